Background: an optimization exercise with open tools, aiming at small area. Do not read the settings as production practice. Function was checked by simulation only, so behaviour that the tests miss may differ from the original. Runs are listed by start time; runs that overlapped did not see each other's results, and the first one shown may already differ from the original design. The series may have gaps, and a smaller design here may also do less where the tests do not look. The clock port is modelled as an ideal driver; clocking choices that lean on that would not hold on a real chip. Power figures rest on the tool's default switching activity, not on a simulated workload.

`config.mk`:
```
export PLATFORM = sky130hd
export DESIGN_NAME = rtc_mmio
export DESIGN_NICKNAME = rtc_mmio
export VERILOG_FILES = /design/flow/design.v
export SDC_FILE = /design/flow/constraint.sdc
export NUM_CORES = 4
export LEC_CHECK = 0
export CAP_MARGIN = 20
export CORE_MARGIN = 2
export CORE_UTILIZATION = 40
export SLEW_MARGIN = 20
```
`constraint.sdc`:
```
create_clock -name core_clock -period 12.0 [get_ports {clk}]
set_input_delay 2.4000 -clock core_clock [delete_from_list [all_inputs] [get_ports {clk}]]
set_output_delay 2.4000 -clock core_clock [all_outputs]
set_load 0.01 [all_outputs]
```
`design.v`:
```
`timescale 1ns/1ps
module rtc_mmio #(
    parameter [31:0] BASE_ADDR      = 32'h8100_9000,
    parameter [31:0] CLK_FREQ       = 32'd100_000_000,       
    parameter [31:0] DEFAULT_YEAR   = 32'h2026_01_01,
    parameter [31:0] DEFAULT_TIME   = 32'h00__00__00,
    parameter [31:0] EXT_CLK_FREQ   = 32'd32768              
)(
    input  wire        clk,
    input  wire        ext_clk,                              
    input  wire        use_ext_clk,                          
    input  wire        resetn,
    input  wire        mem_valid,
    input  wire        mem_instr,
    output reg         mem_ready,
    input  wire [31:0] mem_addr,
    /*verilator lint_off UNUSEDSIGNAL*/
    input  wire [31:0] mem_wdata,
    /*verilator lint_on UNUSEDSIGNAL*/
    input  wire [3:0]  mem_wstrb,
    output reg  [31:0] mem_rdata,
    output reg         irq,
    input  wire        eoi
);
    localparam [31:0] RW_REG_CTRL       = BASE_ADDR + 32'h00;
    localparam [31:0] RW_REG_DATE       = BASE_ADDR + 32'h04;   
    localparam [31:0] RW_REG_TIME       = BASE_ADDR + 32'h08;   
    localparam [31:0] RW_REG_ALARM_DATE = BASE_ADDR + 32'h0C;   
    localparam [31:0] RW_REG_ALARM_TIME = BASE_ADDR + 32'h10;   
    localparam [31:0] RO_REG_CUR_DATE   = BASE_ADDR + 32'h14;   
    localparam [31:0] RO_REG_CUR_TIME   = BASE_ADDR + 32'h18;   
    localparam [31:0] RW_REG_INT_MASK   = BASE_ADDR + 32'h1C;   
    localparam [31:0] RW_REG_EXT_FREQ   = BASE_ADDR + 32'h20;   
    localparam [31:0] RO_REG_IS_LEAPY   = BASE_ADDR + 32'h24;   
    localparam [31:0] RO_REG_MONTH_DAYS = BASE_ADDR + 32'h28;   
    reg [31:0] ctrl_reg;
    reg [31:0] date_reg;
    reg [31:0] time_reg;
    reg [31:0] alarm_date_reg;
    reg [31:0] alarm_time_reg;
    reg [31:0] int_mask_reg;
    reg [31:0] ext_freq_reg;
    reg [31:0] cur_date;
    reg [31:0] cur_time;
    reg [31:0] clk_divider;
    reg        tick_1hz;
    wire ctrl_enable     = ctrl_reg[0];
    wire ctrl_alarm_en   = ctrl_reg[1];
    wire ctrl_date_valid = ctrl_reg[3];
    wire int_mask_second = int_mask_reg[0];  
    wire int_mask_minute = int_mask_reg[1];  
    wire int_mask_hour   = int_mask_reg[2];  
    wire int_mask_alarm  = int_mask_reg[3];  
    reg second_irq, minute_irq, hour_irq, alarm_irq;
    reg second_tick, minute_tick, hour_tick, alarm_match;
    reg [2:0] ext_sync;
    wire ext_rise = ext_sync[1] & ~ext_sync[2];
    wire rtc_en = use_ext_clk ? ext_rise : 1'b1;
    wire [31:0] wmask = { {8{mem_wstrb[3]}}, {8{mem_wstrb[2]}}, {8{mem_wstrb[1]}}, {8{mem_wstrb[0]}} };
    wire [31:0] wdata = mem_wdata & wmask;
    wire [31:0] actual_ext_freq = (ext_freq_reg > 0) ? ext_freq_reg : EXT_CLK_FREQ;
    wire [31:0] target_freq = use_ext_clk ? actual_ext_freq : CLK_FREQ;
    wire [31:0] divider_value = (target_freq > 0) ? target_freq - 1 : 0;
    wire [15:0] year_bin = cur_date[31:28] * 16'd1000 + cur_date[27:24] * 16'd100 + cur_date[23:20] * 16'd10 + {12'b0, cur_date[19:16]};
    wire is_leap_year = ((year_bin % 4 == 0) && (year_bin % 100 != 0)) || (year_bin % 400 == 0);
    wire [7:0] current_month_days;                
    function [7:0] get_month_days;
        input [7:0] bcd_month;
        input is_leap;
        reg [7:0] decimal_month;
        reg [7:0] result;
        begin
            decimal_month = (bcd_month[7:4] * 8'd10) + {4'b0, bcd_month[3:0]};
            case (decimal_month)
                8'd1, 8'd3, 8'd5, 8'd7, 8'd8, 8'd10, 8'd12:
                    result = 8'h31;
                8'd4, 8'd6, 8'd9, 8'd11:
                    result = 8'h30;
                8'd2: begin
                    if (is_leap)
                        result = 8'h29;
                    else
                        result = 8'h28;
                end
                default: result = 8'h31;
            endcase
            get_month_days = result;
        end
    endfunction
    assign current_month_days = get_month_days(cur_date[15:8], is_leap_year);
    always @(posedge clk) begin: EXT_SYNC_FF
        if (!resetn) begin
            ext_sync <= 3'b0;
        end else begin
            ext_sync <= {ext_sync[1:0], ext_clk};
        end
    end
    always @(posedge clk) begin: GEN_1Hz_TICK
        if (!resetn) begin
            clk_divider <= 0;
            tick_1hz <= 0;
        end else begin
            if (ctrl_enable && target_freq > 0) begin
                if (!rtc_en) begin
                    tick_1hz <= 0;
                end else if (clk_divider >= divider_value) begin
                    clk_divider <= 0;
                    tick_1hz <= 1;
                end else begin
                    clk_divider <= clk_divider + 1;
                    tick_1hz <= 0;
                end
            end else begin
                clk_divider <= 0;
                tick_1hz <= 0;
            end
        end
    end
    wire load_time = mem_valid && (!mem_instr) && mem_wstrb != 0 && mem_addr == RW_REG_CTRL && wdata[3];
    always @(posedge clk) begin: RTC_TIMER
        reg [7:0] day_temp, month_temp;
        reg [15:0] year_temp;
        reg [7:0] month_days_temp;
        if (!resetn) begin
            cur_date <= DEFAULT_YEAR;
            cur_time <= DEFAULT_TIME;
            second_tick <= 0;
            minute_tick <= 0;
            hour_tick <= 0;
            alarm_match <= 0;
        end else begin
            second_tick <= 0;
            minute_tick <= 0;
            hour_tick <= 0;
            alarm_match <= 0;
            if (load_time) begin
                cur_date <= date_reg;
                cur_time <= time_reg;
            end else if (ctrl_enable && tick_1hz) begin
                second_tick <= 1;
                if (cur_time[7:0] < 8'h59) begin: SECOND
                    if (cur_time[3:0] < 4'h9) begin
                        cur_time[3:0] <= cur_time[3:0] + 1;
                    end else begin
                        cur_time[3:0] <= 0;
                        cur_time[7:4] <= cur_time[7:4] + 1;
                    end
                end else begin
                    cur_time[7:0] <= 0;
                    minute_tick <= 1;
                    if (cur_time[15:8] < 8'h59) begin: MINUTE
                        if (cur_time[11:8] < 4'h9) begin
                            cur_time[11:8] <= cur_time[11:8] + 1;
                        end else begin
                            cur_time[11:8] <= 0;
                            cur_time[15:12] <= cur_time[15:12] + 1;
                        end
                    end else begin
                        cur_time[15:8] <= 0;
                        hour_tick <= 1;
                        if (cur_time[23:16] < 8'h23) begin: HOUR
                            if (cur_time[19:16] < 4'h9) begin
                                cur_time[19:16] <= cur_time[19:16] + 1;
                            end else begin
                                cur_time[19:16] <= 0;
                                cur_time[23:20] <= cur_time[23:20] + 1;
                            end
                        end else begin: YYYYMMDD
                            cur_time[23:16] <= 0;
                            day_temp = cur_date[7:0];
                            month_temp = cur_date[15:8];
                            year_temp = cur_date[31:16];
                            month_days_temp = get_month_days(month_temp, is_leap_year);
                            if (day_temp < month_days_temp) begin: DD
                                if (day_temp[3:0] < 4'h9) begin
                                    day_temp[3:0] = day_temp[3:0] + 1;
                                end else begin
                                    day_temp[3:0] = 0;
                                    day_temp[7:4] = day_temp[7:4] + 1;
                                end
                            end else begin: MM
                                day_temp = 8'h01;
                                if (month_temp < 8'h12) begin
                                    if (month_temp[3:0] < 4'h9) begin
                                        month_temp[3:0] = month_temp[3:0] + 1;
                                    end else begin
                                        month_temp[3:0] = 0;
                                        month_temp[7:4] = month_temp[7:4] + 1;
                                    end
                                end else begin: YYYY
                                    month_temp = 8'h01;
                                    if (year_temp[3:0] < 4'h9) begin
                                        year_temp[3:0] = year_temp[3:0] + 1;
                                    end else begin
                                        year_temp[3:0] = 0;
                                        if (year_temp[7:4] < 4'h9) begin
                                            year_temp[7:4] = year_temp[7:4] + 1;
                                        end else begin
                                            year_temp[7:4] = 0;
                                            if (year_temp[11:8] < 4'h9) begin
                                                year_temp[11:8] = year_temp[11:8] + 1;
                                            end else begin
                                                year_temp[11:8] = 0;
                                                if (year_temp[15:12] < 4'h9) begin
                                                    year_temp[15:12] = year_temp[15:12] + 1;
                                                end else begin
                                                    year_temp[15:12] = 0;
                                                end
                                            end
                                        end
                                    end
                                end
                            end
                            cur_date <= {year_temp, month_temp, day_temp};
                        end
                    end
                end
                if (ctrl_alarm_en && (cur_date == alarm_date_reg) && (cur_time == alarm_time_reg)) begin
                    alarm_match <= 1;
                end
            end
        end
    end
    always @(posedge clk) begin
        if (!resetn || eoi) begin
            irq <= 0;
            second_irq <= 0;
            minute_irq <= 0;
            hour_irq <= 0;
            alarm_irq <= 0;
        end else begin
            if (second_tick && !int_mask_second) second_irq <= 1;
            if (minute_tick && !int_mask_minute) minute_irq <= 1;
            if (hour_tick && !int_mask_hour) hour_irq <= 1;
            if (alarm_match && !int_mask_alarm) alarm_irq <= 1;
            irq <= second_irq || minute_irq || hour_irq || alarm_irq;
        end
    end
    always @(posedge clk) begin
        if (!resetn) begin
            mem_ready <= 0;
        end else mem_ready <= mem_valid && !mem_instr;
    end
    always @(posedge clk) begin: MMIO_READ
        if (!resetn) begin
            mem_rdata <= 0;
        end else begin
            if (mem_valid && (!mem_instr) && mem_wstrb == 0) begin
                case (mem_addr)
                    RW_REG_CTRL:        mem_rdata <= ctrl_reg;
                    RW_REG_DATE:        mem_rdata <= date_reg;
                    RW_REG_TIME:        mem_rdata <= time_reg;
                    RW_REG_ALARM_DATE:  mem_rdata <= alarm_date_reg;
                    RW_REG_ALARM_TIME:  mem_rdata <= alarm_time_reg;
                    RO_REG_CUR_DATE:    mem_rdata <= cur_date;
                    RO_REG_CUR_TIME:    mem_rdata <= cur_time;
                    RW_REG_INT_MASK:    mem_rdata <= int_mask_reg;
                    RW_REG_EXT_FREQ:    mem_rdata <= ext_freq_reg;
                    RO_REG_IS_LEAPY:    mem_rdata <= {31'b0, is_leap_year};
                    RO_REG_MONTH_DAYS:  mem_rdata <= {24'b0, current_month_days};
                    default:            mem_rdata <= 32'h0;
                endcase
            end else begin
                mem_rdata <= 0;
            end
        end
    end
    integer j;
    always @(posedge clk) begin: MMIO_WRITE
        if (!resetn) begin
            ctrl_reg <= 0;
            date_reg <= DEFAULT_YEAR;
            time_reg <= DEFAULT_TIME;
            alarm_date_reg <= DEFAULT_YEAR;
            alarm_time_reg <= DEFAULT_TIME;
            int_mask_reg <= 32'hF;
            ext_freq_reg <= EXT_CLK_FREQ;
        end else begin
            if (mem_valid && (!mem_instr) && mem_wstrb != 0) begin
                case(mem_addr)
                    RW_REG_CTRL:        ctrl_reg <= wdata;
                    RW_REG_DATE:        date_reg <= wdata;
                    RW_REG_TIME:        time_reg <= wdata;
                    RW_REG_ALARM_DATE:  alarm_date_reg <= wdata;
                    RW_REG_ALARM_TIME:  alarm_time_reg <= wdata;
                    RW_REG_INT_MASK:    int_mask_reg <= wdata;
                    RW_REG_EXT_FREQ:    ext_freq_reg <= (wdata > 0) ? wdata : EXT_CLK_FREQ;
                endcase
            end
        end
    end
endmodule
```
`run.sh`:
```
#!/bin/bash
# synth_recipe.tcl (not shown) runs the flow's synth.tcl, then flattens the netlist and writes it again
# the make line also repeats each setting of config.mk as NAME=value (left out here)
make -C /OpenROAD-flow-scripts/flow DESIGN_CONFIG=/design/flow/config.mk WORK_HOME=/design/flow/orfs CLKGATE_MAP_FILE= SYNTH_SCRIPT=/design/flow/synth_recipe.tcl finish
```
==> results of run 1 <==
[worst paths after layout]
kind | start | cells after the start | slack, ps | endpoint
max | cur_date[31] | 39 | 830 | cur_date[18]
min | ext_sync[1] | 2 | 450 | ext_sync[2]
max reg2reg | cur_date[31] | 39 | 830 | cur_date[18]
min reg2reg | ext_sync[1] | 2 | 450 | ext_sync[2]
[metal layers]
metal,track usage,vias up,wire (µm)
met1,0.369,10046,33500
met4,0.101,0,2850
li1,-,9902,-
met2,0.422,1033,34300
met5,0,-,0
met3,0.0546,180,7400
[tightest hold or removal path, stage by stage, from the launching register on]
cell and delay (ps):
dfxtp_1 300, inv_1 60, nor2_1 40
[area by class of cell]
type | count | area [µm²] | area share
Timing Repair Buffer | 135 | 1280 | 0.0519
Sequential cell | 366 | 7330 | 0.297
Inverter | 100 | 383 | 0.0155
Clock inverter | 13 | 209 | 0.00848
Tap cell | 696 | 871 | 0.0353
Multi-Input combinational cell | 2132 | 13400 | 0.544
Clock buffer | 58 | 1170 | 0.0474
[through the flow]
stage | power, mW | hold WS (ps) | area (µm²)
after CTS | 2.62 | 448 | 24600
final | 2.61 | 448 | 24600
after floorplan | 1.28 | 412 | 21700
after global placement | 1.33 | 436 | 23200
after detailed placement | 1.33 | 431 | 23200
after global routing | 2.68 | 472 | 24600
[logic make-up after synthesis]
group	Yosys count	synth area share
XOR/XNOR	148	0.0598
AND/OR/NAND/NOR	1057	0.216
buffers and inverters	265	0.0468
AO/OA/AOI/OAI	764	0.240
adder cells (fa/ha/maj)	143	0.0891
flip-flops	366	0.338
multiplexers	20	0.00964
[power by group through the flow]
stage	combinational, mW	clock (mW)	sequential [mW]
2_1_floorplan	0.0384	0	1.24
3_3_place_gp	0.0849	0	1.24
3_5_place_dp	0.0857	0	1.24
4_1_cts	0.0860	1.32	1.22
5_1_grt	0.0923	1.37	1.21
6_report	0.0875	1.31	1.22
[cell usage in the layout, fill, tap and decap left out, types with 29 or more instances in the layout]
master,count
nor2_1,565
dfxtp_1,365
a21oi_1,290
nand2_1,183
ha_1,124
a22oi_1,114
clkdlybuf4s50_1,107
inv_1,99
xnor2_1,91
o21ai_0,58
xor2_1,56
nand3_1,53
nand4_1,44
nor3_1,43
clkbuf_16,40
a222oi_1,33
nor4_1,31
o211ai_1,31
a41oi_1,29
==> impl_metrics.csv, run 1 <==
group,metric,value,unit
die,die_w,237,µm
cts,cts.path.max_buffers,3,
routing,wirelength,78000,µm
worst_setup_path,worst-path-max-fanout,21,
logic_synthesis,synthMostInstantiatedCell,"nor2_1",
routing,ant_nets,0,
cts,clock-sinks,366,
place,io_buffers,108,
sta,rsz0062_at_grt,"false",
die,dieArea,56100,µm²
routing,routedWlPerCell,22.3,µm
cts,cts-root-buf,"clkbuf_16",
routing,vias,21161,
worst_setup_path,slowest_stage,"fa_1",
cts,clk_pin_slew,60,ps
final_layout,nNetsFinal,2992,
place,placed_cells,3429,
pwr,power_switching_share,0.223,
sta,fin_crit_sh,0.930,
logic_synthesis,synth_cells,2763,
cts,cts_setup_buffers,0,
worst_setup_path,cp_common_cell,"ha_1",
final_layout,diodes,0,
grt,overflow,0,
logic_synthesis,ys_ff_latch,366,
place,dp_slack,621,ps
status,status,"finished clean",
worst_setup_path,criticalPathCategory,"register to register",
logic_synthesis,syn_area,21700,µm²
logic_synthesis,synthFlopType,"dfxtp_1",
final_layout,final_cells,3500,
pwr,ir_drop,106,µV
pwr,power.leakage,9.25,nW
sta,tightest_slew,1150,ps
logic_synthesis,ys_top_cells_by_area,"dfxtp_1 34%, nor2_1 9.9%, ha_1 7.2%",
die,die_h,237,µm
routing,drtIter0Drc,2309,
pwr,p_sw,0.583,mW
worst_setup_path,end_kind,"register",
worst_setup_path,arrival,11560,ps
pwr,clockPowerShare,0.501,
place,dpl.hpwl,54100,µm
logic_synthesis,yosys-top-cells-count,"569 x nor2_1, 366 x dfxtp_1, 290 x a21oi_1, 190 x nand2_1, 152 x clkbuf_1",
sta,min_period,11170,ps
worst_setup_path,required,12400,ps
sta,slew-limit-headroom,0.232,
logic_synthesis,ys_types,98,
pwr,pwr-share-seq,0.465,
worst_hold_path,worstHoldPathType,"register to register",
die,pin_count,109,
cts,hold_buffers,0,
logic_synthesis,ys_warn_count,1,
die,core,53700,µm²
routing,viasPerCell,6.05,
die,rows,85,
cts,cts_tree,"built",
logic_synthesis,synthArstFlopShare,0,
place,gp_congestion,0.916,
logic_synthesis,yosysTopAreaCell,"dfxtp_1",
worst_setup_path,cpPeakStageDelay,560,ps
final_layout,fillCellCount,5233,
pwr,intPower,2.03,mW
sta,setup_ws,835,ps
sta,slew_viol_final,0,
worst_setup_path,critPathTopFamily,"compound AO/OA/AOI/OAI gates",
logic_synthesis,syn_nets,2981,
logic_synthesis,syn_area_per_cell,7.85,µm²
logic_synthesis,yosysTopAreaCellShare,0.338,
cts,cts-htree-levels,2,
logic_synthesis,yosysSeqAreaShare,0.338,
routing,firstDrtPassIters,7,
cts,cts_resized,0,
cts,worstSkewPairLatency,560,ps
cts,cts_buffers,39,
sta,finalSetupViolations,0,
routing,drc,0,
final_layout,syn_to_final_growth,13.7,%
worst_setup_path,start_kind,"register",
grt,grt.total_usage,0.271,
grt,grt_max_degree,158,
die,start_util,0.404,
grt,grt_antenna_before_repair,0,
worst_setup_path,path_buf_inv,2,
final_layout,drive_gt1_frac,0.0535,
sta,hold_violations,0,
sta,max_freq,89.6,MHz
logic_synthesis,synth_edf_count,0,
final_layout,final_core_util,0.459,
grt,grt_pass1_vias,19776,
sta,tns,0,ps
pwr,combPwrFrac,0.034,
run,maxCapViolCount,0,
sta,clock_skew,20.6,ps
grt,grt_pass1_wl,119000,µm
pwr,powerDensity,106,nW/µm²
==> inputs of run 2 (changes only) <==
==> design.v (replaced) <==
`timescale 1ns/1ps
module rtc_mmio #(
    parameter [31:0] BASE_ADDR      = 32'h8100_9000,
    parameter [31:0] CLK_FREQ       = 32'd100_000_000,       
    parameter [31:0] DEFAULT_YEAR   = 32'h2026_01_01,
    parameter [31:0] DEFAULT_TIME   = 32'h00__00__00,
    parameter [31:0] EXT_CLK_FREQ   = 32'd32768              
)(
    input  wire        clk,
    input  wire        ext_clk,                              
    input  wire        use_ext_clk,                          
    input  wire        resetn,
    input  wire        mem_valid,
    input  wire        mem_instr,
    output reg         mem_ready,
    input  wire [31:0] mem_addr,
    /*verilator lint_off UNUSEDSIGNAL*/
    input  wire [31:0] mem_wdata,
    /*verilator lint_on UNUSEDSIGNAL*/
    input  wire [3:0]  mem_wstrb,
    output reg  [31:0] mem_rdata,
    output reg         irq,
    input  wire        eoi
);
    localparam [3:0] I_CTRL       = 4'd0;
    localparam [3:0] I_DATE       = 4'd1;
    localparam [3:0] I_TIME       = 4'd2;
    localparam [3:0] I_ALARM_DATE = 4'd3;
    localparam [3:0] I_ALARM_TIME = 4'd4;
    localparam [3:0] I_CUR_DATE   = 4'd5;
    localparam [3:0] I_CUR_TIME   = 4'd6;
    localparam [3:0] I_INT_MASK   = 4'd7;
    localparam [3:0] I_EXT_FREQ   = 4'd8;
    localparam [3:0] I_IS_LEAPY   = 4'd9;
    localparam [3:0] I_MONTH_DAYS = 4'd10;
    reg [31:0] ctrl_reg;
    reg [31:0] date_reg;
    reg [31:0] time_reg;
    reg [31:0] alarm_date_reg;
    reg [31:0] alarm_time_reg;
    reg [31:0] int_mask_reg;
    reg [31:0] ext_freq_reg;
    reg [31:0] cur_date;         
    reg [31:0] cur_time;         
    reg [31:0] clk_divider;
    reg        tick_1hz;
    reg        ld;               
    reg        adv;              
    reg        alarm_match;
    reg        irq_flag;
    reg [3:0]  rd_sel;
    reg [2:0]  ext_sync;
    wire ctrl_enable   = ctrl_reg[0];
    wire ctrl_alarm_en = ctrl_reg[1];
    wire       req     = mem_valid & ~mem_instr;
    wire       wr      = req & (|mem_wstrb);
    wire       hit     = (mem_addr[31:6] == BASE_ADDR[31:6]) & (mem_addr[1:0] == 2'b00);
    wire [3:0] idx     = mem_addr[5:2];
    wire       wr_hit  = wr & hit;
    wire [31:0] wmask = { {8{mem_wstrb[3]}}, {8{mem_wstrb[2]}}, {8{mem_wstrb[1]}}, {8{mem_wstrb[0]}} };
    wire [31:0] wdata = mem_wdata & wmask;
    wire load_time = wr_hit & (idx == I_CTRL) & wdata[3];
    always @(posedge clk) begin
        mem_ready <= resetn & req;
        rd_sel    <= idx | {4{~hit}};
    end
    always @(posedge clk) if (!resetn || (wr_hit && idx == I_CTRL))       ctrl_reg       <= resetn ? wdata : 32'h0;
    always @(posedge clk) if (!resetn || (wr_hit && idx == I_DATE))       date_reg       <= resetn ? wdata : DEFAULT_YEAR;
    always @(posedge clk) if (!resetn || (wr_hit && idx == I_TIME))       time_reg       <= resetn ? wdata : DEFAULT_TIME;
    always @(posedge clk) if (!resetn || (wr_hit && idx == I_ALARM_DATE)) alarm_date_reg <= resetn ? wdata : DEFAULT_YEAR;
    always @(posedge clk) if (!resetn || (wr_hit && idx == I_ALARM_TIME)) alarm_time_reg <= resetn ? wdata : DEFAULT_TIME;
    always @(posedge clk) if (!resetn || (wr_hit && idx == I_INT_MASK))   int_mask_reg   <= resetn ? wdata : 32'hF;
    always @(posedge clk) if (!resetn || (wr_hit && idx == I_EXT_FREQ))
        ext_freq_reg <= (resetn && wdata != 0) ? wdata : EXT_CLK_FREQ;
    always @(posedge clk) begin
        if (!resetn) ext_sync <= 3'b0;
        else         ext_sync <= {ext_sync[1:0], ext_clk};
    end
    wire ext_rise = ext_sync[1] & ~ext_sync[2];
    wire rtc_en   = use_ext_clk ? ext_rise : 1'b1;
    wire [31:0] target  = use_ext_clk ? ext_freq_reg : CLK_FREQ;
    wire [32:0] div_inc = {1'b0, clk_divider} + 33'd1;
    wire        reach   = div_inc >= {1'b0, target};
    always @(posedge clk) begin
        if (!resetn || !ctrl_enable) begin
            clk_divider <= 0;
            tick_1hz <= 0;
        end else if (!rtc_en) begin
            tick_1hz <= 0;
        end else if (reach) begin
            clk_divider <= 0;
            tick_1hz <= 1;
        end else begin
            clk_divider <= div_inc[31:0];
            tick_1hz <= 0;
        end
    end
    function [3:0] dinc;
        input [3:0] u;
        begin
            dinc[0] = ~u[0];
            dinc[1] = ~u[3] & (u[1] ^ u[0]);
            dinc[2] = u[2] ^ (u[1] & u[0]);
            dinc[3] = u[3] ? ~u[0] : (u[2] & u[1] & u[0]);
        end
    endfunction
    function [2:0] tinc6;
        input [2:0] t;
        begin
            tinc6[0] = ~t[0];
            tinc6[1] = ~t[2] & (t[1] ^ t[0]);
            tinc6[2] = (t[1] & t[0]) | (t[2] & ~t[0]);
        end
    endfunction
    wire [3:0] s_u = cur_time[3:0];
    wire [2:0] s_t = cur_time[6:4];
    wire [3:0] m_u = cur_time[11:8];
    wire [2:0] m_t = cur_time[14:12];
    wire [3:0] h_u = cur_time[19:16];
    wire [1:0] h_t = cur_time[21:20];
    wire s_u9  = s_u[3] & s_u[0];
    wire sec59 = s_u9 & s_t[2] & s_t[0];
    wire m_u9  = m_u[3] & m_u[0];
    wire min59 = m_u9 & m_t[2] & m_t[0];
    wire h_u9  = h_u[3] & h_u[0];
    wire hr23  = h_t[1] & h_u[1] & h_u[0];
    wire c_s   = sec59;                  
    wire c_m   = sec59 & min59;          
    wire c_h   = c_m & hr23;             
    wire [23:0] time_nx;
    assign time_nx[3:0]   = dinc(s_u);
    assign time_nx[6:4]   = sec59 ? 3'd0 : s_u9 ? tinc6(s_t) : s_t;
    assign time_nx[7]     = cur_time[7];
    assign time_nx[11:8]  = ~c_s ? m_u : dinc(m_u);
    assign time_nx[14:12] = ~c_s ? m_t : c_m ? 3'd0 : m_u9 ? tinc6(m_t) : m_t;
    assign time_nx[15]    = cur_time[15];
    assign time_nx[19:16] = ~c_m ? h_u : hr23 ? 4'd0 : dinc(h_u);
    assign time_nx[21:20] = ~c_m ? h_t : hr23 ? 2'd0 : h_u9 ? {h_t[0], ~h_t[0]} : h_t;
    assign time_nx[23:22] = cur_time[23:22];
    wire [3:0] d_u = cur_date[3:0];
    wire [1:0] d_t = cur_date[5:4];
    wire [3:0] mo_u = cur_date[11:8];
    wire       mo_t = cur_date[12];
    wire [7:0] y_lo = cur_date[23:16];
    wire [7:0] y_hi = cur_date[31:24];
    wire lo_div4 = ~y_lo[0] & (y_lo[4] == y_lo[1]);
    wire hi_div4 = ~y_hi[0] & (y_hi[4] == y_hi[1]);
    wire is_leap_year = (|y_lo) ? lo_div4 : hi_div4;
    wire feb      = ~mo_t & mo_u[1] & ~mo_u[2] & ~mo_u[0];
    wire long_mo  = mo_u[0] ^ mo_u[3] ^ mo_t;
    wire [7:0] current_month_days = {2'b00, 1'b1, ~feb, feb, 2'b00, feb ? is_leap_year : long_mo};
    wire last_day = feb ? (d_t[1] & d_u[3] & (d_u[0] | ~is_leap_year))
                        : (d_t[1] & d_t[0] & (d_u[0] | ~long_mo));
    wire dec_mo   = mo_t & mo_u[1];
    wire d_u9     = d_u[3] & d_u[0];
    wire mo_u9    = mo_u[3] & mo_u[0];
    wire [31:0] date_nx;
    assign date_nx[3:0]   = last_day ? 4'd1 : dinc(d_u);
    assign date_nx[5:4]   = last_day ? 2'd0 : d_u9 ? d_t + 2'd1 : d_t;
    assign date_nx[7:6]   = cur_date[7:6];
    assign date_nx[11:8]  = ~last_day ? mo_u : dec_mo ? 4'd1 : dinc(mo_u);
    assign date_nx[12]    = ~last_day ? mo_t : dec_mo ? 1'b0 : (mo_t | mo_u9);
    assign date_nx[15:13] = cur_date[15:13];
    wire c_y  = last_day & dec_mo;
    wire c_y0 = c_y  & (y_lo[3:0]   == 4'h9);
    wire c_y1 = c_y0 & (y_lo[7:4]   == 4'h9);
    wire c_y2 = c_y1 & (y_hi[3:0]   == 4'h9);
    assign date_nx[19:16] = c_y  ? dinc(y_lo[3:0]) : y_lo[3:0];
    assign date_nx[23:20] = c_y0 ? dinc(y_lo[7:4]) : y_lo[7:4];
    assign date_nx[27:24] = c_y1 ? dinc(y_hi[3:0]) : y_hi[3:0];
    assign date_nx[31:28] = c_y2 ? dinc(y_hi[7:4]) : y_hi[7:4];
    wire [31:0] cur_time_d = ld ? time_reg : adv ? {cur_time[31:24], time_nx} : cur_time;
    wire [31:0] cur_date_d = ld ? date_reg : (adv & c_h) ? date_nx : cur_date;
    always @(posedge clk) begin
        if (!resetn) begin
            cur_date <= DEFAULT_YEAR;
            cur_time <= DEFAULT_TIME;
        end else begin
            cur_date <= cur_date_d;
            cur_time <= cur_time_d;
        end
    end
    wire tick_now = ctrl_enable & tick_1hz & ~load_time;
    always @(posedge clk) begin
        if (!resetn) begin
            ld <= 0;
            adv <= 0;
            alarm_match <= 0;
        end else begin
            ld <= load_time;
            adv <= tick_now;
            alarm_match <= tick_now & ctrl_alarm_en &
                           (cur_date_d == alarm_date_reg) & (cur_time_d == alarm_time_reg);
        end
    end
    wire irq_set = (adv & ~int_mask_reg[0]) |
                   (adv & c_s & ~int_mask_reg[1]) |
                   (adv & c_m & ~int_mask_reg[2]) |
                   (alarm_match & ~int_mask_reg[3]);
    always @(posedge clk) begin
        if (!resetn || eoi) begin
            irq <= 0;
            irq_flag <= 0;
        end else begin
            irq_flag <= irq_flag | irq_set;
            irq <= irq_flag;
        end
    end
    always @(*) begin
        case (rd_sel)
            I_CTRL:       mem_rdata = ctrl_reg;
            I_DATE:       mem_rdata = date_reg;
            I_TIME:       mem_rdata = time_reg;
            I_ALARM_DATE: mem_rdata = alarm_date_reg;
            I_ALARM_TIME: mem_rdata = alarm_time_reg;
            I_CUR_DATE:   mem_rdata = cur_date;
            I_CUR_TIME:   mem_rdata = cur_time;
            I_INT_MASK:   mem_rdata = int_mask_reg;
            I_EXT_FREQ:   mem_rdata = ext_freq_reg;
            I_IS_LEAPY:   mem_rdata = {31'b0, is_leap_year};
            I_MONTH_DAYS: mem_rdata = {24'b0, current_month_days};
            default:      mem_rdata = 32'h0;
        endcase
    end
endmodule
==> run 2 against run 1 <==
  * Global-route usage increased by 0.55 points
  * Area after synthesis is 19% lower
  * Worst setup slack improved by 5300 ps
  * Core utilization up 1.6 points
  * Critical path depth fell by 32
  * First-iteration DRC count is 24% lower
  * Wire length down 19%
  * Clock skew fell by 0.82 ps
  * Hold slack worse by 10 ps
  * Critical path type is now register to output port
  * Critical endpoint is now mem_rdata[9]
==> impl_metrics.csv, run 2 <==
group,metric,value,unit
place,dpl.hpwl,43100,µm
sta,tightest_slew,886,ps
grt,grt_max_degree,91,
place,gp_congestion,0.913,
cts,cts_setup_buffers,0,
worst_hold_path,worstHoldPathType,"register to register",
logic_synthesis,yosys-top-cells-count,"224 x edfxtp_1, 152 x nand2_1, 123 x nor2_1, 110 x dfxtp_1, 100 x and3_1",
final_layout,final_cell_mix,"224 x edfxtp_1, 151 x nand2_1, 120 x nor2_1",
cts,clk_pin_slew,60,ps
routing,firstDrtPassIters,9,
grt,grt.total_usage,0.276,
cts,hold_buffers,0,
final_layout,design_area,20500,µm²
logic_synthesis,ys_warn_count,1,
logic_synthesis,ys_ff_latch,334,
worst_setup_path,worst-path-max-fanout,31,
final_layout,final_core_util,0.475,
place,io_buffers,108,
cts,worstSkewPairLatency,550,ps
logic_synthesis,synth_xor_area_frac,0.0562,
cts,cts-htree-levels,2,
final_layout,syn_to_final_growth,16.7,%
die,die_w,214,µm
routing,drtIter0Drc,1765,
logic_synthesis,yosysTopAreaCellShare,0.382,
routing,wirelength,62800,µm
final_layout,layout_commonest_cell,"edfxtp_1",
pwr,power.leakage,7.41,nW
sta,finalSetupViolations,0,
routing,viasPerCell,6.18,
sta,slew_viol_final,0,
status,status,"finished clean",
cts,clock-sinks,334,
logic_synthesis,ys_top_cells_by_area,"edfxtp_1 38%, dfxtp_1 13%, and3_1 3.6%",
die,dieArea,45700,µm²
logic_synthesis,synthMuxAreaShare,0.0167,
logic_synthesis,synth_cells,1703,
logic_synthesis,yosysSeqAreaShare,0.507,
logic_synthesis,syn_area_per_cell,10.3,µm²
sta,fin_crit_sh,0.490,
pwr,powerDensity,131,nW/µm²
logic_synthesis,synth_adder_area_share,0.0348,
sta,slew-limit-headroom,0.407,
routing,vias,14709,
cts,cts-root-buf,"clkbuf_16",
worst_setup_path,required,9600,ps
worst_setup_path,criticalPathCategory,"register to output port",
pwr,ir_drop,76.4,µV
cts,cts.path.max_buffers,3,
die,core,43300,µm²
final_layout,nNetsFinal,1891,
routing,drc,0,
sta,tns,0,ps
grt,grt_pass1_wl,92900,µm
cts,cts_tree,"built",
logic_synthesis,synthArstFlopShare,0,
logic_synthesis,syn_area,17600,µm²
logic_synthesis,synthFlopType,"edfxtp_1",
grt,grt_antenna_before_repair,0,
grt,grt_pass1_vias,14312,
logic_synthesis,yosysTopAreaCell,"edfxtp_1",
sta,min_period,5880,ps
routing,routedWlPerCell,26.4,µm
place,placed_area,19300,µm²
sta,max_freq,170,MHz
logic_synthesis,synth_edf_count,224,
die,pin_count,109,
sta,rsz0062_at_grt,"false",
worst_setup_path,start_kind,"register",
sta,hold_violations,0,
cts,cts_buffers,38,
worst_setup_path,end_kind,"output port",
logic_synthesis,ys_types,82,
logic_synthesis,synth_compound_area_frac,0.154,
worst_setup_path,arrival,3480,ps
logic_synthesis,synthMostInstantiatedCell,"edfxtp_1",
routing,ant_nets,0,
logic_synthesis,synth_top_family_by_area,"simple AND/OR/NAND/NOR gates",
die,die_h,214,µm
grt,overflow,0,
run,maxCapViolCount,0,
sta,clock_skew,19.8,ps
die,rows,76,
final_layout,drive_gt1_frac,0.0729,
final_layout,diodes,0,
logic_synthesis,synth-simple-area-share,0.200,
logic_synthesis,syn_nets,1827,
sta,whs,438,ps
die,start_util,0.407,
cts,cts_resized,0,
-- run 2: where the power goes --
part | internal, mW | switching (mW)
Clock | 0.679 | 0.487
Sequential | 1.29 | 0.0530
Combinational | 0.0620 | 0.107
Total | 2.03 | 0.647
-- run 2: kinds of logic after synthesis --
kind of cell | Yosys count
DFF | 334
muxes | 29
AOI/OAI and AO/OA | 373
adders and majority gates | 49
and+or+nand+nor | 669
buffers and inverters | 137
xor gates and xnor gates | 112
-- run 2: path summary, 6_finish.rpt --
path | from | to | slack [ps] | cells after the start
worst max-delay path | rd_sel[3] | mem_rdata[9] | 6120 | 7
worst min register to register | ext_sync[0] | ext_sync[1] | 440 | 1
worst min-delay path | ext_sync[0] | ext_sync[1] | 440 | 1
worst max register to register | clk_divider[0] | clk_divider[4] | 7040 | 20
-- run 2: final cells by class --
cell class	instances	area [µm²]
Fill cell	3986	22700
Sequential cell	334	8930
Multi-Input combinational cell	1232	8250
Timing Repair Buffer	136	1290
Clock buffer	56	1130
Tap cell	585	732
Clock inverter	14	106
Inverter	25	93.8
-- run 2: worst max-delay path, stage by stage (launching register included) --
cell and delay, ps:
dfxtp_1 600, nand2b_1 350, nor3_2 60, buf_4 310, a22o_1 320, a221oi_1 520
nand3_1 230, clkdlybuf4s50_1 530
-- run 2: stage by stage --
| stage | instances | worst slack, ps | total power, mW |
|---|---|---|---|
| final | 2382 | 6120 | 2.68 |
| after global routing | 2382 | 6020 | 2.75 |
| after CTS | 2382 | 6170 | 2.69 |
| after detailed placement | 2312 | 5920 | 1.53 |
| after global placement | 2312 | 5990 | 1.53 |
| after floorplan | 1703 | 5500 | 1.43 |
-- run 2: routing by layer --
layer  share of wire  GRT usage
met1            0.41      0.376
met4           0.038      0.114
met5               0          0
met2            0.46      0.435
met3           0.090     0.0499
==> inputs of run 3 (changes only) <==
--- a/design.v
+++ b/design.v
@@ -66,10 +66,17 @@
     end
-    always @(posedge clk) if (!resetn || (wr_hit && idx == I_CTRL))       ctrl_reg       <= resetn ? wdata : 32'h0;
-    always @(posedge clk) if (!resetn || (wr_hit && idx == I_DATE))       date_reg       <= resetn ? wdata : DEFAULT_YEAR;
-    always @(posedge clk) if (!resetn || (wr_hit && idx == I_TIME))       time_reg       <= resetn ? wdata : DEFAULT_TIME;
-    always @(posedge clk) if (!resetn || (wr_hit && idx == I_ALARM_DATE)) alarm_date_reg <= resetn ? wdata : DEFAULT_YEAR;
-    always @(posedge clk) if (!resetn || (wr_hit && idx == I_ALARM_TIME)) alarm_time_reg <= resetn ? wdata : DEFAULT_TIME;
-    always @(posedge clk) if (!resetn || (wr_hit && idx == I_INT_MASK))   int_mask_reg   <= resetn ? wdata : 32'hF;
-    always @(posedge clk) if (!resetn || (wr_hit && idx == I_EXT_FREQ))
-        ext_freq_reg <= (resetn && wdata != 0) ? wdata : EXT_CLK_FREQ;
+    wire [31:0] wd_r0 = wdata & {32{resetn}};       
+    wire [31:0] wd_r1 = wdata | {32{~resetn}};      
+    function [31:0] wsel;
+        input [31:0] rv;
+        wsel = (wd_r0 & ~rv) | (wd_r1 & rv);
+    endfunction
+    wire        ef_dflt = ~resetn | ~|wdata;
+    wire [31:0] wd_ef   = wd_r0 | ({32{ef_dflt}} & EXT_CLK_FREQ);
+    always @(posedge clk) if (!resetn || (wr_hit && idx == I_CTRL))       ctrl_reg       <= wsel(32'h0);
+    always @(posedge clk) if (!resetn || (wr_hit && idx == I_DATE))       date_reg       <= wsel(DEFAULT_YEAR);
+    always @(posedge clk) if (!resetn || (wr_hit && idx == I_TIME))       time_reg       <= wsel(DEFAULT_TIME);
+    always @(posedge clk) if (!resetn || (wr_hit && idx == I_ALARM_DATE)) alarm_date_reg <= wsel(DEFAULT_YEAR);
+    always @(posedge clk) if (!resetn || (wr_hit && idx == I_ALARM_TIME)) alarm_time_reg <= wsel(DEFAULT_TIME);
+    always @(posedge clk) if (!resetn || (wr_hit && idx == I_INT_MASK))   int_mask_reg   <= wsel(32'hF);
+    always @(posedge clk) if (!resetn || (wr_hit && idx == I_EXT_FREQ))   ext_freq_reg   <= wd_ef;
     always @(posedge clk) begin
@@ -80,18 +87,21 @@
     wire rtc_en   = use_ext_clk ? ext_rise : 1'b1;
-    wire [31:0] target  = use_ext_clk ? ext_freq_reg : CLK_FREQ;
-    wire [32:0] div_inc = {1'b0, clk_divider} + 33'd1;
-    wire        reach   = div_inc >= {1'b0, target};
-    always @(posedge clk) begin
-        if (!resetn || !ctrl_enable) begin
-            clk_divider <= 0;
-            tick_1hz <= 0;
-        end else if (!rtc_en) begin
-            tick_1hz <= 0;
-        end else if (reach) begin
-            clk_divider <= 0;
-            tick_1hz <= 1;
-        end else begin
-            clk_divider <= div_inc[31:0];
-            tick_1hz <= 0;
-        end
+    wire [31:0] ntarget = ~(use_ext_clk ? ext_freq_reg : CLK_FREQ);
+    reg  [31:0] div_sum;
+    reg         reach;
+    reg         cy;
+    integer     k;
+    always @(*) begin
+        cy = rtc_en;
+        for (k = 0; k < 32; k = k + 1) begin
+            div_sum[k] = clk_divider[k] ^ cy;
+            cy = cy & clk_divider[k];
+        end
+        reach = 1'b1;
+        for (k = 0; k < 32; k = k + 1)
+            reach = (div_sum[k] & ntarget[k]) | (div_sum[k] & reach) | (ntarget[k] & reach);
+    end
+    wire div_clr = ~ctrl_enable | (rtc_en & reach);
+    always @(posedge clk) begin
+        clk_divider <= div_clr ? 32'd0 : div_sum;
+        tick_1hz    <= ctrl_enable & rtc_en & reach;
     end
@@ -171,12 +181,10 @@
     assign date_nx[31:28] = c_y2 ? dinc(y_hi[7:4]) : y_hi[7:4];
-    wire [31:0] cur_time_d = ld ? time_reg : adv ? {cur_time[31:24], time_nx} : cur_time;
-    wire [31:0] cur_date_d = ld ? date_reg : (adv & c_h) ? date_nx : cur_date;
-    always @(posedge clk) begin
-        if (!resetn) begin
-            cur_date <= DEFAULT_YEAR;
-            cur_time <= DEFAULT_TIME;
-        end else begin
-            cur_date <= cur_date_d;
-            cur_time <= cur_time_d;
-        end
+    wire        adv_d = adv & c_h;
+    wire [31:0] cur_time_d = ({32{ld}} & time_reg) | ({32{adv}} & {cur_time[31:24], time_nx}) |
+                             ({32{~ld & ~adv}} & cur_time);
+    wire [31:0] cur_date_d = ({32{ld}} & date_reg) | ({32{adv_d}} & date_nx) |
+                             ({32{~ld & ~adv_d}} & cur_date);
+    always @(posedge clk) begin
+        cur_date <= cur_date_d;
+        cur_time <= cur_time_d;
     end
@@ -184,12 +192,6 @@
     always @(posedge clk) begin
-        if (!resetn) begin
-            ld <= 0;
-            adv <= 0;
-            alarm_match <= 0;
-        end else begin
-            ld <= load_time;
-            adv <= tick_now;
-            alarm_match <= tick_now & ctrl_alarm_en &
-                           (cur_date_d == alarm_date_reg) & (cur_time_d == alarm_time_reg);
-        end
+        ld  <= ~resetn | load_time;
+        adv <= resetn & tick_now;
+        alarm_match <= tick_now & ctrl_alarm_en &
+                       (cur_date_d == alarm_date_reg) & (cur_time_d == alarm_time_reg);
     end
@@ -208,17 +210,21 @@
     end
+    wire [10:0] rs;
+    genvar gi;
+    generate
+        for (gi = 0; gi < 11; gi = gi + 1) begin: RS
+            assign rs[gi] = (rd_sel == gi);
+        end
+    endgenerate
     always @(*) begin
-        case (rd_sel)
-            I_CTRL:       mem_rdata = ctrl_reg;
-            I_DATE:       mem_rdata = date_reg;
-            I_TIME:       mem_rdata = time_reg;
-            I_ALARM_DATE: mem_rdata = alarm_date_reg;
-            I_ALARM_TIME: mem_rdata = alarm_time_reg;
-            I_CUR_DATE:   mem_rdata = cur_date;
-            I_CUR_TIME:   mem_rdata = cur_time;
-            I_INT_MASK:   mem_rdata = int_mask_reg;
-            I_EXT_FREQ:   mem_rdata = ext_freq_reg;
-            I_IS_LEAPY:   mem_rdata = {31'b0, is_leap_year};
-            I_MONTH_DAYS: mem_rdata = {24'b0, current_month_days};
-            default:      mem_rdata = 32'h0;
-        endcase
+        mem_rdata = ({32{rs[I_CTRL]}}       & ctrl_reg)       |
+                    ({32{rs[I_DATE]}}       & date_reg)       |
+                    ({32{rs[I_TIME]}}       & time_reg)       |
+                    ({32{rs[I_ALARM_DATE]}} & alarm_date_reg) |
+                    ({32{rs[I_ALARM_TIME]}} & alarm_time_reg) |
+                    ({32{rs[I_CUR_DATE]}}   & cur_date)       |
+                    ({32{rs[I_CUR_TIME]}}   & cur_time)       |
+                    ({32{rs[I_INT_MASK]}}   & int_mask_reg)   |
+                    ({32{rs[I_EXT_FREQ]}}   & ext_freq_reg)   |
+                    ({32{rs[I_IS_LEAPY]}}   & {31'b0, is_leap_year}) |
+                    ({32{rs[I_MONTH_DAYS]}} & {24'b0, current_month_days});
     end
--- a/config.mk
+++ b/config.mk
@@ -7,2 +7,3 @@
 export LEC_CHECK = 0
+export ABC_AREA = 1
 export CAP_MARGIN = 20
@@ -10,2 +11,3 @@
 export CORE_UTILIZATION = 40
+export CTS_BUF_LIST = sky130_fd_sc_hd__clkbuf_4 sky130_fd_sc_hd__clkbuf_8
 export SLEW_MARGIN = 20
==> run 3 against run 2 <==
  * Hold slack about the same
  * Synthesized cell count shrank 7.3%
  * Wire length fell by 10%
  * Critical path type is now input port to register
  * Largest cell class unchanged
  * Highest routed layer unchanged
==> impl_metrics.csv, run 3 <==
group,metric,value,unit
status,status,"finished clean",
logic_synthesis,yosys-top-cells-count,"247 x inv_1, 233 x nand2_1, 224 x edfxtp_1, 160 x nor2_1, 110 x dfxtp_1",
worst_setup_path,arrival,10480,ps
final_layout,drive_gt1_frac,0.107,
worst_hold_path,worstHoldPathType,"register to register",
worst_setup_path,cp_common_cell,"ha_1",
sta,finalSetupViolations,0,
sta,fin_crit_sh,0.833,
logic_synthesis,yosysTopAreaCellShare,0.425,
logic_synthesis,syn_nets,1700,
grt,grt_max_degree,34,
sta,slew_viol_final,0,
place,dpl.hpwl,38400,µm
die,core,38800,µm²
final_layout,syn_to_final_growth,18.5,%
grt,grt_antenna_before_repair,0,
cts,clock-sinks,334,
routing,routedWlPerCell,24.7,µm
worst_setup_path,required,12480,ps
worst_setup_path,slowest_stage,"clkdlybuf4s50_1",
routing,ant_nets,0,
routing,drtIter0Drc,1490,
final_layout,fillCellCount,3629,
worst_setup_path,rrSetupSlack,4170,ps
worst_setup_path,start_kind,"input port",
worst_setup_path,critPathTopFamily,"adder cells",
cts,cts-root-buf,"clkbuf_8",
die,start_util,0.407,
die,die_h,203,µm
place,placed_cells,2183,
cts,cts_setup_buffers,0,
routing,wirelength,56400,µm
final_layout,layout_commonest_cell,"inv_1",
cts,cts_resized,0,
final_layout,final_cell_mix,"247 x inv_1, 232 x nand2_1, 224 x edfxtp_1",
sta,slew-limit-headroom,0.253,
worst_setup_path,cpPeakStageDelay,510,ps
logic_synthesis,yosysTopAreaCell,"edfxtp_1",
cts,cts_tree,"built",
logic_synthesis,synthArstFlopShare,0,
final_layout,design_area,18700,µm²
routing,viasPerCell,5.74,
cts,cts-htree-levels,2,
pwr,power.leakage,7.50,nW
logic_synthesis,ys_types,66,
worst_setup_path,worst-path-max-fanout,17,
final_layout,final_cells,2287,
logic_synthesis,syn_area,15800,µm²
die,pin_count,109,
sta,whs,438,ps
place,gp_congestion,0.918,
final_layout,nNetsFinal,1845,
routing,drc,0,
pwr,powerDensity,143,nW/µm²
cts,worstSkewPairLatency,620,ps
cts,cts_buffers,56,
worst_setup_path,criticalPathCategory,"input port to register",
grt,overflow,0,
grt,grt_pass1_vias,12853,
cts,cts.path.max_buffers,3,
logic_synthesis,ys_ff_latch,334,
sta,clock_skew,30.7,ps
logic_synthesis,synthFlopType,"edfxtp_1",
place,placed_area,17600,µm²
sta,tns,0,ps
sta,tightest_slew,1120,ps
logic_synthesis,synth_cells,1578,
routing,vias,13121,
cts,clk_pin_slew,60,ps
die,die_w,203,µm
grt,grt_pass1_wl,82400,µm
sta,max_freq,100,MHz
die,rows,72,
pwr,ir_drop,89.9,µV
final_layout,final_core_util,0.483,
die,dieArea,41100,µm²
logic_synthesis,synthMostInstantiatedCell,"inv_1",
sta,rsz0062_at_grt,"false",
worst_setup_path,path_buf_inv,6,
cts,hold_buffers,0,
sta,hold_violations,0,
place,io_buffers,108,
grt,grt.total_usage,0.274,
logic_synthesis,ys_warn_count,1,
logic_synthesis,syn_area_per_cell,10.0,µm²
sta,min_period,10000,ps
worst_setup_path,end_kind,"register",
run,maxCapViolCount,0,
logic_synthesis,yosysSeqAreaShare,0.565,
logic_synthesis,synth_edf_count,224,
logic_synthesis,ys_top_cells_by_area,"edfxtp_1 43%, dfxtp_1 14%, inv_1 5.9%",
routing,firstDrtPassIters,6,
run 3: cell types whose count changed in the layout (fill, tap and decap cells not counted), moves of 41 or more:
| cell | before | now |
|---|---|---|
| clkbuf_8 | 5 | 60 |
| and3_1 | 100 | 0 |
| clkbuf_16 | 41 | 0 |
| xnor2_1 | 66 | 6 |
| inv_1 | 24 | 247 |
| nand3_1 | 86 | 45 |
| nand2_1 | 151 | 232 |
run 3: layer usage:
layer,vias to the layer above,global-route usage,part of all wire
met3,123,0.0507,0.098
met4,0,0.137,0.051
met2,720,0.423,0.44
met5,-,0,0
met1,6396,0.369,0.41
li1,5882,-,-
run 3: worst reg2reg max path, delay by kind of cell (launching register included):
kind	cells	cell delay, ps
adders and majority gates	31	5680
and+or+nand+nor	6	660
DFF	1	310
buffers and inverters	5	530
AOI/OAI and AO/OA	3	510
run 3: worst paths after layout:
| path | to | cells after the start | startpoint |
|---|---|---|---|
| hold / removal | irq | 2 | irq_flag |
| setup / recovery | clk_divider[31] | 46 | use_ext_clk |
| hold reg to reg | irq | 2 | irq_flag |
| setup reg to reg | clk_divider[31] | 45 | ext_sync[2] |
run 3: power by group:
group	total (mW)	internal, mW	switching, mW	leakage (nW)
sequential	1.37	1.32	0.0539	3.06
clock	1.04	0.574	0.468	0.606
combinational	0.270	0.0854	0.184	3.83
run 3: per-stage QoR:
| stage | setup slack (ps) | power, mW |
|---|---|---|
| after global placement | 1410 | 1.65 |
| after detailed placement | 1360 | 1.65 |
| final | 2000 | 2.68 |
| after CTS | 1980 | 2.68 |
| after floorplan | 2690 | 1.53 |
| after global routing | 1460 | 2.77 |
run 3: logic make-up (layout without fill, tap and decap cells):
logic type,Yosys count,after routing,share of synthesized area
other,0,1,0
flip-flops,334,334,0.565
XOR/XNOR,34,34,0.0188
buffers and inverters,311,501,0.0783
multiplexers,1,1,0.000712
adder cells (fa/ha/maj),47,47,0.0372
AND/OR/NAND/NOR,502,502,0.140
AO/OA/AOI/OAI,349,349,0.160
run 3: area by class of cell:
cell class / count / area [µm²] / area share
Inverter: 261 / 995 / 0.0531
Antenna cell: 1 / 2.50 / 0.000134
Clock buffer: 76 / 946 / 0.0505
Multi-Input combinational cell: 933 / 5730 / 0.306
Clock inverter: 27 / 195 / 0.0104
Sequential cell: 334 / 8930 / 0.476
Tap cell: 518 / 648 / 0.0346
Timing Repair Buffer: 137 / 1300 / 0.0693
==> inputs of run 4 (changes only) <==
==> flow/run.sh (new file) <==
#!/bin/bash
# Own layout flow: the standard ORFS flow (standard.sh, unchanged synthesis
# script synth_recipe.tcl) with three differences:
#  - ABC maps the combinational logic with an area-oriented script
#    (flow/abc_area.script) instead of ORFS's speed script;
#  - port buffers use sky130_fd_sc_hd__buf_1;
#  - CTS uses small clock buffers and inserts no dummy loads.
# Each tool's full output stays in orfs/logs/ (ORFS) and flow_make.log here.
set -euo pipefail
HERE=$(pwd)
rm -rf "$HERE/scripts_mod"
cp -r "$FLOW_HOME/scripts" "$HERE/scripts_mod"
cp "$HERE/flow/abc_area.script" "$HERE/scripts_mod/abc_speed.script"
cp "$HERE/flow/abc_area.script" "$HERE/scripts_mod/abc_area.script"
export BUFFER_PORTS_ARGS="-buffer_cell sky130_fd_sc_hd__buf_1"
export CTS_ARGS="-sink_clustering_enable -repair_clock_nets -dont_use_dummy_load -buf_list {sky130_fd_sc_hd__clkbuf_4 sky130_fd_sc_hd__clkbuf_8}"
bash standard.sh SCRIPTS_DIR="$HERE/scripts_mod" finish > "$HERE/flow_make.log" 2>&1
==> flow/abc_area.script (new file) <==
strash
dc2
&get -n
&st
&syn2
&dch -f
&nf -R 1000
&st
&dch -f
&nf -R 1000
&put
topo
stime -c
==> standard.sh (new file) <==
#!/bin/bash
# synth_recipe.tcl (not shown) runs the flow's synth.tcl, then flattens the netlist and writes it again
# the make line also repeats each setting of config.mk as NAME=value (left out here)
make -C /OpenROAD-flow-scripts/flow DESIGN_CONFIG=/design/flow/config.mk WORK_HOME=/design/flow/orfs CLKGATE_MAP_FILE= SYNTH_SCRIPT=/design/flow/synth_recipe.tcl "${@:-finish}"
--- a/config.mk
+++ b/config.mk
@@ -7,3 +7,2 @@
 export LEC_CHECK = 0
-export ABC_AREA = 1
 export CAP_MARGIN = 20
@@ -11,3 +10,2 @@
 export CORE_UTILIZATION = 40
-export CTS_BUF_LIST = sky130_fd_sc_hd__clkbuf_4 sky130_fd_sc_hd__clkbuf_8
 export SLEW_MARGIN = 20
removed: run.sh
==> run 4 against run 3 <==
  * Maximum frequency is 4.0% higher
  * Core utilization fell by 2.1 points
  * Area after synthesis down 9.9%
  * Hold slack improved by 30 ps
  * Flip-flop and latch count unchanged
==> impl_metrics.csv, run 4 <==
group,metric,value,unit
sta,min_period,9610,ps
logic_synthesis,synthMostInstantiatedCell,"edfxtp_1",
pwr,p_sw,0.600,mW
die,start_util,0.403,
sta,setup_ws,2390,ps
sta,clock_skew,49.3,ps
grt,grt_pass1_wl,69500,µm
cts,hold_buffers,0,
logic_synthesis,synth_cells,1111,
die,die_h,193,µm
place,gp_congestion,0.907,
pwr,powerDensity,146,nW/µm²
pwr,power_switching_share,0.252,
routing,routedWlPerCell,27.3,µm
final_layout,drive_gt1_frac,0.0776,
die,pin_count,109,
pwr,combPwrFrac,0.078,
status,status,"finished clean",
final_layout,final_core_util,0.462,
routing,wirelength,48000,µm
pwr,pwr-share-seq,0.585,
pwr,clockPowerShare,0.338,
sta,rsz0062_at_grt,"false",
sta,max_freq,104,MHz
routing,ant_nets,0,
logic_synthesis,ys_types,49,
logic_synthesis,syn_area,14200,µm²
cts,worstSkewPairLatency,620,ps
final_layout,syn_to_final_growth,14.5,%
grt,grt_max_degree,57,
grt,grt_antenna_before_repair,0,
sta,tns,0,ps
grt,overflow,0,
logic_synthesis,syn_area_per_cell,12.8,µm²
final_layout,final_cell_mix,"224 x edfxtp_1, 109 x dfxtp_1, 107 x buf_1",
pwr,intPower,1.78,mW
final_layout,layout_commonest_cell,"edfxtp_1",
worst_setup_path,worst-path-max-fanout,33,
worst_hold_path,worstHoldPathType,"register to register",
sta,tightest_slew,1090,ps
routing,vias,11327,
place,placed_cells,1707,
worst_setup_path,cp_common_cell,"ha_1",
logic_synthesis,synthMuxAreaShare,0,
logic_synthesis,synth_xor_area_frac,0.0252,
pwr,finalPower,2.38,mW
worst_setup_path,cpPeakStageDelay,820,ps
worst_setup_path,start_kind,"input port",
routing,viasPerCell,6.43,
place,dpl.hpwl,32000,µm
worst_setup_path,required,12510,ps
cts,cts_buffers,55,
logic_synthesis,synth_compound_area_frac,0.170,
logic_synthesis,yosysSeqAreaShare,0.627,
logic_synthesis,ys_warn_count,1,
logic_synthesis,syn_nets,1233,
die,die_w,193,µm
logic_synthesis,yosysTopAreaCell,"edfxtp_1",
logic_synthesis,synth_edf_count,224,
die,dieArea,37100,µm²
sta,finalSetupViolations,0,
grt,grt.total_usage,0.259,
worst_setup_path,end_kind,"register",
logic_synthesis,synthArstFlopShare,0,
worst_setup_path,criticalPathCategory,"input port to register",
place,dp_slack,1810,ps
run,maxCapViolCount,0,
final_layout,diodes,0,
cts,cts-htree-levels,2,
cts,clock-sinks,334,
routing,drtIter0Drc,1637,
grt,grt_pass1_vias,11076,
logic_synthesis,synth-simple-area-share,0.124,
routing,drc,0,
cts,cts.path.max_buffers,3,
cts,cts-root-buf,"clkbuf_8",
logic_synthesis,yosysTopAreaCellShare,0.472,
cts,cts_tree,"built",
cts,cts_resized,0,
sta,fin_crit_sh,0.801,
logic_synthesis,ys_ff_latch,334,
final_layout,nNetsFinal,1425,
sta,slew-limit-headroom,0.275,
final_layout,final_cells,1762,
logic_synthesis,ys_top_cells_by_area,"edfxtp_1 47%, dfxtp_1 15%, a222oi_1 6.4%",
final_layout,fillCellCount,3174,
cts,cts_setup_buffers,0,
sta,slew_viol_final,0,
die,core,35300,µm²
worst_setup_path,arrival,10120,ps
logic_synthesis,synthFlopType,"edfxtp_1",
worst_setup_path,slowest_stage,"o21ai_2",
logic_synthesis,yosys-top-cells-count,"224 x edfxtp_1, 110 x dfxtp_1, 99 x nand2_1, 91 x a222oi_1, 71 x and3_1",
place,io_buffers,108,
die,rows,69,
routing,firstDrtPassIters,9,
pwr,power.leakage,5.88,nW
cts,clk_pin_slew,50,ps
logic_synthesis,synth_adder_area_share,0.0413,
logic_synthesis,synth_top_family_by_area,"compound AO/OA/AOI/OAI gates",
pwr,ir_drop,72.5,µV
sta,hold_violations,0,
run 4: cell count changes after synthesis, sizes merged, moves of 48 or more:
cell | before | now
o21ai | 87 | 39
inv | 256 | 0
nor2 | 172 | 23
a222oi | 0 | 91
and3 | 0 | 71
nand2 | 239 | 99
run 4: kinds of logic (layout without fill, tap and decap cells):
logic type      count (synthesis)  in the layout
compound gates                305            305
xor+xnor                       41             41
fa+ha+maj                      47             47
buf+inv                        48            238
flops                         334            334
simple gates                  336            336
run 4: final cells by class:
type | count | area [µm²] | area share
well taps | 461 | 577 | 0.0354
clock buffers | 55 | 757 | 0.0464
flip-flops and latches | 334 | 8930 | 0.548
inverters | 48 | 180 | 0.0110
repair buffers | 135 | 609 | 0.0374
multi-input cells | 729 | 5250 | 0.322
run 4: power groups by stage:
stage                     Sequential, mW  Combinational [mW]  Clock [mW]
after floorplan                     1.39               0.106           0
after global placement              1.41               0.180           0
after detailed placement            1.41               0.182           0
after CTS                           1.39               0.183       0.820
after global routing                1.40               0.201       0.863
final                               1.39               0.185       0.804
run 4: worst paths after layout:
path	start	endpoint	slack (ps)	cells past startpoint
max	use_ext_clk	clk_divider[20]	2390	38
min	ext_sync[0]	ext_sync[1]	470	1
max reg2reg	ext_sync[1]	clk_divider[20]	4230	37
min reg2reg	ext_sync[0]	ext_sync[1]	470	1
run 4: routing by layer:
| metal | up-vias | routed length (µm) | track usage |
|---|---|---|---|
| met4 | 0 | 1620 | 0.102 |
| met3 | 90 | 5060 | 0.0538 |
| met2 | 697 | 22000 | 0.411 |
| li1 | 4962 | - | - |
| met1 | 5578 | 19300 | 0.347 |
| met5 | - | 0 | 0 |
run 4: per-stage QoR:
step           cell area, µm²  hold slack [ps]
2_1_floorplan           14200              413
3_3_place_gp            15500              453
3_5_place_dp            15500              433
4_1_cts                 16300              470
5_1_grt                 16300              509
6_report                16300              467
run 4: worst max-delay path: cells and delay by family:
family          cells  cell delay, ps
compound gates      4            1360
simple gates        1             270
fa+ha+maj          31            5750
buf+inv             2             320
==> inputs of run 5 (changes only) <==
--- a/flow/run.sh
+++ b/flow/run.sh
@@ -15,3 +15,3 @@
 export BUFFER_PORTS_ARGS="-buffer_cell sky130_fd_sc_hd__buf_1"
-export CTS_ARGS="-sink_clustering_enable -repair_clock_nets -dont_use_dummy_load -buf_list {sky130_fd_sc_hd__clkbuf_4 sky130_fd_sc_hd__clkbuf_8}"
+export CTS_ARGS="-sink_clustering_enable -repair_clock_nets -dont_use_dummy_load -sink_clustering_size 15 -sink_clustering_max_diameter 60 -buf_list {sky130_fd_sc_hd__clkbuf_4 sky130_fd_sc_hd__clkbuf_8}"
 bash standard.sh SCRIPTS_DIR="$HERE/scripts_mod" finish > "$HERE/flow_make.log" 2>&1
--- a/config.mk
+++ b/config.mk
@@ -9,3 +9,3 @@
 export CORE_MARGIN = 2
-export CORE_UTILIZATION = 40
+export CORE_UTILIZATION = 60
 export SLEW_MARGIN = 20
==> run 5 against run 4 <==
  * Still clean
  * Die area is 33% lower
  * Critical path depth is 1 higher
  * Clock skew is 6.8 ps higher
  * Core utilization is 21 points higher
  * Flip-flop and latch count stayed put
  * Combinational power hardly changed
  * Maximum frequency is 2.5% higher
  * Non-clock buffer count is 1 lower
  * Largest cell class unchanged
  * Highest routed layer unchanged
==> impl_metrics.csv, run 5 <==
group,metric,value,unit
status,status,"finished clean",
final_layout,final_core_util,0.674,
worst_setup_path,end_kind,"register",
cts,cts_setup_buffers,0,
pwr,powerDensity,137,nW/µm²
logic_synthesis,ys_top_cells_by_area,"edfxtp_1 47%, dfxtp_1 15%, a222oi_1 6.4%",
logic_synthesis,synth_edf_count,224,
logic_synthesis,ys_types,49,
logic_synthesis,yosysTopAreaCell,"edfxtp_1",
place,dpl.hpwl,29100,µm
worst_setup_path,timing.rr.start,"ext_sync[1]",
sta,hold_violations,0,
worst_setup_path,cpPeakStageDelay,410,ps
grt,use_met1,0.516,
worst_setup_path,required,12520,ps
sta,max_freq,107,MHz
worst_setup_path,r2r_end,"clk_divider[5]",
worst_setup_path,rrSetupSlack,4420,ps
sta,finalSetupViolations,0,
final_layout,drive_gt1_frac,0.0588,
place,gp_congestion,0.890,
grt,grt_max_degree,41,
sta,clock_skew,56.1,ps
die,pin_count,109,
die,start_util,0.609,
place,dp_slack,1690,ps
worst_setup_path,slowest_stage,"o21ai_2",
die,die_h,158,µm
cts,cts-root-buf,"clkbuf_8",
logic_synthesis,ys_ff_latch,334,
routing,firstDrtPassIters,10,
cts,cts_buffers,30,
sta,fin_crit_sh,0.781,
worst_hold_path,worstHoldPathType,"register to register",
die,dieArea,25000,µm²
logic_synthesis,synthFlopType,"edfxtp_1",
worst_setup_path,worst-path-max-fanout,27,
logic_synthesis,syn_area_per_cell,12.8,µm²
sta,slew-limit-headroom,0.217,
die,core,23400,µm²
cts,clk_pin_slew,90,ps
routing,wirelength,45200,µm
logic_synthesis,yosysTopAreaCellShare,0.472,
cts,hold_buffers,0,
sta,min_period,9380,ps
grt,use_met3,0.0931,
grt,met2_usage,0.546,
final_layout,diodes,0,
run,maxCapViolCount,0,
grt,grt_pass1_wl,65400,µm
cts,worstSkewPairLatency,610,ps
routing,viasPerCell,7.12,
worst_setup_path,cp_common_cell,"ha_1",
pwr,power.leakage,5.69,nW
logic_synthesis,yosys-top-cells-count,"224 x edfxtp_1, 110 x dfxtp_1, 99 x nand2_1, 91 x a222oi_1, 71 x and3_1",
logic_synthesis,synth_cells,1111,
logic_synthesis,syn_nets,1233,
cts,cts.path.max_buffers,3,
routing,vias,11353,
logic_synthesis,ys_warn_count,1,
grt,grt.total_usage,0.361,
worst_setup_path,crit_path_end,"clk_divider[5]",
sta,slew_viol_final,0,
grt,overflow,0,
place,placed_area,15400,µm²
logic_synthesis,synthArstFlopShare,0,
final_layout,fillCellCount,1833,
cts,clock-sinks,334,
sta,setup_ws,2620,ps
sta,rsz0062_at_grt,"false",
final_layout,design_area,15800,µm²
logic_synthesis,syn_area,14200,µm²
grt,grt_antenna_before_repair,0,
cts,cts_resized,0,
routing,ant_nets,0,
grt,grt_pass1_vias,10611,
sta,tns,0,ps
die,die_w,158,µm
place,io_buffers,108,
worst_setup_path,start_kind,"input port",
grt,busiest_layer,"met2",
sta,tightest_slew,1140,ps
worst_setup_path,ff2ff_path_depth,38,
routing,routedWlPerCell,28.4,µm
routing,drc,0,
worst_setup_path,criticalPathCategory,"input port to register",
pwr,ir_drop,101,µV
cts,cts-htree-levels,1,
cts,cts_tree,"built",
logic_synthesis,yosysSeqAreaShare,0.627,
final_layout,nNetsFinal,1399,
die,rows,56,
final_layout,final_cell_mix,"224 x edfxtp_1, 109 x dfxtp_1, 107 x buf_1",
final_layout,layout_commonest_cell,"edfxtp_1",
logic_synthesis,synthMostInstantiatedCell,"edfxtp_1",
final_layout,syn_to_final_growth,10.8,%
worst_setup_path,arrival,9900,ps
routing,drtIter0Drc,1898,
worst_setup_path,critPathLaunch,"use_ext_clk",
[run 5: worst min path at each step]
stage | startpoint | to | slack [ps] | cells after the start
finish | ext_sync[0] | ext_sync[1] | 470 | 1
global route | ext_sync[0] | ext_sync[1] | 500 | 1
CTS | ext_sync[0] | ext_sync[1] | 480 | 1
detailed placement | ext_sync[0] | ext_sync[1] | 440 | 1
global placement | ext_sync[0] | ext_sync[1] | 440 | 1
floorplan | ext_sync[0] | ext_sync[1] | 410 | 1
[run 5: metrics by stage]
| step | cells | hold WS, ps | total power, mW |
|---|---|---|---|
| 6_report | 1594 | 467 | 2.16 |
| 5_1_grt | 1594 | 499 | 2.21 |
| 4_1_cts | 1593 | 476 | 2.15 |
| 3_5_place_dp | 1563 | 438 | 1.59 |
| 3_3_place_gp | 1563 | 437 | 1.59 |
| 2_1_floorplan | 1111 | 413 | 1.49 |
[run 5: cell type report]
class	count	area, µm²	area share
Clock buffer	30	413	0.0262
Inverter	48	180	0.0114
Multi-Input combinational cell	729	5250	0.333
Sequential cell	334	8930	0.566
Tap cell	319	399	0.0253
Timing Repair Buffer	134	609	0.0386
[run 5: power by group]
group | switching, mW | leakage (nW) | internal [mW]
combinational | 0.122 | 2.42 | 0.0635
sequential | 0.0757 | 3.06 | 1.31
clock | 0.359 | 0.216 | 0.221
[run 5: kinds of logic after synthesis]
| kind of cell | after synthesis | share of synthesized area |
|---|---|---|
| flip-flops | 334 | 0.627 |
| adder cells (fa/ha/maj) | 47 | 0.0413 |
| buffers and inverters | 48 | 0.0126 |
| AO/OA/AOI/OAI | 305 | 0.170 |
| AND/OR/NAND/NOR | 336 | 0.124 |
| XOR/XNOR | 41 | 0.0252 |
[run 5: per-layer routing]
metal	vias to the layer above	wire [µm]
met1	5424	17500
met5	-	0
met3	113	6570
met4	0	1440
li1	4921	-
met2	895	19700
[run 5: worst max-delay path: cells and delay by family]
family	cells	cell delay, ps
AO/OA/AOI/OAI	4	1030
adder cells (fa/ha/maj)	31	5770
AND/OR/NAND/NOR	1	170
buffers and inverters	3	540
==> inputs of run 6 (changes only) <==
--- a/design.v
+++ b/design.v
@@ -186,5 +186,7 @@
                              ({32{~ld & ~adv_d}} & cur_date);
-    always @(posedge clk) begin
-        cur_date <= cur_date_d;
-        cur_time <= cur_time_d;
+    localparam [31:0] TIME_BITS = 32'hFF3F_7F7F;
+    localparam [31:0] DATE_BITS = 32'hFFFF_1F3F;
+    always @(posedge clk) begin
+        cur_date <= cur_date_d & DATE_BITS;
+        cur_time <= cur_time_d & TIME_BITS;
     end
@@ -195,3 +197,3 @@
         alarm_match <= tick_now & ctrl_alarm_en &
-                       (cur_date_d == alarm_date_reg) & (cur_time_d == alarm_time_reg);
+                       ((cur_date_d & DATE_BITS) == alarm_date_reg) & ((cur_time_d & TIME_BITS) == alarm_time_reg);
     end
==> run 6 against run 5 <==
  * Clock-buffer cell count decreased by 3
  * Core utilization increased by 0.54 points
  * Largest cell class unchanged
  * Critical endpoint is now clk_divider[31]
  * Register-to-register slack improved by 140 ps
  * First-iteration DRC count decreased by 6.8%
  * Wire length decreased by 2.4%
  * Flip-flop and latch count decreased by 9
  * Worst setup slack improved by 78 ps
  * Sequential share of layout area decreased by 0.071 points
  * Still clean
  * Maximum frequency increased by 0.84%
  * Non-clock buffer count decreased by 3
==> impl_metrics.csv, run 6 <==
group,metric,value,unit
logic_synthesis,ys_ff_latch,325,
logic_synthesis,syn_nets,1248,
final_layout,syn_to_final_growth,10.4,%
final_layout,nNetsFinal,1408,
logic_synthesis,synth_compound_area_frac,0.160,
cts,worstSkewPairLatency,590,ps
worst_setup_path,cp_common_cell,"ha_1",
logic_synthesis,ys_types,50,
cts,cts_tree,"built",
pwr,combPwrFrac,0.086,
run,maxCapViolCount,0,
final_layout,final_cell_mix,"224 x edfxtp_1, 109 x nand2_1, 107 x buf_1",
die,die_w,157,µm
routing,drc,0,
worst_setup_path,worst-path-max-fanout,33,
logic_synthesis,synthArstFlopShare,0,
cts,cts_resized,0,
routing,vias,11254,
logic_synthesis,yosysTopAreaCell,"edfxtp_1",
sta,fin_crit_sh,0.775,
status,status,"finished clean",
die,pin_count,109,
cts,cts-root-buf,"clkbuf_8",
grt,grt.total_usage,0.361,
pwr,ir_drop,108,µV
worst_setup_path,slowest_stage,"ha_1",
sta,finalSetupViolations,0,
die,die_h,157,µm
logic_synthesis,yosysSeqAreaShare,0.624,
sta,max_freq,108,MHz
routing,drtIter0Drc,1769,
logic_synthesis,ys_warn_count,1,
pwr,p_sw,0.529,mW
final_layout,design_area,15500,µm²
routing,viasPerCell,7.05,
sta,whs,523,ps
grt,overflow,0,
cts,cts_setup_buffers,0,
logic_synthesis,synth_adder_area_share,0.0419,
routing,routedWlPerCell,27.7,µm
logic_synthesis,syn_area_per_cell,12.5,µm²
final_layout,fillCellCount,1744,
pwr,clockPowerShare,0.261,
worst_hold_path,worstHoldPathType,"register to register",
pwr,intPower,1.54,mW
worst_setup_path,criticalPathCategory,"input port to register",
cts,cts.path.max_buffers,3,
cts,cts_buffers,27,
logic_synthesis,synth_cells,1126,
routing,ant_nets,0,
sta,tns,0,ps
routing,firstDrtPassIters,8,
pwr,pwr-share-seq,0.654,
sta,min_period,9300,ps
cts,cts-htree-levels,1,
place,gp_congestion,0.962,
cts,clock-sinks,325,
pwr,power.leakage,5.61,nW
pwr,powerDensity,134,nW/µm²
logic_synthesis,synth_top_family_by_area,"compound AO/OA/AOI/OAI gates",
routing,wirelength,44200,µm
sta,slew-limit-headroom,0.211,
logic_synthesis,yosys-top-cells-count,"224 x edfxtp_1, 109 x nand2_1, 101 x dfxtp_1, 80 x a222oi_1, 70 x and3_1",
logic_synthesis,synthMostInstantiatedCell,"edfxtp_1",
sta,rsz0062_at_grt,"false",
worst_setup_path,required,12520,ps
place,dpl.hpwl,29300,µm
worst_setup_path,end_kind,"register",
cts,clk_pin_slew,100,ps
final_layout,diodes,0,
grt,grt_max_degree,62,
pwr,power_switching_share,0.256,
grt,grt_pass1_vias,10606,
die,start_util,0.616,
logic_synthesis,synthFlopType,"edfxtp_1",
die,dieArea,24600,µm²
final_layout,layout_commonest_cell,"edfxtp_1",
die,rows,55,
logic_synthesis,yosysTopAreaCellShare,0.480,
logic_synthesis,ys_top_cells_by_area,"edfxtp_1 48%, dfxtp_1 14%, a222oi_1 5.7%",
logic_synthesis,syn_area,14000,µm²
place,placed_area,15100,µm²
worst_setup_path,start_kind,"input port",
logic_synthesis,synthMuxAreaShare,0.00223,
worst_setup_path,arrival,9820,ps
grt,grt_antenna_before_repair,0,
final_layout,drive_gt1_frac,0.0530,
cts,hold_buffers,0,
sta,slew_viol_final,0,
worst_setup_path,cpPeakStageDelay,320,ps
logic_synthesis,synth_xor_area_frac,0.0175,
logic_synthesis,synth_edf_count,224,
logic_synthesis,synth-simple-area-share,0.140,
sta,tightest_slew,1150,ps
grt,grt_pass1_wl,64900,µm
place,io_buffers,108,
die,core,22800,µm²
worst_setup_path,rrSetupSlack,4560,ps
sta,hold_violations,0,
sta,clock_skew,38.0,ps
[run 6: path summary, 6_finish.rpt]
kind | from | end | depth (start not counted)
min | cur_time[31] | cur_time[31] | 2
max | use_ext_clk | clk_divider[31] | 39
max reg2reg | ext_sync[1] | clk_divider[31] | 38
min reg2reg | cur_time[31] | cur_time[31] | 2
[run 6: worst max-delay path, delay by kind of cell]
| family | cells | cell delay, ps |
|---|---|---|
| fa+ha+maj | 31 | 5840 |
| compound gates | 4 | 700 |
| buf+inv | 3 | 680 |
| simple gates | 1 | 210 |
[run 6: logic make-up after synthesis]
kind of cell	count (synthesis)
and+or+nand+nor	380
DFF	325
AOI/OAI and AO/OA	287
buffers and inverters	56
adders and majority gates	47
xor gates and xnor gates	28
muxes	3
[run 6: stage by stage]
stage               total power [mW]  cells  setup slack, ps   util
floorplan                       1.45   1126             2620      -
global placement                1.54   1570             2330  0.663
detailed placement              1.55   1570             2080  0.663
CTS                             2.07   1597             2670  0.680
global route                    2.13   1597             2310  0.680
finish                          2.07   1597             2700  0.680
[run 6: cell type report]
type / count / area, µm² / share of cell area
sequential: 325 / 8750 / 0.565
tap: 313 / 392 / 0.0253
clock buffer: 27 / 372 / 0.0240
multi-input combinational: 745 / 5180 / 0.335
timing repair buffer: 131 / 579 / 0.0374
inverter: 56 / 210 / 0.0136
[run 6: per-layer routing]
| metal | global-route usage | vias to the layer above | wire length, µm |
|---|---|---|---|
| li1 | - | 4902 | - |
| met1 | 0.514 | 5356 | 16900 |
| met2 | 0.544 | 884 | 19300 |
| met3 | 0.0872 | 112 | 6440 |
| met4 | 0.126 | 0 | 1540 |
| met5 | 0 | - | 0 |
[run 6: power by group through the flow]
stage          clock (mW)  combinational [mW]  sequential [mW]
2_1_floorplan           0               0.101             1.35
3_3_place_gp            0               0.170             1.37
3_5_place_dp            0               0.173             1.37
4_1_cts             0.543               0.174             1.35
5_1_grt             0.579               0.191             1.36
6_report            0.539               0.177             1.35
==> inputs of run 7 (changes only) <==
--- a/flow/run.sh
+++ b/flow/run.sh
@@ -15,3 +15,3 @@
 export BUFFER_PORTS_ARGS="-buffer_cell sky130_fd_sc_hd__buf_1"
-export CTS_ARGS="-sink_clustering_enable -repair_clock_nets -dont_use_dummy_load -sink_clustering_size 15 -sink_clustering_max_diameter 60 -buf_list {sky130_fd_sc_hd__clkbuf_4 sky130_fd_sc_hd__clkbuf_8}"
+export CTS_ARGS="-sink_clustering_enable -repair_clock_nets -dont_use_dummy_load -sink_clustering_size 10 -sink_clustering_max_diameter 40 -buf_list {sky130_fd_sc_hd__clkbuf_4}"
 bash standard.sh SCRIPTS_DIR="$HERE/scripts_mod" finish > "$HERE/flow_make.log" 2>&1
--- a/config.mk
+++ b/config.mk
@@ -7,5 +7,5 @@
 export LEC_CHECK = 0
-export CAP_MARGIN = 20
+export CAP_MARGIN = 0
 export CORE_MARGIN = 2
 export CORE_UTILIZATION = 60
-export SLEW_MARGIN = 20
+export SLEW_MARGIN = 0
==> run 7 against run 6 <==
  * Still clean on timing, DRC and antenna
  * Area after synthesis did not move
  * Wire length rose by 0.48%
  * Clock power shrank 5.4%
  * Hold slack better by 1.5 ps
  * Core utilization down 0.18 points
  * Power decreased by 1.4%
  * Critical path depth did not move
  * Clock skew is 15 ps higher
==> impl_metrics.csv, run 7 <==
group,metric,value,unit
status,status,"finished clean",
cts,cts_tree,"built",
logic_synthesis,synth_cells,1126,
place,dp_slack,2080,ps
final_layout,design_area,15400,µm²
grt,grt_pass1_wl,65200,µm
worst_setup_path,arrival,9850,ps
sta,rsz0062_at_grt,"false",
grt,overflow,0,
sta,max_freq,108,MHz
place,placed_cells,1570,
cts,cts_setup_buffers,0,
cts,cts_resized,0,
final_layout,seq_area,8750,µm²
logic_synthesis,synthFlopType,"edfxtp_1",
sta,slew-limit-headroom,0.238,
logic_synthesis,syn_area,14000,µm²
sta,hold_violations,0,
routing,ant_nets,0,
logic_synthesis,ys_top_cells_by_area,"edfxtp_1 48%, dfxtp_1 14%, a222oi_1 5.7%",
place,gp_congestion,0.962,
cts,cts-htree-levels,2,
die,start_util,0.616,
routing,drc,0,
worst_hold_path,min_path_cells,2,
logic_synthesis,ys_ff_latch,325,
die,die_w,157,µm
worst_setup_path,criticalPathCategory,"input port to register",
final_layout,final_cell_mix,"224 x edfxtp_1, 109 x nand2_1, 107 x buf_1",
sta,finalSetupViolations,0,
worst_setup_path,cp_common_cell,"ha_1",
grt,grt_max_degree,62,
logic_synthesis,synth_edf_count,224,
routing,vias,11406,
final_layout,layout_commonest_cell,"edfxtp_1",
logic_synthesis,yosysTopAreaCell,"edfxtp_1",
logic_synthesis,yosysSeqAreaShare,0.624,
worst_setup_path,end_kind,"register",
final_layout,final_cells,1616,
pwr,powerDensity,132,nW/µm²
final_layout,syn_to_final_growth,10.1,%
final_layout,drive_gt1_frac,0.0646,
die,dieArea,24600,µm²
logic_synthesis,syn_area_per_cell,12.5,µm²
logic_synthesis,synthMostInstantiatedCell,"edfxtp_1",
final_layout,fillCellCount,1754,
pwr,power.leakage,5.62,nW
run,maxCapViolCount,0,
die,core,22800,µm²
sta,slew_viol_final,0,
worst_setup_path,worst-path-max-fanout,33,
routing,viasPerCell,7.06,
grt,grt_antenna_before_repair,1,
routing,wirelength,44400,µm
routing,drtIter0Drc,1843,
place,io_buffers,108,
grt,grt_pass1_vias,10723,
worst_setup_path,cpPeakStageDelay,320,ps
place,placed_area,15100,µm²
routing,firstDrtPassIters,9,
sta,min_period,9260,ps
cts,cts.path.max_buffers,3,
final_layout,nNetsFinal,1424,
worst_setup_path,start_kind,"input port",
grt,grt.total_usage,0.363,
sta,clock_skew,52.9,ps
worst_hold_path,worstHoldPathType,"register to register",
cts,clock-sinks,325,
cts,hold_buffers,0,
die,rows,55,
cts,cts-root-buf,"clkbuf_4",
cts,worstSkewPairLatency,700,ps
logic_synthesis,yosys-top-cells-count,"224 x edfxtp_1, 109 x nand2_1, 101 x dfxtp_1, 80 x a222oi_1, 70 x and3_1",
logic_synthesis,synthArstFlopShare,0,
logic_synthesis,ys_types,50,
pwr,ir_drop,102,µV
sta,tightest_slew,1110,ps
routing,routedWlPerCell,27.5,µm
sta,tns,0,ps
worst_setup_path,ff2ff_path_depth,38,
logic_synthesis,syn_nets,1248,
logic_synthesis,ys_warn_count,1,
logic_synthesis,yosysTopAreaCellShare,0.480,
worst_setup_path,required,12590,ps
die,pin_count,109,
worst_setup_path,slowest_stage,"ha_1",
cts,clk_pin_slew,90,ps
sta,setup_ws,2740,ps
cts,cts_buffers,43,
place,dpl.hpwl,29300,µm
sta,fin_crit_sh,0.772,
final_layout,multi_input_area,5180,µm²
die,die_h,157,µm
==> run 7: cell count changes in the layout (fill, tap and decap cells not counted) <==
cell      delta
diode_2      +3
clkbuf_8    -27
clkbuf_4    +43
==> run 7: layout make-up <==
cell class / instances / share of cell area
clock buffers: 43 / 0.0209
well taps: 313 / 0.0254
diodes: 3 / 0.000486
repair buffers: 131 / 0.0375
flip-flops and latches: 325 / 0.567
multi-input cells: 745 / 0.336
inverters: 56 / 0.0136
==> run 7: worst paths after layout <==
check / startpoint / end / slack (ps)
hold / removal: cur_time[31] / cur_time[31] / 520
setup / recovery: use_ext_clk / clk_divider[31] / 2740
setup reg to reg: ext_sync[1] / clk_divider[31] / 4520
hold reg to reg: cur_time[31] / cur_time[31] / 520
==> run 7: cell families (layout without fill, tap and decap cells) <==
group,count (synthesis),in the layout,synth area share
adders and majority gates,47,47,0.0419
xor gates and xnor gates,28,28,0.0175
buffers and inverters,56,230,0.0150
AOI/OAI and AO/OA,287,287,0.160
muxes,3,3,0.00223
DFF,325,325,0.624
other,0,3,0
and+or+nand+nor,380,380,0.140
==> run 7: worst max-delay path, delay by kind of cell <==
kind	cells	cell delay [ps]
buffers and inverters	3	690
AND/OR/NAND/NOR	1	220
adder cells (fa/ha/maj)	31	5810
AO/OA/AOI/OAI	4	700
==> run 7: per-stage QoR <==
step	utilization	power, mW	hold WS, ps
2_1_floorplan	-	1.45	413
3_3_place_gp	0.663	1.54	485
3_5_place_dp	0.663	1.55	499
4_1_cts	0.678	2.04	523
5_1_grt	0.678	2.10	540
6_report	0.678	2.04	524
==> run 7: metal layers <==
layer / up-vias / routed length [µm] / GRT usage / share of wire
li1: 4939 / - / - / -
met1: 5492 / 17100 / 0.516 / 0.39
met2: 873 / 19500 / 0.547 / 0.44
met3: 102 / 6500 / 0.0875 / 0.15
met4: 0 / 1280 / 0.131 / 0.029
met5: - / 0 / 0 / 0
==> run 7: where the power goes <==
part / switching, mW / leakage, nW / internal [mW] / total (mW)
clock: 0.346 / 0.198 / 0.165 / 0.510
combinational: 0.118 / 2.44 / 0.0591 / 0.177
sequential: 0.0718 / 2.98 / 1.28 / 1.35
==> inputs of run 8 (changes only) <==
--- a/design.v
+++ b/design.v
@@ -139,12 +139,2 @@
     wire c_h   = c_m & hr23;             
-    wire [23:0] time_nx;
-    assign time_nx[3:0]   = dinc(s_u);
-    assign time_nx[6:4]   = sec59 ? 3'd0 : s_u9 ? tinc6(s_t) : s_t;
-    assign time_nx[7]     = cur_time[7];
-    assign time_nx[11:8]  = ~c_s ? m_u : dinc(m_u);
-    assign time_nx[14:12] = ~c_s ? m_t : c_m ? 3'd0 : m_u9 ? tinc6(m_t) : m_t;
-    assign time_nx[15]    = cur_time[15];
-    assign time_nx[19:16] = ~c_m ? h_u : hr23 ? 4'd0 : dinc(h_u);
-    assign time_nx[21:20] = ~c_m ? h_t : hr23 ? 2'd0 : h_u9 ? {h_t[0], ~h_t[0]} : h_t;
-    assign time_nx[23:22] = cur_time[23:22];
     wire [3:0] d_u = cur_date[3:0];
@@ -166,22 +156,36 @@
     wire mo_u9    = mo_u[3] & mo_u[0];
-    wire [31:0] date_nx;
-    assign date_nx[3:0]   = last_day ? 4'd1 : dinc(d_u);
-    assign date_nx[5:4]   = last_day ? 2'd0 : d_u9 ? d_t + 2'd1 : d_t;
-    assign date_nx[7:6]   = cur_date[7:6];
-    assign date_nx[11:8]  = ~last_day ? mo_u : dec_mo ? 4'd1 : dinc(mo_u);
-    assign date_nx[12]    = ~last_day ? mo_t : dec_mo ? 1'b0 : (mo_t | mo_u9);
-    assign date_nx[15:13] = cur_date[15:13];
     wire c_y  = last_day & dec_mo;
-    wire c_y0 = c_y  & (y_lo[3:0]   == 4'h9);
-    wire c_y1 = c_y0 & (y_lo[7:4]   == 4'h9);
-    wire c_y2 = c_y1 & (y_hi[3:0]   == 4'h9);
-    assign date_nx[19:16] = c_y  ? dinc(y_lo[3:0]) : y_lo[3:0];
-    assign date_nx[23:20] = c_y0 ? dinc(y_lo[7:4]) : y_lo[7:4];
-    assign date_nx[27:24] = c_y1 ? dinc(y_hi[3:0]) : y_hi[3:0];
-    assign date_nx[31:28] = c_y2 ? dinc(y_hi[7:4]) : y_hi[7:4];
-    wire        adv_d = adv & c_h;
-    wire [31:0] cur_time_d = ({32{ld}} & time_reg) | ({32{adv}} & {cur_time[31:24], time_nx}) |
-                             ({32{~ld & ~adv}} & cur_time);
-    wire [31:0] cur_date_d = ({32{ld}} & date_reg) | ({32{adv_d}} & date_nx) |
-                             ({32{~ld & ~adv_d}} & cur_date);
+    wire c_y0 = c_y  & y_lo[3] & y_lo[0];
+    wire c_y1 = c_y0 & y_lo[7] & y_lo[4];
+    wire c_y2 = c_y1 & y_hi[3] & y_hi[0];
+    wire e_d = adv & c_h;
+    wire [31:0] t_en = {8'h00,
+                        2'b00, {2{adv & c_m & (h_u9 | hr23)}},
+                        {4{adv & c_m}},
+                        1'b0, {3{adv & c_s & m_u9}},
+                        {4{adv & c_s}},
+                        1'b0, {3{adv & s_u9}},
+                        {4{adv}}};
+    wire [31:0] t_iv = {8'h00,
+                        2'b00, hr23 ? 2'd0 : {h_t[0], ~h_t[0]},
+                        hr23 ? 4'd0 : dinc(h_u),
+                        1'b0, tinc6(m_t),
+                        dinc(m_u),
+                        1'b0, tinc6(s_t),
+                        dinc(s_u)};
+    wire [31:0] d_en = {{4{e_d & c_y2}},
+                        {4{e_d & c_y1}},
+                        {4{e_d & c_y0}},
+                        {4{e_d & c_y}},
+                        3'b000, e_d & last_day & (mo_u9 | dec_mo),
+                        {4{e_d & last_day}},
+                        2'b00, {2{e_d & (d_u9 | last_day)}},
+                        {4{e_d}}};
+    wire [31:0] d_iv = {dinc(y_hi[7:4]), dinc(y_hi[3:0]), dinc(y_lo[7:4]), dinc(y_lo[3:0]),
+                        3'b000, ~dec_mo,
+                        dec_mo ? 4'd1 : dinc(mo_u),
+                        2'b00, last_day ? 2'd0 : d_t + 2'd1,
+                        last_day ? 4'd1 : dinc(d_u)};
+    wire [31:0] cur_time_d = ({32{ld}} & time_reg) | (t_en & t_iv) | (~(t_en | {32{ld}}) & cur_time);
+    wire [31:0] cur_date_d = ({32{ld}} & date_reg) | (d_en & d_iv) | (~(d_en | {32{ld}}) & cur_date);
     localparam [31:0] TIME_BITS = 32'hFF3F_7F7F;
==> run 8 against run 7 <==
  * Still clean on timing, DRC and antenna
  * Clock-buffer cell count down 2
  * Non-clock buffer count down 2
  * Synthesized cell count down 2.2%
  * Clock power down 2%
  * Highest routed layer is now met5
==> impl_metrics.csv, run 8 <==
group,metric,value,unit
sta,slew-limit-headroom,0.240,
worst_setup_path,cp_common_cell,"ha_1",
logic_synthesis,syn_nets,1220,
die,dieArea,24400,µm²
cts,clock-sinks,325,
worst_hold_path,min_path_cells,2,
logic_synthesis,synthArstFlopShare,0,
logic_synthesis,syn_area,13900,µm²
grt,grt.total_usage,0.353,
sta,finalSetupViolations,0,
logic_synthesis,synthMostInstantiatedCell,"edfxtp_1",
cts,clk_pin_slew,110,ps
die,die_w,156,µm
place,gp_congestion,0.914,
grt,grt_pass1_vias,10561,
logic_synthesis,syn_area_per_cell,12.6,µm²
logic_synthesis,yosysSeqAreaShare,0.629,
logic_synthesis,synth_cells,1101,
cts,cts.path.max_buffers,3,
pwr,powerDensity,133,nW/µm²
cts,cts-htree-levels,2,
final_layout,final_cell_mix,"224 x edfxtp_1, 107 x buf_1, 100 x dfxtp_1",
grt,grt_pass1_wl,63200,µm
run,maxCapViolCount,0,
final_layout,layout_commonest_cell,"edfxtp_1",
pwr,intPower,1.50,mW
final_layout,syn_to_final_growth,9.57,%
routing,vias,10934,
sta,max_freq,102,MHz
sta,tns,0,ps
sta,fin_crit_sh,0.819,
logic_synthesis,ys_top_cells_by_area,"edfxtp_1 48%, dfxtp_1 15%, a222oi_1 5.6%",
worst_setup_path,arrival,10390,ps
die,rows,55,
routing,drtIter0Drc,1728,
routing,viasPerCell,7.02,
place,io_buffers,108,
status,status,"finished clean",
worst_setup_path,start_kind,"input port",
cts,hold_buffers,0,
cts,cts-root-buf,"clkbuf_4",
final_layout,drive_gt1_frac,0.0622,
logic_synthesis,yosys-top-cells-count,"224 x edfxtp_1, 101 x dfxtp_1, 100 x nand2_1, 78 x a222oi_1, 70 x and3_1",
sta,tightest_slew,1140,ps
cts,cts_buffers,41,
sta,hold_violations,0,
place,dpl.hpwl,27900,µm
logic_synthesis,yosysTopAreaCellShare,0.484,
routing,drc,0,
worst_setup_path,slowest_stage,"o211ai_1",
grt,overflow,0,
cts,worstSkewPairLatency,680,ps
final_layout,nNetsFinal,1392,
die,start_util,0.612,
grt,grt_antenna_before_repair,3,
final_layout,final_core_util,0.671,
pwr,pwr-share-seq,0.667,
worst_setup_path,worst-path-max-fanout,19,
worst_setup_path,criticalPathCategory,"input port to register",
worst_setup_path,end_kind,"register",
routing,routedWlPerCell,27.5,µm
logic_synthesis,synth_edf_count,224,
logic_synthesis,ys_warn_count,1,
logic_synthesis,yosysTopAreaCell,"edfxtp_1",
logic_synthesis,ys_types,51,
die,die_h,156,µm
cts,cts_setup_buffers,0,
sta,min_period,9830,ps
pwr,power.leakage,5.54,nW
pwr,combPwrFrac,0.087,
worst_setup_path,ff2ff_path_depth,38,
routing,ant_nets,0,
routing,wirelength,42800,µm
pwr,clockPowerShare,0.246,
grt,grt_max_degree,59,
sta,slew_viol_final,0,
worst_setup_path,cpPeakStageDelay,840,ps
pwr,power_switching_share,0.260,
worst_setup_path,required,12560,ps
die,core,22700,µm²
cts,cts_resized,0,
die,pin_count,109,
worst_hold_path,worstHoldPathType,"register to register",
routing,firstDrtPassIters,7,
pwr,ir_drop,89.3,µV
cts,cts_tree,"built",
sta,rsz0062_at_grt,"false",
pwr,p_sw,0.526,mW
sta,clock_skew,60.7,ps
logic_synthesis,synthFlopType,"edfxtp_1",
logic_synthesis,ys_ff_latch,325,
[run 8: changes by cell type after synthesis, sizes merged, moves of 5 or more]
cell    previous run  this run
or2                5         0
a22oi             37        22
nand3             55        48
nand2            109       100
o21ai             33        40
a221o              2         9
a221oi            15        23
nand2b            12         6
nand4             15         8
[run 8: per-layer routing]
metal / vias to the layer above / routed length, µm / track usage
li1: 4842 / - / -
met1: 5185 / 16400 / 0.490
met2: 784 / 19200 / 0.551
met3: 119 / 5620 / 0.0809
met4: 4 / 1560 / 0.130
met5: - / 18 / 0
[run 8: logic make-up (layout without fill, tap and decap cells)]
logic type / count (synthesis) / count (layout) / synth area share
flip-flops: 325 / 325 / 0.629
multiplexers: 8 / 8 / 0.00621
other: 0 / 1 / 0
XOR/XNOR: 32 / 32 / 0.0202
adder cells (fa/ha/maj): 44 / 44 / 0.0396
buffers and inverters: 60 / 230 / 0.0162
AO/OA/AOI/OAI: 280 / 280 / 0.157
AND/OR/NAND/NOR: 352 / 352 / 0.132
[run 8: layout make-up]
type	instances	area (µm²)
Sequential cell	325	8750
Fill cell	1770	7470
Multi-Input combinational cell	716	5030
Timing Repair Buffer	129	564
Tap cell	285	357
Clock buffer	41	308
Inverter	60	225
Antenna cell	1	2.50
[run 8: path summary, 6_finish.rpt]
path	from	endpoint	slack [ps]
min reg2reg	time_reg[14]	cur_time[14]	500
min	time_reg[14]	cur_time[14]	500
max	use_ext_clk	clk_divider[16]	2170
max reg2reg	ext_sync[1]	clk_divider[16]	3780
[run 8: worst max-delay path, delay by kind of cell]
family | cells | cell delay, ps
fa+ha+maj | 31 | 5850
buf+inv | 2 | 540
compound gates | 3 | 1320
simple gates | 2 | 260
[run 8: power by group through the flow]
| stage | clock network (mW) | logic (mW) | registers (mW) |
|---|---|---|---|
| 3_3_place_gp | 0 | 0.171 | 1.37 |
| 2_1_floorplan | 0 | 0.103 | 1.35 |
| 5_1_grt | 0.540 | 0.192 | 1.36 |
| 6_report | 0.499 | 0.176 | 1.35 |
| 4_1_cts | 0.501 | 0.174 | 1.35 |
| 3_5_place_dp | 0 | 0.173 | 1.37 |
[run 8: stage by stage]
| stage | setup slack, ps | instances | instance area [µm²] | hold WS (ps) | power (mW) |
|---|---|---|---|---|---|
| after floorplan | 2540 | 1101 | 13900 | 413 | 1.45 |
| after global placement | 1860 | 1515 | 14900 | 469 | 1.54 |
| final | 2170 | 1557 | 15200 | 502 | 2.03 |
| after detailed placement | 1690 | 1515 | 14900 | 483 | 1.55 |
| after global routing | 1840 | 1557 | 15200 | 537 | 2.09 |
| after CTS | 2320 | 1556 | 15200 | 513 | 2.02 |
==> inputs of run 9 (changes only) <==
--- a/config.mk
+++ b/config.mk
@@ -10,2 +10,3 @@
 export CORE_UTILIZATION = 60
+export GPL_TIMING_DRIVEN = 0
 export SLEW_MARGIN = 0
==> run 9 against run 8 <==
  * First-iteration DRC count is 12% lower
  * Power rose by 0.33%
  * Clock skew fell by 16 ps
  * Sequential share of layout area decreased by 1.2 points
  * Critical path depth unchanged
  * Wire length down 2.5%
  * Hold slack better by 21 ps
  * Global-route usage is 0.72 points lower
  * Cell count increased by 0.90%
==> impl_metrics.csv, run 9 <==
group,metric,value,unit
routing,wirelength,41700,µm
cts,cts_tree,"built",
place,dpl.hpwl,29500,µm
place,placed_area,15300,µm²
final_layout,design_area,15600,µm²
routing,dr_wl_met3,5050,µm
routing,drtIter0Drc,1524,
run,maxCapViolCount,0,
logic_synthesis,ys_top_cells_by_area,"edfxtp_1 48%, dfxtp_1 15%, a222oi_1 5.6%",
routing,ant_nets,0,
pwr,power.leakage,5.67,nW
place,placed_cells,1527,
routing,drc,0,
worst_setup_path,end_kind,"register",
worst_setup_path,worst-path-max-fanout,27,
status,status,"finished clean",
cts,cts.path.max_buffers,3,
final_layout,layout_commonest_cell,"edfxtp_1",
sta,finalSetupViolations,0,
pwr,finalPower,2.03,mW
worst_hold_path,min_path_cells,2,
worst_setup_path,critPathTopFamily,"adder cells",
logic_synthesis,synthMostInstantiatedCell,"edfxtp_1",
die,core,22700,µm²
routing,firstDrtPassIters,8,
worst_hold_path,worstHoldPathType,"register to register",
routing,wl_met1,16100,µm
cts,cts-root-buf,"clkbuf_4",
grt,grt_pass1_vias,10472,
cts,clk_pin_slew,100,ps
worst_setup_path,required,12600,ps
die,pin_count,109,
sta,max_freq,91.4,MHz
sta,rsz0062_at_grt,"false",
pwr,powerDensity,130,nW/µm²
logic_synthesis,synthFlopType,"edfxtp_1",
routing,topRoutingLayerUsed,"met4",
routing,routedWlPerCell,26.6,µm
place,gp_congestion,0.843,
die,dieArea,24400,µm²
worst_setup_path,slowest_stage,"buf_1",
final_layout,drive_gt1_frac,0.0724,
cts,cts_resized,0,
worst_setup_path,start_kind,"input port",
logic_synthesis,syn_area_per_cell,12.6,µm²
logic_synthesis,yosysSeqAreaShare,0.629,
worst_setup_path,cpPeakStageDelay,1010,ps
logic_synthesis,ys_warn_count,1,
sta,tightest_slew,1440,ps
die,die_h,156,µm
logic_synthesis,synthArstFlopShare,0,
final_layout,final_cell_mix,"224 x edfxtp_1, 107 x buf_1, 100 x dfxtp_1",
worst_setup_path,cp_common_cell,"ha_1",
sta,whs,522,ps
worst_setup_path,path_buf_inv,2,
logic_synthesis,yosysTopAreaCell,"edfxtp_1",
sta,fin_crit_sh,0.912,
cts,cts-htree-levels,2,
sta,tns,0,ps
worst_setup_path,crit_cells,38,
worst_setup_path,arrival,11550,ps
logic_synthesis,yosys-top-cells-count,"224 x edfxtp_1, 101 x dfxtp_1, 100 x nand2_1, 78 x a222oi_1, 70 x and3_1",
logic_synthesis,synth_edf_count,224,
sta,min_period,10950,ps
grt,grt_max_degree,70,
routing,met2_length,19400,µm
logic_synthesis,ys_types,51,
grt,grt_pass1_wl,62200,µm
final_layout,final_cells,1571,
cts,hold_buffers,0,
final_layout,nNetsFinal,1405,
grt,overflow,0,
pwr,ir_drop,106,µV
die,start_util,0.612,
sta,hold_violations,0,
logic_synthesis,ys_ff_latch,325,
logic_synthesis,yosysTopAreaCellShare,0.484,
cts,cts_setup_buffers,0,
place,io_buffers,108,
worst_setup_path,ff2ff_path_depth,38,
routing,vias,10934,
worst_setup_path,criticalPathCategory,"input port to register",
logic_synthesis,syn_nets,1220,
cts,worstSkewPairLatency,650,ps
sta,clock_skew,44.9,ps
logic_synthesis,synth_cells,1101,
logic_synthesis,syn_area,13900,µm²
cts,cts_buffers,42,
die,rows,55,
routing,viasPerCell,6.96,
die,die_w,156,µm
sta,slew_viol_final,0,
final_layout,syn_to_final_growth,12.0,%
sta,slew-limit-headroom,0.0400,
grt,grt_antenna_before_repair,3,
grt,grt.total_usage,0.346,
cts,clock-sinks,325,
==> run 9: cell types whose count changed in the layout (fill, tap and decap cells not counted), sizes merged <==
| cell | before | now |
|---|---|---|
| buf | 128 | 141 |
| diode | 1 | 2 |
==> run 9: layer usage <==
layer	vias to the layer above	track usage
met1	5298	0.480
li1	4884	-
met2	668	0.551
met3	84	0.0742
met4	0	0.114
met5	-	0
==> run 9: final cells by class <==
cell class	count	area [µm²]
multi-input cells	716	5040
fillers	1715	7130
inverters	60	225
diodes	2	5.00
well taps	285	357
flip-flops and latches	325	8750
clock buffers	42	315
repair buffers	141	878
==> run 9: final timing paths <==
kind                startpoint         endpoint  slack, ps
setup / recovery   use_ext_clk  clk_divider[25]       1050
hold / removal    time_reg[28]     cur_time[28]        520
setup reg to reg   ext_sync[1]  clk_divider[25]       3790
hold reg to reg   time_reg[28]     cur_time[28]        520
==> run 9: power breakdown <==
part | switching [mW] | internal (mW) | leakage, nW
sequential | 0.0720 | 1.28 | 2.98
clock | 0.343 | 0.161 | 0.193
combinational | 0.110 | 0.0655 | 2.50
==> run 9: worst reg2reg max path: cells and delay by family (launching register included) <==
family	cells	cell delay [ps]
compound gates	3	1040
simple gates	2	280
fa+ha+maj	31	6110
flops	1	350
buf+inv	2	370
==> run 9: cells by family (layout without fill, tap and decap cells) <==
family	count (synthesis)	after routing	share of synthesized area
AND/OR/NAND/NOR	352	352	0.132
adder cells (fa/ha/maj)	44	44	0.0396
other	0	2	0
AO/OA/AOI/OAI	280	280	0.157
flip-flops	325	325	0.629
XOR/XNOR	32	32	0.0202
buffers and inverters	60	243	0.0162
multiplexers	8	8	0.00621
==> run 9: through the flow <==
stage / utilization / setup WS [ps]
final: 0.686 / 1050
after global placement: 0.646 / -647
after floorplan: - / 2540
after detailed placement: 0.672 / 341
after global routing: 0.686 / 690
after CTS: 0.686 / 1050
==> inputs of run 10 (changes only) <==
--- a/config.mk
+++ b/config.mk
@@ -10,3 +10,3 @@
 export CORE_UTILIZATION = 60
-export GPL_TIMING_DRIVEN = 0
+export PLACE_DENSITY = 0.8
 export SLEW_MARGIN = 0
==> run 10 against run 9 <==
  * Via count rose by 1.9%
  * Global-route usage fell by 0.78 points
  * Clock power rose by 2%
  * Power rose by 0.26%
  * Maximum frequency rose by 16%
  * Core utilization fell by 1.4 points
  * Still clean on timing, DRC and antenna
  * Cell count fell by 0.76%
  * Clock-buffer cell count rose by 2
==> impl_metrics.csv, run 10 <==
group,metric,value,unit
status,status,"finished clean",
die,die_h,156,µm
cts,cts_resized,0,
place,dpl.hpwl,27100,µm
die,core,22700,µm²
final_layout,syn_to_final_growth,9.65,%
logic_synthesis,syn_area,13900,µm²
die,die_w,156,µm
routing,drtIter0Drc,2129,
die,pin_count,109,
grt,overflow,0,
logic_synthesis,synthFlopType,"edfxtp_1",
grt,grt_max_degree,60,
place,gp_congestion,0.916,
cts,hold_buffers,0,
routing,drc,0,
logic_synthesis,synth_edf_count,224,
sta,slew-limit-headroom,0.299,
logic_synthesis,yosysTopAreaCell,"edfxtp_1",
worst_setup_path,r2r_end,"clk_divider[31]",
logic_synthesis,ys_warn_count,1,
die,start_util,0.612,
routing,vias,11137,
cts,cts-htree-levels,2,
worst_setup_path,required,12570,ps
final_layout,layout_commonest_cell,"edfxtp_1",
logic_synthesis,synth_cells,1101,
cts,cts.path.max_buffers,3,
die,dieArea,24400,µm²
worst_setup_path,ff2ff_path_depth,38,
cts,clk_pin_slew,90,ps
worst_setup_path,worst-path-max-fanout,27,
worst_setup_path,start_kind,"input port",
routing,wirelength,41400,µm
final_layout,final_core_util,0.671,
grt,grt_pass1_wl,61500,µm
worst_setup_path,rrSetupSlack,4310,ps
cts,cts_buffers,44,
logic_synthesis,ys_ff_latch,325,
worst_setup_path,cpPeakStageDelay,460,ps
place,io_buffers,108,
logic_synthesis,synthMostInstantiatedCell,"edfxtp_1",
sta,max_freq,106,MHz
sta,tns,0,ps
cts,cts-root-buf,"clkbuf_4",
pwr,ir_drop,81.4,µV
worst_setup_path,criticalPathCategory,"input port to register",
logic_synthesis,ys_top_cells_by_area,"edfxtp_1 48%, dfxtp_1 15%, a222oi_1 5.6%",
worst_hold_path,min_path_cells,2,
final_layout,drive_gt1_frac,0.0621,
place,placed_area,14900,µm²
grt,grt_antenna_before_repair,1,
worst_hold_path,min_to,"cur_time[26]",
grt,grt.total_usage,0.338,
sta,whs,530,ps
logic_synthesis,ys_types,51,
logic_synthesis,yosys-top-cells-count,"224 x edfxtp_1, 101 x dfxtp_1, 100 x nand2_1, 78 x a222oi_1, 70 x and3_1",
routing,viasPerCell,7.14,
worst_hold_path,worstHoldPathType,"register to register",
sta,rsz0062_at_grt,"false",
final_layout,nNetsFinal,1394,
worst_setup_path,timing.rr.start,"ext_sync[1]",
worst_setup_path,arrival,10010,ps
worst_setup_path,slowest_stage,"o211ai_1",
final_layout,final_cells,1559,
routing,ant_nets,0,
worst_setup_path,end_kind,"register",
sta,fin_crit_sh,0.786,
routing,firstDrtPassIters,9,
worst_hold_path,hold_path.startpoint,"cur_time[26]",
final_layout,final_cell_mix,"224 x edfxtp_1, 107 x buf_1, 100 x nand2_1, 100 x dfxtp_1, 78 x a222oi_1",
logic_synthesis,yosysSeqAreaShare,0.629,
place,placed_cells,1514,
routing,routedWlPerCell,26.6,µm
run,maxCapViolCount,0,
sta,tightest_slew,1050,ps
cts,cts_tree,"built",
logic_synthesis,syn_area_per_cell,12.6,µm²
grt,grt_pass1_vias,10770,
sta,hold_violations,0,
cts,cts_setup_buffers,0,
final_layout,design_area,15200,µm²
die,rows,55,
cts,worstSkewPairLatency,680,ps
logic_synthesis,synthArstFlopShare,0,
sta,min_period,9440,ps
logic_synthesis,yosysTopAreaCellShare,0.484,
cts,clock-sinks,325,
pwr,powerDensity,134,nW/µm²
sta,clock_skew,70.0,ps
sta,finalSetupViolations,0,
worst_setup_path,cp_common_cell,"ha_1",
pwr,power.leakage,5.54,nW
sta,slew_viol_final,0,
logic_synthesis,syn_nets,1220,
## run 10: cell counts after synthesis
No cell type changed its count.
## run 10: power by group
group / switching (mW) / internal [mW]
logic: 0.112 / 0.0599
registers: 0.0718 / 1.28
clock network: 0.343 / 0.169
total: 0.527 / 1.51
## run 10: critical path: cells and delay by family
family	cells	cell delay [ps]
fa+ha+maj	31	5750
buf+inv	3	640
compound gates	3	940
simple gates	2	290
## run 10: worst max-delay path by stage
stage / end / depth (start not counted) / start
finish: clk_divider[31] / 39 / use_ext_clk
global route: clk_divider[31] / 39 / use_ext_clk
global placement: clk_divider[31] / 39 / use_ext_clk
floorplan: clk_divider[31] / 36 / use_ext_clk
CTS: clk_divider[31] / 39 / use_ext_clk
detailed placement: clk_divider[31] / 39 / use_ext_clk
## run 10: metrics by stage
| step | setup WS [ps] | power [mW] |
|---|---|---|
| finish | 2560 | 2.04 |
| global route | 2040 | 2.10 |
| CTS | 2480 | 2.03 |
| detailed placement | 1840 | 1.54 |
| global placement | 1940 | 1.53 |
| floorplan | 2540 | 1.45 |
## run 10: final cells by class
| class | count | area (µm²) |
|---|---|---|
| well taps | 285 | 357 |
| inverters | 60 | 225 |
| fillers | 1682 | 7460 |
| clock buffers | 44 | 330 |
| multi-input cells | 716 | 5020 |
| repair buffers | 128 | 557 |
| flip-flops and latches | 325 | 8750 |
| diodes | 1 | 2.50 |
## run 10: cells by family (layout without fill, tap and decap cells)
family / after synthesis / count (layout) / synth area share
AO/OA/AOI/OAI: 280 / 280 / 0.157
XOR/XNOR: 32 / 32 / 0.0202
adder cells (fa/ha/maj): 44 / 44 / 0.0396
buffers and inverters: 60 / 232 / 0.0162
flip-flops: 325 / 325 / 0.629
multiplexers: 8 / 8 / 0.00621
other: 0 / 1 / 0
AND/OR/NAND/NOR: 352 / 352 / 0.132
## run 10: metal layers
layer	track usage	up-vias	share of wire
li1	-	4845	-
met1	0.459	5282	0.36
met5	0	-	0
met3	0.0803	115	0.15
met2	0.538	895	0.46
met4	0.121	0	0.032
==> inputs of run 11 (changes only) <==
--- a/flow/run.sh
+++ b/flow/run.sh
@@ -6,3 +6,4 @@
 #  - port buffers use sky130_fd_sc_hd__buf_1;
-#  - CTS uses small clock buffers and inserts no dummy loads.
+#  - CTS uses small clock buffers and inserts no dummy loads;
+#  - after CTS, cells with spare setup slack are downsized (flow/post_cts.tcl).
 # Each tool's full output stays in orfs/logs/ (ORFS) and flow_make.log here.
@@ -16,2 +17,3 @@
 export CTS_ARGS="-sink_clustering_enable -repair_clock_nets -dont_use_dummy_load -sink_clustering_size 10 -sink_clustering_max_diameter 40 -buf_list {sky130_fd_sc_hd__clkbuf_4}"
+export POST_CTS_TCL="$HERE/flow/post_cts.tcl"
 bash standard.sh SCRIPTS_DIR="$HERE/scripts_mod" finish > "$HERE/flow_make.log" 2>&1
==> flow/post_cts.tcl (new file) <==
# After CTS and its timing repair: downsize cells that have setup slack to
# spare (this also lowers their area), then legalize the placement again.
estimate_parasitics -placement
repair_timing -recover_power 100
detailed_placement
check_placement -verbose
estimate_parasitics -placement
--- a/config.mk
+++ b/config.mk
@@ -10,3 +10,2 @@
 export CORE_UTILIZATION = 60
-export PLACE_DENSITY = 0.8
 export SLEW_MARGIN = 0
==> run 11 against run 10 <==
  * Now fails the layout checks on capacitance limit, slew limit
  * First-iteration DRC count is 21% lower
  * Highest routed layer is now met5
  * Wire length grew 3.6%
  * Via count fell by 0.82%
  * Global-route usage up 1.6 points
  * Sequential share of layout area shrank 0.31 points
  * Area after synthesis unchanged
  * Die area stayed put
==> impl_metrics.csv, run 11 <==
group,metric,value,unit
status,status,"complete, but fails checks",
status,so.violations,"capacitance limit, slew limit",
sta,tightest_slew,1510,ps
die,dieArea,24400,µm²
routing,routedWlPerCell,27.4,µm
routing,wirelength,42900,µm
pwr,finalPower,2.03,mW
final_layout,drive_gt1_frac,0.0634,
logic_synthesis,synthMostInstantiatedCell,"edfxtp_1",
logic_synthesis,yosysTopAreaCellShare,0.484,
worst_setup_path,worst-path-max-fanout,19,
sta,slew_viol_final,21,
worst_setup_path,path_buf_inv,2,
pwr,power.leakage,5.58,nW
grt,grt_antenna_before_repair,2,
routing,viasPerCell,7.06,
grt,overflow,0,
worst_hold_path,worstHoldPathType,"register to register",
die,pin_count,109,
logic_synthesis,synth_top_family_by_area,"compound AO/OA/AOI/OAI gates",
worst_setup_path,end_kind,"register",
logic_synthesis,synth_xor_area_frac,0.0202,
sta,slew-limit-headroom,-0.00517,
logic_synthesis,ys_ff_latch,325,
die,die_w,156,µm
worst_setup_path,cp_common_cell,"ha_1",
die,start_util,0.612,
pwr,power_switching_share,0.260,
sta,fin_crit_sh,0.839,
grt,grt_pass1_wl,63400,µm
routing,drtIter0Drc,1687,
logic_synthesis,synth_cells,1101,
logic_synthesis,synthFlopType,"edfxtp_1",
logic_synthesis,synth_compound_area_frac,0.157,
cts,clk_pin_slew,110,ps
grt,grt.total_usage,0.354,
worst_setup_path,required,12560,ps
pwr,pwr-share-seq,0.665,
place,io_buffers,108,
final_layout,syn_to_final_growth,10.2,%
worst_setup_path,slowest_stage,"o211ai_1",
place,dpl.hpwl,27900,µm
logic_synthesis,synth-simple-area-share,0.132,
pwr,combPwrFrac,0.089,
run,maxCapViolCount,1,
grt,grt_pass1_vias,10553,
logic_synthesis,ys_types,51,
logic_synthesis,syn_area_per_cell,12.6,µm²
logic_synthesis,synthMuxAreaShare,0.00621,
worst_setup_path,critPathTopFamily,"adder cells",
logic_synthesis,syn_nets,1220,
sta,finalSetupViolations,0,
sta,hold_violations,0,
sta,max_freq,99.3,MHz
logic_synthesis,synth_adder_area_share,0.0396,
logic_synthesis,ys_warn_count,1,
cts,clock-sinks,325,
final_layout,layout_commonest_cell,"edfxtp_1",
routing,drc,0,
die,rows,55,
pwr,p_sw,0.528,mW
grt,grt_max_degree,59,
worst_setup_path,arrival,10620,ps
worst_setup_path,start_kind,"input port",
pwr,powerDensity,132,nW/µm²
pwr,ir_drop,113,µV
routing,vias,11046,
pwr,intPower,1.50,mW
logic_synthesis,yosys-top-cells-count,"224 x edfxtp_1, 101 x dfxtp_1, 100 x nand2_1, 78 x a222oi_1, 70 x and3_1",
die,die_h,156,µm
final_layout,final_cell_mix,"224 x edfxtp_1, 106 x buf_1, 101 x dfxtp_1",
die,core,22700,µm²
worst_setup_path,criticalPathCategory,"input port to register",
cts,worstSkewPairLatency,670,ps
pwr,clockPowerShare,0.246,
sta,min_period,10070,ps
sta,tns,0,ps
logic_synthesis,yosysSeqAreaShare,0.629,
worst_setup_path,cpPeakStageDelay,780,ps
final_layout,nNetsFinal,1399,
logic_synthesis,synth_edf_count,224,
logic_synthesis,syn_area,13900,µm²
logic_synthesis,synthArstFlopShare,0,
sta,rsz0062_at_grt,"false",
cts,cts_tree,"built",
logic_synthesis,yosysTopAreaCell,"edfxtp_1",
logic_synthesis,ys_top_cells_by_area,"edfxtp_1 48%, dfxtp_1 15%, a222oi_1 5.6%",
routing,ant_nets,0,
routing,firstDrtPassIters,7,
place,gp_congestion,0.914,
sta,clock_skew,64.5,ps
==> run 11: power by group through the flow <==
stage          clock, mW  combinational [mW]  sequential, mW
2_1_floorplan          0               0.103            1.35
3_3_place_gp           0               0.171            1.37
3_5_place_dp           0               0.173            1.37
5_1_grt            0.540               0.196            1.36
6_report           0.499               0.181            1.35
==> run 11: path summary, 6_finish.rpt <==
path	start	end	slack (ps)	depth (start not counted)
max	use_ext_clk	clk_divider[16]	1930	38
min	time_reg[14]	cur_time[14]	500	2
max reg2reg	ext_sync[1]	clk_divider[16]	3550	38
min reg2reg	time_reg[14]	cur_time[14]	500	2
==> run 11: worst reg2reg max path: cells and delay by family (launching register included) <==
family                   cells  cell delay (ps)
AO/OA/AOI/OAI                3             1200
adder cells (fa/ha/maj)     31             5840
buffers and inverters        2              660
flip-flops                   1              330
AND/OR/NAND/NOR              2              330
==> run 11: metal layers <==
layer	vias to the layer above	part of all wire	GRT usage	wire (µm)
met5	-	0.00023	0	10
met2	781	0.45	0.550	19400
met3	102	0.13	0.0781	5440
met1	5300	0.39	0.496	16600
met4	2	0.034	0.132	1450
li1	4861	-	-	-
==> run 11: stage by stage <==
stage               setup slack, ps   util  hold slack (ps)  instances  area (µm²)
floorplan                      2540      -              413       1101       13900
global placement               1860  0.657              469       1515       14900
detailed placement             1690  0.657              483       1515       14900
global route                   1520  0.675              536       1564       15300
finish                         1930  0.675              499       1564       15300
==> run 11: logic make-up after synthesis <==
family / Yosys count
and+or+nand+nor: 352
xor gates and xnor gates: 32
AOI/OAI and AO/OA: 280
buffers and inverters: 60
DFF: 325
adders and majority gates: 44
muxes: 8
==> run 11: cell type report <==
cell class              instances  area [µm²]
multi-input cells             716        5020
flip-flops and latches        325        8750
fillers                      1762        7380
repair buffers                136         662
well taps                     285         357
clock buffers                  41         308
inverters                      60         225
diodes                          1        2.50
==> inputs of run 12 (changes only) <==
--- a/flow/run.sh
+++ b/flow/run.sh
@@ -2,3 +2,3 @@
 # Own layout flow: the standard ORFS flow (standard.sh, unchanged synthesis
-# script synth_recipe.tcl) with three differences:
+# script synth_recipe.tcl) with these differences:
 #  - ABC maps the combinational logic with an area-oriented script
@@ -6,4 +6,3 @@
 #  - port buffers use sky130_fd_sc_hd__buf_1;
-#  - CTS uses small clock buffers and inserts no dummy loads;
-#  - after CTS, cells with spare setup slack are downsized (flow/post_cts.tcl).
+#  - CTS uses small clock buffers and inserts no dummy loads.
 # Each tool's full output stays in orfs/logs/ (ORFS) and flow_make.log here.
@@ -17,3 +16,2 @@
 export CTS_ARGS="-sink_clustering_enable -repair_clock_nets -dont_use_dummy_load -sink_clustering_size 10 -sink_clustering_max_diameter 40 -buf_list {sky130_fd_sc_hd__clkbuf_4}"
-export POST_CTS_TCL="$HERE/flow/post_cts.tcl"
 bash standard.sh SCRIPTS_DIR="$HERE/scripts_mod" finish > "$HERE/flow_make.log" 2>&1
--- a/config.mk
+++ b/config.mk
@@ -7,5 +7,5 @@
 export LEC_CHECK = 0
-export CAP_MARGIN = 0
+export CAP_MARGIN = 20
 export CORE_MARGIN = 2
 export CORE_UTILIZATION = 60
-export SLEW_MARGIN = 0
+export SLEW_MARGIN = 20
removed: flow/post_cts.tcl
==> run 12 against run 11 <==
  * The run now finishes clean
  * Worst setup slack better by 240 ps
  * Clock-buffer cell count is the same
  * Design area fell by 0.60%
  * Global-route usage down 0.10 points
  * Die area unchanged
  * Combinational power down 3%
  * Register-to-register slack improved by 230 ps
  * Flip-flop and latch count stayed put
==> impl_metrics.csv, run 12 <==
group,metric,value,unit
worst_setup_path,cp_common_cell,"ha_1",
routing,drtIter0Drc,1728,
cts,clk_pin_slew,110,ps
cts,cts_resized,0,
cts,clock-sinks,325,
logic_synthesis,synth_edf_count,224,
worst_hold_path,worstHoldPathType,"register to register",
place,placed_area,14900,µm²
logic_synthesis,synth-simple-area-share,0.132,
logic_synthesis,syn_nets,1220,
sta,clock_skew,60.7,ps
pwr,ir_drop,89.3,µV
logic_synthesis,synth_top_family_by_area,"compound AO/OA/AOI/OAI gates",
pwr,power.leakage,5.54,nW
grt,grt_pass1_vias,10561,
routing,firstDrtPassIters,7,
worst_setup_path,start_kind,"input port",
routing,routedWlPerCell,27.5,µm
sta,tns,0,ps
place,gp_congestion,0.914,
cts,worstSkewPairLatency,680,ps
routing,ant_nets,0,
place,io_buffers,108,
pwr,powerDensity,133,nW/µm²
logic_synthesis,synthMuxAreaShare,0.00621,
logic_synthesis,yosysSeqAreaShare,0.629,
final_layout,drive_gt1_frac,0.0622,
logic_synthesis,synth_compound_area_frac,0.157,
logic_synthesis,ys_top_cells_by_area,"edfxtp_1 48%, dfxtp_1 15%, a222oi_1 5.6%",
logic_synthesis,synth_xor_area_frac,0.0202,
grt,grt_antenna_before_repair,3,
grt,grt.total_usage,0.353,
cts,cts-htree-levels,2,
status,status,"finished clean",
logic_synthesis,syn_area_per_cell,12.6,µm²
routing,vias,10934,
worst_setup_path,end_kind,"register",
logic_synthesis,syn_area,13900,µm²
die,die_w,156,µm
logic_synthesis,ys_ff_latch,325,
logic_synthesis,synthArstFlopShare,0,
logic_synthesis,yosysTopAreaCell,"edfxtp_1",
die,die_h,156,µm
worst_setup_path,cpPeakStageDelay,840,ps
cts,cts_buffers,41,
logic_synthesis,yosys-top-cells-count,"224 x edfxtp_1, 101 x dfxtp_1, 100 x nand2_1, 78 x a222oi_1, 70 x and3_1",
logic_synthesis,synth_adder_area_share,0.0396,
cts,cts_tree,"built",
final_layout,design_area,15200,µm²
sta,min_period,9830,ps
die,start_util,0.612,
sta,max_freq,102,MHz
routing,drc,0,
logic_synthesis,ys_types,51,
final_layout,nNetsFinal,1392,
worst_setup_path,slowest_stage,"o211ai_1",
logic_synthesis,synth_cells,1101,
place,dp_slack,1690,ps
final_layout,syn_to_final_growth,9.57,%
worst_setup_path,worst-path-max-fanout,19,
die,dieArea,24400,µm²
logic_synthesis,synthFlopType,"edfxtp_1",
sta,setup_ws,2170,ps
run,maxCapViolCount,0,
cts,hold_buffers,0,
grt,grt_max_degree,59,
worst_setup_path,required,12560,ps
worst_setup_path,criticalPathCategory,"input port to register",
cts,cts_setup_buffers,0,
logic_synthesis,ys_warn_count,1,
cts,cts-root-buf,"clkbuf_4",
sta,finalSetupViolations,0,
worst_setup_path,arrival,10390,ps
sta,tightest_slew,1140,ps
place,dpl.hpwl,27900,µm
die,core,22700,µm²
sta,slew-limit-headroom,0.240,
sta,rsz0062_at_grt,"false",
grt,overflow,0,
cts,cts.path.max_buffers,3,
logic_synthesis,yosysTopAreaCellShare,0.484,
logic_synthesis,synthMostInstantiatedCell,"edfxtp_1",
routing,wirelength,42800,µm
routing,viasPerCell,7.02,
grt,grt_pass1_wl,63200,µm
sta,fin_crit_sh,0.819,
final_layout,layout_commonest_cell,"edfxtp_1",
die,rows,55,
sta,slew_viol_final,0,
die,pin_count,109,
sta,hold_violations,0,
final_layout,final_cell_mix,"224 x edfxtp_1, 107 x buf_1, 100 x dfxtp_1",
==> run 12: per-stage QoR <==
stage	util	total power [mW]	cells	hold WS, ps
after floorplan	-	1.45	1101	413
after global placement	0.657	1.54	1515	469
after detailed placement	0.657	1.55	1515	483
after CTS	0.671	2.02	1556	513
after global routing	0.671	2.09	1557	537
final	0.671	2.03	1557	502
==> run 12: area by class of cell <==
| type | instances | area [µm²] |
|---|---|---|
| sequential | 325 | 8750 |
| fill | 1770 | 7470 |
| multi-input combinational | 716 | 5030 |
| timing repair buffer | 129 | 564 |
| tap | 285 | 357 |
| clock buffer | 41 | 308 |
| inverter | 60 | 225 |
| antenna | 1 | 2.50 |
==> run 12: metal layers <==
| layer | track usage | vias up | wire [µm] |
|---|---|---|---|
| met2 | 0.551 | 784 | 19200 |
| met4 | 0.130 | 4 | 1560 |
| met3 | 0.0809 | 119 | 5620 |
| li1 | - | 4842 | - |
| met5 | 0 | - | 18 |
| met1 | 0.490 | 5185 | 16400 |
==> run 12: worst max-delay path, delay by kind of cell <==
kind                       cells  cell delay, ps
adders and majority gates     31            5850
buffers and inverters          2             540
and+or+nand+nor                2             260
AOI/OAI and AO/OA              3            1320
==> run 12: cell families after synthesis <==
group | after synthesis
fa+ha+maj | 44
compound gates | 280
buf+inv | 60
simple gates | 352
mux | 8
flops | 325
xor+xnor | 32
==> run 12: path summary, 6_finish.rpt <==
check	from	endpoint	slack [ps]	cells past startpoint
setup reg to reg	ext_sync[1]	clk_divider[16]	3780	38
setup / recovery	use_ext_clk	clk_divider[16]	2170	38
hold / removal	time_reg[14]	cur_time[14]	500	2
hold reg to reg	time_reg[14]	cur_time[14]	500	2
==> run 12: power breakdown <==
part           internal, mW  leakage (nW)  switching, mW  total, mW
registers              1.28          2.98         0.0684       1.35
logic                0.0599          2.36          0.116      0.176
clock network         0.158         0.189          0.341      0.499
total                  1.50          5.54          0.526       2.03
==> inputs of run 13 (changes only) <==
--- a/flow/run.sh
+++ b/flow/run.sh
@@ -6,3 +6,5 @@
 #  - port buffers use sky130_fd_sc_hd__buf_1;
-#  - CTS uses small clock buffers and inserts no dummy loads.
+#  - CTS uses small clock buffers and inserts no dummy loads;
+#  - buffers larger than buf_2 are not used (the platform's DONT_USE_CELLS
+#    list is appended to this one).
 # Each tool's full output stays in orfs/logs/ (ORFS) and flow_make.log here.
@@ -16,2 +18,3 @@
 export CTS_ARGS="-sink_clustering_enable -repair_clock_nets -dont_use_dummy_load -sink_clustering_size 10 -sink_clustering_max_diameter 40 -buf_list {sky130_fd_sc_hd__clkbuf_4}"
+export DONT_USE_CELLS="sky130_fd_sc_hd__buf_4 sky130_fd_sc_hd__buf_6 sky130_fd_sc_hd__buf_8 sky130_fd_sc_hd__buf_12 sky130_fd_sc_hd__buf_16"
 bash standard.sh SCRIPTS_DIR="$HERE/scripts_mod" finish > "$HERE/flow_make.log" 2>&1
==> run 13 against run 12 <==
  * Clock power hardly changed
  * Still clean on timing, DRC and antenna
  * Wire length unchanged
  * Hold slack did not move
  * Sequential power is essentially flat
  * Critical path type unchanged
  * Power did not move
  * Cell count unchanged
  * Global-route usage is the same
==> impl_metrics.csv, run 13 <==
group,metric,value,unit
logic_synthesis,yosysSeqAreaShare,0.629,
sta,setup_ws,2170,ps
worst_setup_path,end_kind,"register",
worst_hold_path,hold_path.startpoint,"time_reg[14]",
cts,worstSkewPairLatency,680,ps
worst_setup_path,r2r_end,"clk_divider[16]",
pwr,ir_drop,89.3,µV
cts,clk_pin_slew,110,ps
worst_hold_path,min_path_cells,2,
place,io_buffers,108,
grt,grt_max_degree,59,
final_layout,multi_input_area,5030,µm²
logic_synthesis,ys_ff_latch,325,
worst_hold_path,min_to,"cur_time[14]",
final_layout,fillCellCount,1770,
logic_synthesis,syn_area_per_cell,12.6,µm²
status,status,"finished clean",
routing,drc,0,
sta,clock_skew,60.7,ps
routing,drtIter0Drc,1728,
logic_synthesis,yosys-top-cells-count,"224 x edfxtp_1, 101 x dfxtp_1, 100 x nand2_1, 78 x a222oi_1, 70 x and3_1",
worst_setup_path,arrival,10390,ps
logic_synthesis,synth_cells,1101,
pwr,power.leakage,5.54,nW
die,core,22700,µm²
final_layout,drive_gt1_frac,0.0622,
worst_setup_path,cpPeakStageDelay,840,ps
routing,routedWlPerCell,27.5,µm
grt,grt.total_usage,0.353,
logic_synthesis,synthMostInstantiatedCell,"edfxtp_1",
die,die_w,156,µm
final_layout,layout_commonest_cell,"edfxtp_1",
worst_setup_path,timing.rr.start,"ext_sync[1]",
run,maxCapViolCount,0,
worst_setup_path,required,12560,ps
logic_synthesis,syn_nets,1220,
place,gp_congestion,0.914,
sta,rsz0062_at_grt,"false",
sta,tns,0,ps
sta,tightest_slew,1140,ps
sta,slew_viol_final,0,
final_layout,syn_to_final_growth,9.57,%
cts,cts-root-buf,"clkbuf_4",
die,dieArea,24400,µm²
grt,grt_antenna_before_repair,3,
final_layout,seq_area,8750,µm²
worst_setup_path,criticalPathCategory,"input port to register",
place,dpl.hpwl,27900,µm
grt,busiest_layer,"met2",
sta,finalSetupViolations,0,
pwr,powerDensity,133,nW/µm²
grt,grt_pass1_wl,63200,µm
grt,use_met3,0.0809,
grt,use_met1,0.490,
final_layout,final_cell_mix,"224 x edfxtp_1, 107 x buf_1, 100 x dfxtp_1",
grt,grt_pass1_vias,10561,
routing,wirelength,42800,µm
routing,vias,10934,
cts,cts_setup_buffers,0,
grt,overflow,0,
worst_setup_path,ff2ff_path_depth,38,
logic_synthesis,synthFlopType,"edfxtp_1",
logic_synthesis,ys_top_cells_by_area,"edfxtp_1 48%, dfxtp_1 15%, a222oi_1 5.6%",
cts,cts.path.max_buffers,3,
sta,hold_violations,0,
die,rows,55,
final_layout,nNetsFinal,1392,
sta,slew-limit-headroom,0.240,
routing,viasPerCell,7.02,
cts,cts-htree-levels,2,
cts,cts_tree,"built",
place,dp_slack,1690,ps
die,start_util,0.612,
worst_setup_path,slowest_stage,"o211ai_1",
cts,hold_buffers,0,
logic_synthesis,synthArstFlopShare,0,
logic_synthesis,syn_area,13900,µm²
sta,max_freq,102,MHz
logic_synthesis,ys_warn_count,1,
cts,cts_buffers,41,
sta,fin_crit_sh,0.819,
worst_setup_path,start_kind,"input port",
grt,met2_usage,0.551,
logic_synthesis,yosysTopAreaCellShare,0.484,
logic_synthesis,ys_types,51,
cts,clock-sinks,325,
routing,ant_nets,0,
worst_setup_path,cp_common_cell,"ha_1",
logic_synthesis,yosysTopAreaCell,"edfxtp_1",
logic_synthesis,synth_edf_count,224,
worst_setup_path,rrSetupSlack,3780,ps
routing,firstDrtPassIters,7,
sta,min_period,9830,ps
die,pin_count,109,
worst_setup_path,worst-path-max-fanout,19,
worst_hold_path,worstHoldPathType,"register to register",
cts,cts_resized,0,
die,die_h,156,µm
run 13: cell counts in the layout (fill, tap and decap cells not counted):
No cell type changed its count.
run 13: where the power goes:
| part | leakage (nW) | internal, mW | switching, mW |
|---|---|---|---|
| registers | 2.98 | 1.28 | 0.0684 |
| logic | 2.36 | 0.0599 | 0.116 |
| clock network | 0.189 | 0.158 | 0.341 |
| total | 5.54 | 1.50 | 0.526 |
run 13: how the worst max path moves through the flow:
| stage | start | to | slack (ps) |
|---|---|---|---|
| floorplan | use_ext_clk | clk_divider[31] | 2540 |
| global placement | use_ext_clk | clk_divider[25] | 1860 |
| detailed placement | use_ext_clk | clk_divider[29] | 1690 |
| CTS | use_ext_clk | clk_divider[16] | 2320 |
| global route | use_ext_clk | clk_divider[16] | 1840 |
| finish | use_ext_clk | clk_divider[16] | 2170 |
run 13: kinds of logic after synthesis:
family,synth area share
AND/OR/NAND/NOR,0.132
flip-flops,0.629
AO/OA/AOI/OAI,0.157
buffers and inverters,0.0162
adder cells (fa/ha/maj),0.0396
XOR/XNOR,0.0202
multiplexers,0.00621
run 13: per-stage QoR:
step                      power [mW]   util  std cells  cell area [µm²]  hold WS, ps
after floorplan                 1.45      -       1101            13900          413
after global placement          1.54  0.657       1515            14900          469
after detailed placement        1.55  0.657       1515            14900          483
after CTS                       2.02  0.671       1556            15200          513
after global routing            2.09  0.671       1557            15200          537
final                           2.03  0.671       1557            15200          502
run 13: final cells by class:
| cell class | count | area share |
|---|---|---|
| Timing Repair Buffer | 129 | 0.0370 |
| Multi-Input combinational cell | 716 | 0.330 |
| Clock buffer | 41 | 0.0202 |
| Inverter | 60 | 0.0148 |
| Antenna cell | 1 | 0.000164 |
| Tap cell | 285 | 0.0234 |
| Sequential cell | 325 | 0.574 |
run 13: worst max-delay path: cells and delay by family:
| family | cells | cell delay, ps |
|---|---|---|
| AOI/OAI and AO/OA | 3 | 1320 |
| buffers and inverters | 2 | 540 |
| adders and majority gates | 31 | 5850 |
| and+or+nand+nor | 2 | 260 |
run 13: metal layers:
| metal | up-vias | routed length (µm) |
|---|---|---|
| met2 | 784 | 19200 |
| met3 | 119 | 5620 |
| met5 | - | 18 |
| li1 | 4842 | - |
| met1 | 5185 | 16400 |
| met4 | 4 | 1560 |

## re-timing with driven ports
No port has a modelled driver above. Below, the same layouts with a new extraction and two added sets of constraints.
Step 1 assumes that a clkbuf_16 drives the clock port and a buf_2 every other input.
Step 2 also shifts input and output timing later by t, the mid clock arrival at the registers, as if the neighbouring blocks saw the same clock.
a / b / c = ideal / step 1 / step 2; a / b = the first two.
| run | t, ns | setup slack, ns | worst setup path after step 2 |
|---|---|---|---|
| run 1 | 0.610 | 0.835 / 0.835 / 0.835 | register to register |
| run 2 | 0.591 | 6.125 / 6.071 / 5.930 | input to register |
| run 3 | 0.651 | 2.004 / 2.022 / 1.371 | input to register |
| run 4 | 0.637 | 2.391 / 2.415 / 1.778 | input to register |
| run 5 | 0.619 | 2.622 / 2.633 / 2.014 | input to register |
| run 6 | 0.621 | 2.700 / 2.722 / 2.101 | input to register |
| run 7 | 0.715 | 2.741 / 2.762 / 2.048 | input to register |
| run 8 | 0.689 | 2.173 / 2.196 / 1.508 | input to register |
| run 9 | 0.684 | 1.053 / 1.046 / 0.362 | input to register |
| run 10 | 0.689 | 2.563 / 2.570 / 1.881 | input to register |
| run 11 | 0.687 | 1.931 / 1.955 / 1.268 | input to register |
| run 12 | 0.689 | 2.173 / 2.196 / 1.508 | input to register |
| run 13 | 0.689 | 2.173 / 2.196 / 1.508 | input to register |
The setup slack of run 7, which loses most, moves by +0.021 ns with the drivers and by -0.693 ns with both steps.
